Context: an optimization exercise on an open-source flow, tuned for small area, a short achievable clock period and few clock cycles. The choices shown serve that exercise and are no tape-out recipe.
RTL that was checked went through simulation tests only; none was proved equivalent to the original.
The runs stand in the order in which they began. Some may have run side by side, so a run need not build on the results above it, and the first need not be the original design.
Some runs may be left out. An edit can pass the tests and still lose a function that they never use.
The RTL of run 3 was laid out without a check of its function.

## flow/design.v

```verilog
module ALU (
    input [31:0] A,
    input [31:0] B,
    input [2:0] func,
    input sub_sra,
    input branch_type_op,
    input [4:0] shamt,
    output reg [31:0] Q,
    output reg EQ,
    output reg A_greater_than_equal_B_signed,
    output reg A_greater_than_equal_B_unsigned,
    output reg A_less_than_B_signed,
    output reg A_less_than_B_unsigned
);
always @ (*) begin
    case (func)
        3'b000 : begin
            if (sub_sra)
                Q = $signed(A) - $signed(B);
            else
                Q = A + B;
        end
        3'b001 : Q = A << B[4:0];
        3'b010 : begin
            if ( $signed(A) < $signed(B))
                Q = 32'b1;
            else
                Q = 32'b0;
        end
        3'b011 : begin
            if ( A < B)
                Q = 32'b1;
            else
                Q = 32'b0;
        end
        3'b100 : Q = A ^ B;
        3'b101 : begin
            if (sub_sra)
                Q = $signed(A) >>> B[4:0];
            else
                Q = A >> B[4:0];
        end
        3'b110 : Q = A | B;
        3'b111 : Q = A & B;
        default: Q = 32'b0;
    endcase
    EQ = (A == B);
    A_less_than_B_signed = ($signed(A) < $signed(B));
    A_less_than_B_unsigned = (A < B);
    A_greater_than_equal_B_signed = ($signed(A) >= $signed(B));
    A_greater_than_equal_B_unsigned = (A >= B);
end
endmodule
module registers (
    input clk,
    input rst_n,
    input wr_en,
    input rd_en,
    input [4:0] write_address, address_A, address_B,
    input [31:0] write_data,
    output reg [31:0] data_A, data_B
    );
    reg [31:0] register [31:1];
    always @ ( posedge clk ) begin
        if (wr_en && write_address != 5'd0)
            register[write_address] <= write_data;
    end
    always @ ( posedge clk or negedge rst_n ) begin
        if (!rst_n) begin
            data_A <= 32'b0;
            data_B <= 32'b0;
        end
        else begin
            if (!wr_en && rd_en) begin
                data_A <= (address_A == 5'd0) ? 32'b0 : register[address_A];
                data_B <= (address_B == 5'd0) ? 32'b0 : register[address_B];
            end
        end
    end
endmodule
module program_counter (
    input clk,
    input rst_n,
    input en,
    input pc_int_ext_alu_sel,
    input pc_alu_incr_4_imm_sel,
    input [31:0] ext_alu_in,
    input [31:0] imm_val,
    output reg [31:0] pc,
    output [31:0] pc_alu_out
);
wire [31:0] pc_d_in, adder_A_in;
reg [31:0] ext_alu_in_reg;
assign adder_A_in = pc_alu_incr_4_imm_sel ? imm_val : 32'h4;
assign pc_alu_out = adder_A_in + pc;
assign pc_d_in = pc_int_ext_alu_sel ? ext_alu_in_reg : pc_alu_out;
always @ (posedge clk or negedge rst_n) begin
    if (!rst_n)
        pc <= 32'b0;
    else begin
        if (en)
            pc <= {pc_d_in[31:2], 2'b0};
        else
            pc <= pc;
    end
end
always @ (posedge clk) begin
    ext_alu_in_reg <= ext_alu_in;
end
endmodule
module sign_extender (
    input [31:0] instruction,
    input [2:0] sx_type,
    output reg [31:0] imm_sign_extended
    );
always @ (instruction or sx_type) begin
    case (sx_type)
        3'b000 : imm_sign_extended = 32'b0;
        3'b001 : imm_sign_extended = { {20{instruction[31]}}, instruction[31:25], instruction[11:7] };
        3'b010 : imm_sign_extended = { {20{instruction[31]}}, instruction[31:20] };
        3'b011 : imm_sign_extended = { {20'b0}, instruction[31:20] };
        3'b100 : imm_sign_extended = { instruction[31:12], {12'b0} };
        3'b101 : imm_sign_extended = { {19{instruction[31]}}, instruction[31], instruction[7] , instruction[30:25] , instruction[11:8] , 1'b0};
        3'b110 : imm_sign_extended = { {11{instruction[31]}}, instruction[31], instruction[19:12], instruction[20], instruction[30:21], 1'b0};
        3'b111 : imm_sign_extended = { {27{instruction[31]}}, instruction[24:20] };
        default: imm_sign_extended = 32'b0;
    endcase
end
endmodule
module instruction_register (
	input clk,
	input en,
	input [31:0] D,
	input rst_n,
	output reg [31:0] Q);
	always @ (posedge clk or negedge rst_n) begin
		if (!rst_n)
			Q <= 32'b0;
		else begin
			if (en)
				Q <= D;
			else
				Q <= Q;
		end
	end
endmodule  
module mux_4x1 (
    input [1:0] select,
    input [31:0] A0,
    input [31:0] A1,
    input [31:0] A2,
    input [31:0] A3,
    output reg [31:0] Z
);
always @ (*) begin
    case (select)
        2'b00 : Z = A0;
        2'b01 : Z = A1;
        2'b10 : Z = A2;
        2'b11 : Z = A3;
        default : Z = A0;
    endcase
end
endmodule
module load_store_unit (
    input [2:0] func,
    input [1:0] byte_offset,
    input [31:0] store_data,
    input [31:0] mem_rdata,
    output reg [31:0] mem_wdata,
    output reg [3:0] mem_wstrb,
    output reg [31:0] load_data
);
    reg [31:0] shifted;
    always @ (*) begin
        case (func[1:0])
            2'b00 : begin
                mem_wdata = {4{store_data[7:0]}};
                mem_wstrb = 4'b0001 << byte_offset;
            end
            2'b01 : begin
                mem_wdata = {2{store_data[15:0]}};
                mem_wstrb = byte_offset[1] ? 4'b1100 : 4'b0011;
            end
            default : begin
                mem_wdata = store_data;
                mem_wstrb = 4'b1111;
            end
        endcase
        shifted = mem_rdata >> {byte_offset, 3'b000};
        case (func)
            3'b000 : load_data = {{24{shifted[7]}}, shifted[7:0]};
            3'b001 : load_data = {{16{shifted[15]}}, shifted[15:0]};
            3'b100 : load_data = {24'b0, shifted[7:0]};
            3'b101 : load_data = {16'b0, shifted[15:0]};
            default: load_data = mem_rdata;
        endcase
    end
endmodule
module controller_new (
    input clk,
    input rst_n,
    input [31:0] data_from_instruction_reg,
    input EQ,
    input A_greater_than_equal_B_signed,
    input A_greater_than_equal_B_unsigned,
    input A_less_than_B_signed,
    input A_less_than_B_unsigned,
    input mem_ready,
    output reg sub_sra_out,
    output reg [2:0] ALU_func,
    output reg ALU_pc_adder_select,
    output reg [1:0] write_reg_sel,
    output reg ALU_A_select,
    output reg ALU_B_select,
    output reg mem_en,
    output reg mem_wr_en,
    output reg reg_wr_en,
    output reg reg_rd_en,
    output reg instruction_reg_en,
    output reg pc_en,
    output reg pc_alu_incr_4_imm_sel,
    output reg pc_int_ext_alu_sel,
    output reg [2:0] sx_type,
    output reg run_complete,
    output reg branch_type_op
);
    parameter FETCH  = 3'd0,
              DECODE = 3'd1,
              EXEC   = 3'd2,
              MEM    = 3'd3,
              JUMP   = 3'd4,
              HALT   = 3'd5;
    parameter zero_extend = 0,
              imm_s_extend = 1,
              imm_i_sign_extend = 2,
              imm_i_zero_extend = 3,
              imm_u_extend = 4,
              imm_b_extend = 5,
              imm_j_extend = 6,
              shamt_i_extend = 7;
    parameter OP_R      = 7'b0110011,
              OP_S      = 7'b0100011,
              OP_LOAD   = 7'b0000011,
              OP_IMM    = 7'b0010011,
              OP_B      = 7'b1100011,
              OP_LUI    = 7'b0110111,
              OP_AUIPC  = 7'b0010111,
              OP_JAL    = 7'b1101111,
              OP_JALR   = 7'b1100111,
              OP_SYSTEM = 7'b1110011;
    reg [2:0] state, next_state;
    wire [6:0] opcode;
    wire [2:0] func;
    wire sub_sra_in;
    wire is_ebreak;
    reg branch_taken;
    assign opcode = data_from_instruction_reg[6:0];
    assign func = data_from_instruction_reg[14:12];
    assign sub_sra_in = data_from_instruction_reg[30];
    assign is_ebreak = (data_from_instruction_reg == 32'h00100073);
    always @ (posedge clk or negedge rst_n) begin
        if (!rst_n)
            state <= FETCH;
        else
            state <= next_state;
    end
    always @ (*) begin
        case (func)
            3'b000 : branch_taken = EQ;
            3'b001 : branch_taken = ~EQ;
            3'b100 : branch_taken = A_less_than_B_signed;
            3'b101 : branch_taken = A_greater_than_equal_B_signed;
            3'b110 : branch_taken = A_less_than_B_unsigned;
            3'b111 : branch_taken = A_greater_than_equal_B_unsigned;
            default: branch_taken = 1'b0;
        endcase
    end
    always @ (*) begin
        sub_sra_out = 1'b0;
        ALU_func = 3'b000;
        ALU_A_select = 1'b0;
        ALU_B_select = 1'b0;
        sx_type = zero_extend;
        write_reg_sel = 2'b01;
        branch_type_op = 1'b0;
        case (opcode)
            OP_R : begin
                ALU_func = func;
                sub_sra_out = sub_sra_in;
            end
            OP_IMM : begin
                ALU_func = func;
                ALU_B_select = 1'b1;
                if (func == 3'd1 || func == 3'd5) begin
                    sx_type = shamt_i_extend;
                    sub_sra_out = sub_sra_in;
                end
                else
                    sx_type = imm_i_sign_extend;
            end
            OP_LOAD : begin
                sx_type = imm_i_sign_extend;
                ALU_B_select = 1'b1;
                write_reg_sel = 2'b10;
            end
            OP_S : begin
                sx_type = imm_s_extend;
                ALU_B_select = 1'b1;
            end
            OP_B : begin
                sx_type = imm_b_extend;
                branch_type_op = 1'b1;
            end
            OP_LUI : begin
                sx_type = imm_u_extend;
                write_reg_sel = 2'b11;
            end
            OP_AUIPC : begin
                sx_type = imm_u_extend;
                ALU_A_select = 1'b1;
                ALU_B_select = 1'b1;
            end
            OP_JAL : begin
                sx_type = imm_j_extend;
                ALU_A_select = 1'b1;
                ALU_B_select = 1'b1;
                write_reg_sel = 2'b00;
            end
            OP_JALR : begin
                sx_type = imm_i_sign_extend;
                ALU_B_select = 1'b1;
                write_reg_sel = 2'b00;
            end
            default : ;
        endcase
    end
    always @ (*) begin
        next_state = state;
        ALU_pc_adder_select = 1'b0;
        mem_en = 1'b0;
        mem_wr_en = 1'b0;
        reg_wr_en = 1'b0;
        reg_rd_en = 1'b0;
        instruction_reg_en = 1'b0;
        pc_en = 1'b0;
        pc_alu_incr_4_imm_sel = 1'b0;
        pc_int_ext_alu_sel = 1'b0;
        run_complete = 1'b0;
        case (state)
            FETCH : begin
                mem_en = 1'b1;
                if (mem_ready) begin
                    instruction_reg_en = 1'b1;
                    next_state = DECODE;
                end
            end
            DECODE : begin
                reg_rd_en = 1'b1;
                next_state = EXEC;
            end
            EXEC : begin
                case (opcode)
                    OP_R, OP_IMM, OP_LUI, OP_AUIPC : begin
                        reg_wr_en = 1'b1;
                        pc_en = 1'b1;
                        next_state = FETCH;
                    end
                    OP_B : begin
                        pc_alu_incr_4_imm_sel = branch_taken;
                        pc_en = 1'b1;
                        next_state = FETCH;
                    end
                    OP_JAL, OP_JALR : begin
                        reg_wr_en = 1'b1;
                        next_state = JUMP;
                    end
                    OP_LOAD, OP_S : begin
                        next_state = MEM;
                    end
                    OP_SYSTEM : begin
                        if (is_ebreak)
                            next_state = HALT;
                        else begin
                            pc_en = 1'b1;
                            next_state = FETCH;
                        end
                    end
                    default : begin
                        pc_en = 1'b1;
                        next_state = FETCH;
                    end
                endcase
            end
            MEM : begin
                ALU_pc_adder_select = 1'b1;
                mem_en = 1'b1;
                mem_wr_en = (opcode == OP_S);
                if (mem_ready) begin
                    reg_wr_en = (opcode == OP_LOAD);
                    pc_en = 1'b1;
                    next_state = FETCH;
                end
            end
            JUMP : begin
                pc_int_ext_alu_sel = 1'b1;
                pc_en = 1'b1;
                next_state = FETCH;
            end
            HALT : begin
                run_complete = 1'b1;
            end
            default : next_state = FETCH;
        endcase
    end
endmodule
module riscv_top (
    input clk,
    input rst_n,
    output mem_req,
    output mem_we,
    output [31:0] mem_addr,
    output [31:0] mem_wdata,
    output [3:0] mem_wstrb,
    input mem_ready,
    input [31:0] mem_rdata,
    output run_complete
    );
    wire [31:0] instr_reg_out, pc_out, pc_alu_out, mem_address, ALU_result, sx_imm_val;
    wire [31:0] A_in, B_in, rs1_val, rs2_val, mux_4x1_out, load_data;
    wire [2:0] ALU_func_data;
    wire pc_alu_incr_4_imm_sel, pc_int_ext_alu_sel, EQ, A_less_than_B_signed, A_less_than_B_unsigned;
    wire sub_sra_data, ALU_pc_adder_select, ALU_A_select, ALU_B_select, mem_en, mem_wr_en;
    wire reg_rd_en, reg_wr_en, instruction_reg_en, pc_en;
    wire A_greater_than_equal_B_signed, A_greater_than_equal_B_unsigned, branch_type_op;
    wire [1:0] write_reg_sel;
    wire [2:0] sx_type;
    program_counter pgm_cntr (.clk(clk), .rst_n(rst_n), .en(pc_en), .pc_alu_incr_4_imm_sel(pc_alu_incr_4_imm_sel),
    .pc_int_ext_alu_sel(pc_int_ext_alu_sel), .imm_val(sx_imm_val), .ext_alu_in(ALU_result), .pc(pc_out), .pc_alu_out(pc_alu_out));
    controller_new fsm_controller (.clk(clk), .rst_n(rst_n), .data_from_instruction_reg(instr_reg_out), .EQ(EQ), .A_less_than_B_signed(A_less_than_B_signed),
    .A_less_than_B_unsigned(A_less_than_B_unsigned), .mem_ready(mem_ready), .sub_sra_out(sub_sra_data) , .ALU_func(ALU_func_data),
    .ALU_pc_adder_select(ALU_pc_adder_select), .write_reg_sel(write_reg_sel), .ALU_A_select(ALU_A_select),
    .ALU_B_select(ALU_B_select), .mem_en(mem_en), .mem_wr_en(mem_wr_en),
    .reg_rd_en(reg_rd_en), .reg_wr_en(reg_wr_en), .instruction_reg_en(instruction_reg_en), .pc_en(pc_en), .sx_type(sx_type),
    .pc_alu_incr_4_imm_sel(pc_alu_incr_4_imm_sel), .pc_int_ext_alu_sel(pc_int_ext_alu_sel),
    .run_complete(run_complete),
    .A_greater_than_equal_B_signed(A_greater_than_equal_B_signed), .A_greater_than_equal_B_unsigned(A_greater_than_equal_B_unsigned),
    .branch_type_op(branch_type_op));
    assign mem_address = ALU_pc_adder_select ? ALU_result : pc_out;
    assign mem_req = mem_en;
    assign mem_we = mem_wr_en;
    assign mem_addr = mem_address;
    load_store_unit lsu (.func(instr_reg_out[14:12]), .byte_offset(mem_address[1:0]), .store_data(rs2_val), .mem_rdata(mem_rdata),
    .mem_wdata(mem_wdata), .mem_wstrb(mem_wstrb), .load_data(load_data));
    instruction_register ins_reg (.clk(clk), .rst_n(rst_n), .en(instruction_reg_en), .D(mem_rdata), .Q(instr_reg_out));
    sign_extender sx (.sx_type(sx_type), .instruction(instr_reg_out), .imm_sign_extended(sx_imm_val));
    assign A_in = ALU_A_select ? pc_out : rs1_val;
    assign B_in = ALU_B_select ? sx_imm_val : rs2_val;
    ALU main_ALU (.func(ALU_func_data), .sub_sra(sub_sra_data), .shamt(sx_imm_val[4:0]), .A(A_in), .B(B_in), .Q(ALU_result),
    .EQ(EQ), .A_less_than_B_signed(A_less_than_B_signed), .A_less_than_B_unsigned(A_less_than_B_unsigned),
    .A_greater_than_equal_B_signed(A_greater_than_equal_B_signed), .A_greater_than_equal_B_unsigned(A_greater_than_equal_B_unsigned),
    .branch_type_op(branch_type_op));
    registers Register (.clk(clk), .rst_n(rst_n), .wr_en(reg_wr_en), .rd_en(reg_rd_en), .write_address(instr_reg_out[11:7]),
    .address_A(instr_reg_out[19:15]), .address_B(instr_reg_out[24:20]), .write_data(mux_4x1_out),
    .data_A(rs1_val), .data_B(rs2_val));
    mux_4x1 mux_0 (.select(write_reg_sel), .A0(pc_alu_out), .A1(ALU_result), .A2(load_data), .A3(sx_imm_val), .Z(mux_4x1_out));
endmodule
```

## flow/run.sh

```bash
#!/bin/bash
# synth_recipe.tcl (not shown) runs the flow's synth.tcl, then flattens the netlist and writes it again
# the make line also repeats each setting of config.mk as NAME=value (left out here)
make -C /OpenROAD-flow-scripts/flow DESIGN_CONFIG=/design/flow/config.mk WORK_HOME=/design/flow/orfs CLKGATE_MAP_FILE= SYNTH_SCRIPT=/design/flow/synth_recipe.tcl finish
```

## flow/config.mk

```make
export PLATFORM = sky130hd
export DESIGN_NAME = riscv_top
export DESIGN_NICKNAME = riscv_top
export VERILOG_FILES = /design/flow/design.v
export SDC_FILE = /design/flow/constraint.sdc
export NUM_CORES = 4
export LEC_CHECK = 0
export CAP_MARGIN = 20
export CORE_MARGIN = 2
export CORE_UTILIZATION = 40
export SLEW_MARGIN = 20
```

## flow/constraint.sdc

```tcl
create_clock -name core_clock -period 12.0 [get_ports {clk}]
set_input_delay 2.4000 -clock core_clock [delete_from_list [all_inputs] [get_ports {clk}]]
set_output_delay 2.4000 -clock core_clock [all_outputs]
set_load 0.01 [all_outputs]
```

==> summary.txt, run 1 <==
crit-path max FO=21; Fmax=89.1 MHz; CTS Buffer Depth=3; syn nets=4874; later-pin clock latency in the skew report=0.76 ns; Post-synth ARST share=0.112; Post-Syn Area=64400 sq um; Critical Path AT=8.82 ns; Hold-fix buffers, CTS=0; TNS Setup=0 ns; port bufs=105; top cells by area, synth=edfxtp_1, mux4_2, mux2i_1; Ys Warns=8; Antenna Violating Nets Remaining=0; CP delay by family, top=compound AO/OA/AOI/OAI gates; Vias=45.8k; 1st-iter DRT viols=6246; vias per std cell=6.55; cts repair resizes=0; first-pass GRT wire length=340 mm; die height=405 um; Die Span X=405 um; #FFs+latches synth=1151; FF-to-FF Start=ins_reg.Q[5]; DRC viols=0; startpoint types=flip-flop; critical path class=reg2out; R2R cell count=36; final core utilization=0.452; HP Class=reg2reg; hold path startpoint=pgm_cntr.ext_alu_in_reg[31]; Max Cap Viol=0; WL per Instance=34.9 um; area grow syn2layout=12.4%; Root Driver=clkbuf_16; Post-CTS Setup Bufs=0; Worst Path Buf+Inv=5; crit end category=output port; Synth cell types=88; hpwl dp=158 mm; Place WS=1.30 ns; worst-case clock skew=0.0474 ns; Post-synth EDFFs=992; NumNets Final=4895; TritonCTS clock tree=done; total global routing track utilization=0.294; I/O pin total=106; First-pass DRT Iterations=8; fillers=14.2k; grt total ovfl=0; site row count=147; proportion of layout cells with a drive suffix above 1=0.226; R2R Setup Slk=1.40 ns; vias in the first global route=44.0k; Slew headroom=0.235; gpl congestion=1.03; ys flop type=edfxtp_1; reg2reg end=Register.register[19][31]; Num CTS Buffers=113; die area=164000 sq um; Core Footprint=160000 sq um; Sinks on Clock Net=1151; Worst Hold Depth=1; fin crit period=11.22 ns; Synth area leader=edfxtp_1; max reg flops=992; sequential cell area fraction in the yosys report=0.522; slowest CP cell=nor4_1; Pins Over Slew Limit=0; Routed WL=244 mm; Slew @ Worst Pin=1.15 ns; Tcrit/Tclk final=0.935; pin count of the biggest net entering global routing=105; H-tree Lvls=3; Biggest register=Register.register; most common cell in the netlist=edfxtp_1; count of final hold-check violations=0; area fraction of the dominant cell type after synthesis=0.463; starting density of the core=0.402; Crit path required time=9.60 ns; mean area per synthesized cell=13.7 sq um; RSZ-0062 raised after global routing=false; most frequent cells after synthesis=edfxtp_1, mux4_2, nand2_1; final worst slack=0.781 ns; Critical Path Max Stage Delay=0.85 ns; status=finished clean; Worst path depth=25; Mapped Cells=4710; initial antenna violation count=16; Worst-path clk slew=0.07 ns; final setup fails=0; Worst Hold End=pgm_cntr.pc[31]
[per-stage QoR]
stage	std cells	instance area (sq um)	hold slack, ns
4_1_cts	6989	72300	0.476
2_1_floorplan	4710	64400	0.439
6_report	6994	72300	0.479
5_1_grt	6991	72300	0.489
3_5_place_dp	6774	68500	0.453
3_3_place_gp	6774	68500	0.451
[routing by layer]
| layer | vias up | track usage | routed length [um] | part of all wire |
|---|---|---|---|---|
| met5 | - | 0 | 82 | 0.00034 |
| met4 | 14 | 0.121 | 11000 | 0.045 |
| met3 | 524 | 0.0559 | 24000 | 0.098 |
| met2 | 2793 | 0.458 | 112000 | 0.46 |
| met1 | 23800 | 0.404 | 96900 | 0.40 |
| li1 | 18700 | - | - | - |
[worst reg2reg max path: cells and delay by family, from the launching register on]
| family | cells | cell delay, ns |
|---|---|---|
| AO/OA/AOI/OAI | 17 | 4.81 |
| AND/OR/NAND/NOR | 11 | 3.02 |
| buffers and inverters | 3 | 0.85 |
| adder cells (fa/ha/maj) | 2 | 0.65 |
| multiplexers | 2 | 0.35 |
| flip-flops | 1 | 0.33 |
| XOR/XNOR | 1 | 0.29 |
[kinds of logic after synthesis]
kind of cell | count (synthesis) | share of synthesized area
buf+inv | 489 | 0.0299
mux | 948 | 0.254
compound gates | 962 | 0.0950
xor+xnor | 48 | 0.00653
flops | 1151 | 0.522
fa+ha+maj | 129 | 0.0254
simple gates | 983 | 0.0666
[cells in the final DEF (no fill, tap or decap), types with 115 or more instances in the layout]
master and instances:
a21oi_1 260, buf_4 166, clkbuf_16 115, dfrtp_1 117
edfxtp_1 992, ha_1 126, mux2i_1 327, mux4_2 540
nand2_1 404, nor2_1 284, o21ai_0 259
[how the worst max path moves through the flow]
stage            startpoint                        end
6_report       ins_reg.Q[5]               mem_addr[26]
3_3_place_gp   ins_reg.Q[5]  Register.register[18][31]
3_5_place_dp   ins_reg.Q[5]  Register.register[18][31]
2_1_floorplan  ins_reg.Q[2]  Register.register[10][31]
4_1_cts        ins_reg.Q[5]               mem_addr[26]
5_1_grt        ins_reg.Q[5]               mem_addr[30]
[final cells by class]
class                      count  area (sq um)  share of cell area
inverter                     119           449             0.00621
multi-input combinational   3070         29300               0.405
timing repair buffer         276          2380              0.0329
sequential                  1151         33700               0.465
clock buffer                 152          3120              0.0431
antenna                        3          7.51            0.000104
tap                         2160          2700              0.0374
clock inverter                63           706             0.00975
Testbench counts, summed over its fixed seeds: cycles 53,967.
Power of run 1 is not shown: the default activity estimate is doubtful for this run.
==> run 2: changes to the inputs <==
==> flow/design.v (replaced) <==
module ALU (
    input [31:0] A,
    input [31:0] B,
    input [31:0] imm,
    input use_imm,
    input [2:0] func,
    input alt,
    output reg [31:0] Q,
    output [31:0] sum,
    output reg taken
);
    wire [31:0] op2 = use_imm ? imm : B;
    wire sub = alt & (func == 3'b000);
    assign sum = A + (sub ? ~op2 : op2) + {31'd0, sub};
    wire eq = (A == op2);
    wire ltu = (A < op2);
    wire lt = (A[31] ^ op2[31]) ? A[31] : ltu;
    always @ (*) begin
        case (func)
            3'b000 : Q = sum;
            3'b001 : Q = A << op2[4:0];
            3'b010 : Q = {31'd0, lt};
            3'b011 : Q = {31'd0, ltu};
            3'b100 : Q = A ^ op2;
            3'b101 : begin
                if (alt)
                    Q = $signed(A) >>> op2[4:0];
                else
                    Q = A >> op2[4:0];
            end
            3'b110 : Q = A | op2;
            default: Q = A & op2;
        endcase
        case (func)
            3'b000 : taken = eq;
            3'b001 : taken = ~eq;
            3'b100 : taken = lt;
            3'b101 : taken = ~lt;
            3'b110 : taken = ltu;
            3'b111 : taken = ~ltu;
            default: taken = 1'b0;
        endcase
    end
endmodule
module registers (
    input clk,
    input we,
    input [4:0] wa,
    input [31:0] wd,
    input [4:0] ra1, ra2,
    output [31:0] rd1, rd2
    );
    reg [31:0] register [31:1];
    always @ (posedge clk) begin
        if (we && wa != 5'd0)
            register[wa] <= wd;
    end
    assign rd1 = (ra1 == 5'd0) ? 32'b0 : register[ra1];
    assign rd2 = (ra2 == 5'd0) ? 32'b0 : register[ra2];
endmodule
module sign_extender (
    input [31:0] instruction,
    output is_load, is_store, is_branch, is_jal, is_jalr, is_lui, is_auipc, is_opimm, is_op, is_ebreak,
    output reg [31:0] imm
    );
    wire [31:0] i = instruction;
    wire [4:0] op = i[6:2];
    assign is_load   = (op == 5'b00000);
    assign is_store  = (op == 5'b01000);
    assign is_branch = (op == 5'b11000);
    assign is_jal    = (op == 5'b11011);
    assign is_jalr   = (op == 5'b11001);
    assign is_lui    = (op == 5'b01101);
    assign is_auipc  = (op == 5'b00101);
    assign is_opimm  = (op == 5'b00100);
    assign is_op     = (op == 5'b01100);
    assign is_ebreak = (i == 32'h00100073);
    always @ (*) begin
        if (is_store)
            imm = {{20{i[31]}}, i[31:25], i[11:7]};
        else if (is_branch)
            imm = {{19{i[31]}}, i[31], i[7], i[30:25], i[11:8], 1'b0};
        else if (is_lui | is_auipc)
            imm = {i[31:12], 12'b0};
        else if (is_jal)
            imm = {{11{i[31]}}, i[31], i[19:12], i[20], i[30:21], 1'b0};
        else
            imm = {{20{i[31]}}, i[31:20]};
    end
endmodule
module load_store_unit (
    input [2:0] func,
    input [1:0] byte_offset,
    input [31:0] store_data,
    input [31:0] mem_rdata,
    output reg [31:0] mem_wdata,
    output reg [3:0] mem_wstrb,
    output reg [31:0] load_data
);
    reg [31:0] shifted;
    always @ (*) begin
        case (func[1:0])
            2'b00 : begin
                mem_wdata = {4{store_data[7:0]}};
                mem_wstrb = 4'b0001 << byte_offset;
            end
            2'b01 : begin
                mem_wdata = {2{store_data[15:0]}};
                mem_wstrb = byte_offset[1] ? 4'b1100 : 4'b0011;
            end
            default : begin
                mem_wdata = store_data;
                mem_wstrb = 4'b1111;
            end
        endcase
        shifted = mem_rdata >> {byte_offset, 3'b000};
        case (func)
            3'b000 : load_data = {{24{shifted[7]}}, shifted[7:0]};
            3'b001 : load_data = {{16{shifted[15]}}, shifted[15:0]};
            3'b100 : load_data = {24'b0, shifted[7:0]};
            3'b101 : load_data = {16'b0, shifted[15:0]};
            default: load_data = mem_rdata;
        endcase
    end
endmodule
module riscv_top (
    input clk,
    input rst_n,
    output mem_req,
    output mem_we,
    output [31:0] mem_addr,
    output [31:0] mem_wdata,
    output [3:0] mem_wstrb,
    input mem_ready,
    input [31:0] mem_rdata,
    output run_complete
    );
    reg        ex_valid;
    reg        halted;
    reg [31:0] ex_a, ex_b, ex_imm;
    reg [29:0] ex_pc;        
    reg [29:0] npc;          
    reg [4:0]  ex_rd;
    reg [2:0]  ex_f3;
    reg        ex_wr, ex_alt, ex_useimm;
    reg        ex_load, ex_store, ex_branch, ex_jal, ex_jalr, ex_lui, ex_auipc, ex_ebreak, ex_pcres;
    wire [31:0] alu_q, sum;
    wire        taken;
    ALU alu (.A(ex_a), .B(ex_b), .imm(ex_imm), .use_imm(ex_useimm), .func(ex_f3), .alt(ex_alt),
             .Q(alu_q), .sum(sum), .taken(taken));
    wire [31:0] pct = {ex_pc & {30{~ex_lui}}, 2'b00} + ex_imm;
    wire [31:0] link = {npc, 2'b00};
    wire ex_mem = ex_valid & (ex_load | ex_store);
    wire redirect_pc = ex_valid & (ex_jal | (ex_branch & taken));
    wire redirect_r = ex_valid & ex_jalr;
    wire ebreak_now = ex_valid & ex_ebreak;
    assign run_complete = halted | ebreak_now;
    wire fetching = ~halted & ~ex_mem & ~ebreak_now;
    wire [31:0] fa = ex_mem      ? sum :
                     redirect_r  ? {sum[31:2], 2'b00} :
                     redirect_pc ? {pct[31:2], 2'b00} :
                                   link;
    assign mem_req = ~run_complete;
    assign mem_we = ex_mem & ex_store;
    assign mem_addr = fa;
    wire [31:0] load_data;
    load_store_unit lsu (.func(ex_f3), .byte_offset(sum[1:0]), .store_data(ex_b), .mem_rdata(mem_rdata),
                         .mem_wdata(mem_wdata), .mem_wstrb(mem_wstrb), .load_data(load_data));
    wire [31:0] res_nl = (ex_jal | ex_jalr) ? link : ex_pcres ? pct : alu_q;
    wire [31:0] wdata = ex_load ? load_data : res_nl;
    wire        rf_we = ex_valid & ex_wr & (~ex_load | mem_ready);
    wire [31:0] ins = mem_rdata;
    wire [4:0]  rs1 = ins[19:15], rs2 = ins[24:20];
    wire [31:0] r1, r2;
    registers rf (.clk(clk), .we(rf_we), .wa(ex_rd), .wd(wdata), .ra1(rs1), .ra2(rs2), .rd1(r1), .rd2(r2));
    wire byp_ok = ex_valid & ex_wr;
    wire [31:0] a_in = (byp_ok & (rs1 == ex_rd)) ? res_nl : r1;
    wire [31:0] b_in = (byp_ok & (rs2 == ex_rd)) ? res_nl : r2;
    wire d_load, d_store, d_branch, d_jal, d_jalr, d_lui, d_auipc, d_opimm, d_op, d_ebreak;
    wire [31:0] d_imm;
    sign_extender dec (.instruction(ins), .is_load(d_load), .is_store(d_store), .is_branch(d_branch),
                       .is_jal(d_jal), .is_jalr(d_jalr), .is_lui(d_lui), .is_auipc(d_auipc),
                       .is_opimm(d_opimm), .is_op(d_op), .is_ebreak(d_ebreak), .imm(d_imm));
    wire d_wr = (d_load | d_jal | d_jalr | d_lui | d_auipc | d_opimm | d_op) & (ins[11:7] != 5'd0);
    always @ (posedge clk or negedge rst_n) begin
        if (!rst_n) begin
            ex_valid <= 1'b0;
            halted <= 1'b0;
            npc <= 30'd0;
        end
        else begin
            if (ebreak_now)
                halted <= 1'b1;
            if (fetching) begin
                ex_valid <= mem_ready;
                npc <= mem_ready ? fa[31:2] + 30'd1 : fa[31:2];
            end
            else if (ex_mem & mem_ready)
                ex_valid <= 1'b0;
        end
    end
    always @ (posedge clk) begin
        if (fetching & mem_ready) begin
            ex_a <= a_in;
            ex_b <= b_in;
            ex_imm <= d_imm;
            ex_pc <= fa[31:2];
            ex_rd <= ins[11:7];
            ex_f3 <= ins[14:12];
            ex_wr <= d_wr;
            ex_alt <= ins[30] & (d_op | (d_opimm & ins[14:12] == 3'b101));
            ex_useimm <= ~(d_op | d_branch);
            ex_load <= d_load;
            ex_store <= d_store;
            ex_branch <= d_branch;
            ex_jal <= d_jal;
            ex_jalr <= d_jalr;
            ex_lui <= d_lui;
            ex_auipc <= d_auipc;
            ex_pcres <= d_lui | d_auipc;
            ex_ebreak <= d_ebreak;
        end
    end
endmodule
==> summary.txt, run 2 <==
status=finished clean; startpoint types=flip-flop; Crit path required time=9.60 ns; Core Footprint=165000 sq um; initial antenna violation count=8; Post-Syn Area=66100 sq um; I/O pin total=106; Critical Path AT=6.69 ns; vias in the first global route=44.4k; most frequent cells in the layout=edfxtp_1, mux4_2, mux2i_1; Biggest register=rf.register; sequential cell area fraction in the yosys report=0.528; later-pin clock latency in the skew report=0.79 ns; Num CTS Buffers=134; first-pass GRT wire length=345 mm; Final Cell Area=74600 sq um; TritonCTS clock tree=done; reg2reg end=npc[28]; NumNets Final=4888; placed inst area=70200 sq um; Fmax=110 MHz; met3 Usage GRT=0.0557; vias per std cell=6.55; Slew headroom=0.208; RSZ-0062 raised after global routing=false; top cells by area, synth=edfxtp_1, mux4_2, mux2i_1; Synth area leader=edfxtp_1; die area=169000 sq um; count of final hold-check violations=0; Post-synth ARST share=0.0274; H-tree Lvls=4; mean area per synthesized cell=14.2 sq um; commonest non-fill, non-tap cell in the layout=edfxtp_1; post-synthesis adder-cell area fraction=0.0303; DRC viols=0; Post-synth EDFFs=1137; Placed Cells=6746; WL per Instance=35.1 um; syn nets=4850; port bufs=105; CTS Buffer Depth=3; critical path class=reg2out; final worst slack=2.91 ns; fillers=14.4k; #FFs+latches synth=1169; Worst Setup EP=mem_addr[20]; area grow syn2layout=12.8%; Die Span X=411 um; crit end category=output port; Pins Over Slew Limit=0; Synth Area in Compound Gates=0.0900; HP Class=reg2reg; crit-path max FO=32; fin crit period=9.09 ns; cts repair resizes=0; main combinational cell family by area after synthesis=multiplexers; 1st-iter DRT viols=6598; R2R cell count=16; Root Driver=clkbuf_16; GR Util met2=0.431; die height=411 um; final setup fails=0; Sinks on Clock Net=1169; R2R Setup Slk=4.62 ns; hpwl dp=159 mm; Hold-fix buffers, CTS=0; Ys Warns=5; Slew @ Worst Pin=1.18 ns; area fraction of the dominant cell type after synthesis=0.516; Antenna Violating Nets Remaining=0; ys flop type=edfxtp_1; total global routing track utilization=0.289; max reg flops=992; Worst-path clk slew=0.06 ns; First-pass DRT Iterations=6; Final Non-Filler Cells=6993; most frequent cells after synthesis=edfxtp_1, mux4_2, nor2_1; starting density of the core=0.402; Post-CTS Setup Bufs=0; Most Used Layer, Global Route=met2; Place WS=3.80 ns; grt total ovfl=0; worst-case clock skew=0.0437 ns; Synth cell types=87; site row count=149; grt met1 use=0.414; TNS Setup=0 ns; post-synthesis mux area share=0.246; most common cell in the netlist=edfxtp_1; FF-to-FF Start=ex_useimm; Routed WL=246 mm; Synth Area in XOR/XNOR=0.0150; Vias=45.8k; pin count of the biggest net entering global routing=145; Crit. Startpoint=ex_useimm; Max Cap Viol=0; proportion of layout cells with a drive suffix above 1=0.220; gpl congestion=1.03; Synth Area in Simple Gates=0.0633; Tcrit/Tclk final=0.758; Mapped Cells=4656
## run 2: area by class of cell
cell class	instances	area, sq um	share of cell area
clock inverters	72	697	0.00934
repair buffers	257	2270	0.0304
flip-flops and latches	1169	34900	0.469
well taps	2189	2740	0.0367
inverters	112	422	0.00565
multi-input cells	3020	29900	0.401
clock buffers	169	3570	0.0478
diodes	5	12.5	0.000168
## run 2: routing by layer
metal | vias up | wire (um)
met5 | - | 36
met4 | 6 | 11200
met3 | 425 | 23400
met2 | 2512 | 109000
met1 | 24000 | 101000
li1 | 18800 | -
## run 2: cells by family after synthesis
family	after synthesis
xor+xnor	113
flops	1169
fa+ha+maj	159
simple gates	904
mux	901
buf+inv	467
compound gates	943
## run 2: critical path, stage by stage, from the launching register on
cell	delay, ns
edfxtp_1	0.32
buf_4	0.59
mux2i_1	0.46
ha_1	0.38
nor4_2	0.59
nand4_1	0.35
or4_1	0.60
a311oi_2	0.42
a21oi_1	0.30
nand3_1	0.19
buf_4	0.32
nand2_1	0.10
a2bb2oi_1	0.53
clkdlybuf4s50_1	0.70
## run 2: worst min path at each step
| stage | start | endpoint | slack, ns | cells past startpoint |
|---|---|---|---|---|
| 6_report | halted | halted | 0.51 | 1 |
| 5_1_grt | halted | halted | 0.54 | 1 |
| 4_1_cts | halted | halted | 0.51 | 1 |
| 2_1_floorplan | npc[20] | npc[20] | 0.46 | 2 |
| 3_3_place_gp | halted | halted | 0.49 | 1 |
| 3_5_place_dp | npc[9] | npc[9] | 0.50 | 2 |
## run 2: per-stage QoR
stage,utilization,hold WS (ns)
5_1_grt,0.453,0.535
4_1_cts,0.453,0.510
3_5_place_dp,0.427,0.496
6_report,0.453,0.513
2_1_floorplan,-,0.459
3_3_place_gp,0.426,0.489
Testbench counts for the RTL of run 2, summed over its fixed seeds: cycles 20,570.
Power of run 2 is not shown: the default activity estimate is doubtful for this run.
==> run 3: changes to the inputs <==
==> flow/design.v (replaced) <==
module ALU (
    input [31:0] A,
    input [31:0] B,
    input [2:0] func,
    input alt,
    output reg [31:0] Q,
    output reg taken
);
    wire sub = alt & (func == 3'b000);
    wire [31:0] sum = A + (sub ? ~B : B) + {31'd0, sub};
    wire eq = (A == B);
    wire ltu = (A < B);
    wire lt = (A[31] ^ B[31]) ? A[31] : ltu;
    always @ (*) begin
        case (func)
            3'b000 : Q = sum;
            3'b001 : Q = A << B[4:0];
            3'b010 : Q = {31'd0, lt};
            3'b011 : Q = {31'd0, ltu};
            3'b100 : Q = A ^ B;
            3'b101 : begin
                if (alt)
                    Q = $signed(A) >>> B[4:0];
                else
                    Q = A >> B[4:0];
            end
            3'b110 : Q = A | B;
            default: Q = A & B;
        endcase
        case (func)
            3'b000 : taken = eq;
            3'b001 : taken = ~eq;
            3'b100 : taken = lt;
            3'b101 : taken = ~lt;
            3'b110 : taken = ltu;
            3'b111 : taken = ~ltu;
            default: taken = 1'b0;
        endcase
    end
endmodule
module registers (
    input clk,
    input we,
    input [4:0] wa,
    input [31:0] wd,
    input [4:0] ra1, ra2,
    output reg [31:0] rd1, rd2
    );
    reg [31:0] register [31:1];
    always @ (posedge clk) begin
        if (we && wa != 5'd0)
            register[wa] <= wd;
    end
    integer k;
    always @ (*) begin
        rd1 = 32'b0;
        rd2 = 32'b0;
        for (k = 1; k < 32; k = k + 1) begin
            rd1 = rd1 | (register[k] & {32{ra1 == k}});
            rd2 = rd2 | (register[k] & {32{ra2 == k}});
        end
    end
endmodule
module sign_extender (
    input [31:0] instruction,
    output is_load, is_store, is_branch, is_jal, is_jalr, is_lui, is_auipc, is_opimm, is_op, is_ebreak,
    output reg [31:0] imm
    );
    wire [31:0] i = instruction;
    wire [4:0] op = i[6:2];
    assign is_load   = (op == 5'b00000);
    assign is_store  = (op == 5'b01000);
    assign is_branch = (op == 5'b11000);
    assign is_jal    = (op == 5'b11011);
    assign is_jalr   = (op == 5'b11001);
    assign is_lui    = (op == 5'b01101);
    assign is_auipc  = (op == 5'b00101);
    assign is_opimm  = (op == 5'b00100);
    assign is_op     = (op == 5'b01100);
    assign is_ebreak = (i == 32'h00100073);
    always @ (*) begin
        if (is_store)
            imm = {{20{i[31]}}, i[31:25], i[11:7]};
        else if (is_branch)
            imm = {{19{i[31]}}, i[31], i[7], i[30:25], i[11:8], 1'b0};
        else if (is_lui | is_auipc)
            imm = {i[31:12], 12'b0};
        else if (is_jal)
            imm = {{11{i[31]}}, i[31], i[19:12], i[20], i[30:21], 1'b0};
        else
            imm = {{20{i[31]}}, i[31:20]};
    end
endmodule
module load_store_unit (
    input [2:0] func,
    input [1:0] byte_offset,
    input [31:0] store_data,
    input [31:0] mem_rdata,
    output reg [31:0] mem_wdata,
    output reg [3:0] mem_wstrb,
    output reg [31:0] load_data
);
    reg [31:0] shifted;
    always @ (*) begin
        case (func[1:0])
            2'b00 : begin
                mem_wdata = {4{store_data[7:0]}};
                mem_wstrb = 4'b0001 << byte_offset;
            end
            2'b01 : begin
                mem_wdata = {2{store_data[15:0]}};
                mem_wstrb = byte_offset[1] ? 4'b1100 : 4'b0011;
            end
            default : begin
                mem_wdata = store_data;
                mem_wstrb = 4'b1111;
            end
        endcase
        shifted = mem_rdata >> {byte_offset, 3'b000};
        case (func)
            3'b000 : load_data = {{24{shifted[7]}}, shifted[7:0]};
            3'b001 : load_data = {{16{shifted[15]}}, shifted[15:0]};
            3'b100 : load_data = {24'b0, shifted[7:0]};
            3'b101 : load_data = {16'b0, shifted[15:0]};
            default: load_data = mem_rdata;
        endcase
    end
endmodule
module riscv_top (
    input clk,
    input rst_n,
    output mem_req,
    output mem_we,
    output [31:0] mem_addr,
    output [31:0] mem_wdata,
    output [3:0] mem_wstrb,
    input mem_ready,
    input [31:0] mem_rdata,
    output run_complete
    );
    reg        halted;
    reg [31:0] ex_a;         
    reg [31:0] ex_b;         
    reg [31:0] ex_imm;       
    reg [29:0] npc;          
    reg [4:0]  ex_rd;
    reg [2:0]  ex_f3;
    reg        ex_alt;
    reg        ex_wr, ex_ld, ex_st, ex_br, ex_jal, ex_jalr, ex_imres, ex_eb;
    wire [31:0] alu_q;
    wire        taken;
    ALU alu (.A(ex_a), .B(ex_b), .func(ex_f3), .alt(ex_alt), .Q(alu_q), .taken(taken));
    wire [31:0] agu = ex_a + ex_imm;
    wire [31:0] link = {npc, 2'b00};
    wire ex_mem = ex_ld | ex_st;
    assign run_complete = halted | ex_eb;
    wire fetching = ~halted & ~ex_mem & ~ex_eb;
    wire [31:0] fa = (ex_mem | ex_jalr) ? agu :
                     (ex_jal | (ex_br & taken)) ? ex_imm :
                     link;
    assign mem_req = ~run_complete;
    assign mem_we = ex_st;
    assign mem_addr = {fa[31:2], ex_mem ? fa[1:0] : 2'b00};
    wire [31:0] load_data;
    load_store_unit lsu (.func(ex_f3), .byte_offset(agu[1:0]), .store_data(ex_b), .mem_rdata(mem_rdata),
                         .mem_wdata(mem_wdata), .mem_wstrb(mem_wstrb), .load_data(load_data));
    wire [31:0] res_nl = (ex_jal | ex_jalr) ? link : ex_imres ? ex_imm : alu_q;
    wire [31:0] wdata = ex_ld ? load_data : res_nl;
    wire        rf_we = ex_wr & (~ex_ld | mem_ready);
    wire [31:0] ins = mem_rdata;
    wire [4:0]  rs1 = ins[19:15], rs2 = ins[24:20];
    wire [31:0] r1, r2;
    registers rf (.clk(clk), .we(rf_we), .wa(ex_rd), .wd(wdata), .ra1(rs1), .ra2(rs2), .rd1(r1), .rd2(r2));
    wire d_load, d_store, d_branch, d_jal, d_jalr, d_lui, d_auipc, d_opimm, d_op, d_ebreak;
    wire [31:0] d_imm;
    sign_extender dec (.instruction(ins), .is_load(d_load), .is_store(d_store), .is_branch(d_branch),
                       .is_jal(d_jal), .is_jalr(d_jalr), .is_lui(d_lui), .is_auipc(d_auipc),
                       .is_opimm(d_opimm), .is_op(d_op), .is_ebreak(d_ebreak), .imm(d_imm));
    wire [31:0] a_in = (ex_wr & (rs1 == ex_rd)) ? res_nl : r1;
    wire [31:0] b_rs = (ex_wr & (rs2 == ex_rd)) ? res_nl : r2;
    wire [31:0] b_in = d_opimm ? d_imm : b_rs;
    wire [31:0] pcrel = {fa[31:2], 2'b00} + d_imm;
    wire [31:0] imm_in = (d_branch | d_jal | d_auipc) ? pcrel : d_imm;
    wire d_wr = (d_load | d_jal | d_jalr | d_lui | d_auipc | d_opimm | d_op) & (ins[11:7] != 5'd0);
    wire take = fetching & mem_ready;    
    wire hold = ex_mem & ~mem_ready;     
    always @ (posedge clk or negedge rst_n) begin
        if (!rst_n) begin
            halted <= 1'b0;
            npc <= 30'd0;
            ex_wr <= 1'b0;
            ex_ld <= 1'b0;
            ex_st <= 1'b0;
            ex_br <= 1'b0;
            ex_jal <= 1'b0;
            ex_jalr <= 1'b0;
            ex_eb <= 1'b0;
        end
        else begin
            if (ex_eb)
                halted <= 1'b1;
            if (fetching)
                npc <= mem_ready ? fa[31:2] + 30'd1 : fa[31:2];
            if (!hold) begin
                ex_wr <= take & d_wr;
                ex_ld <= take & d_load;
                ex_st <= take & d_store;
                ex_br <= take & d_branch;
                ex_jal <= take & d_jal;
                ex_jalr <= take & d_jalr;
                ex_eb <= take & d_ebreak;
            end
        end
    end
    always @ (posedge clk) begin
        if (take) begin
            ex_a <= a_in;
            ex_b <= b_in;
            ex_imm <= imm_in;
            ex_rd <= ins[11:7];
            ex_f3 <= ins[14:12];
            ex_alt <= ins[30] & (d_op | (d_opimm & ins[14:12] == 3'b101));
            ex_imres <= d_lui | d_auipc;
        end
    end
endmodule
--- a/flow/config.mk
+++ b/flow/config.mk
@@ -5,7 +5,9 @@
 export SDC_FILE = /design/flow/constraint.sdc
 export NUM_CORES = 4
 export LEC_CHECK = 0
+export ABC_CLOCK_PERIOD_IN_PS = 5000
 export CAP_MARGIN = 20
 export CORE_MARGIN = 2
 export CORE_UTILIZATION = 40
+export SETUP_SLACK_MARGIN = 5
 export SLEW_MARGIN = 20
==> summary.txt, run 3 <==
status=finished clean; WL per Instance=43.5 um; total global routing track utilization=0.400; die area=157000 sq um; R2R Setup Slk=5.02 ns; die height=396 um; Post-synth EDFFs=1098; Core Footprint=152000 sq um; proportion of layout cells with a drive suffix above 1=0.155; Ys Warns=5; grt total ovfl=0; TritonCTS clock tree=done; Slew headroom=0.115; area grow syn2layout=16.9%; reg2reg end=rf.register[2][25]; Final Cell Area=72000 sq um; First-pass DRT Iterations=12; Worst Hold End=halted; vias in the first global route=53.1k; Tcrit/Tclk final=0.582; Post-synth ARST share=0.0335; ys flop type=edfxtp_1; Pins Over Slew Limit=0; most frequent cells after synthesis=edfxtp_1, nor2_1, a221oi_1; Synth cell types=96; later-pin clock latency in the skew report=0.83 ns; fillers=13.7k; Routed WL=327 mm; crit end category=output port; Crit path required time=9.60 ns; placed inst area=66200 sq um; vias per std cell=7.67; TNS Setup=0 ns; worst-case clock skew=0.102 ns; Critical Path AT=4.59 ns; most common cell in the netlist=edfxtp_1; HP Class=reg2reg; Fmax=143 MHz; commonest non-fill, non-tap cell in the layout=edfxtp_1; Die Span X=396 um; starting density of the core=0.404; initial antenna violation count=16; critical path class=reg2out; Sinks on Clock Net=1136; area fraction of the dominant cell type after synthesis=0.535; most frequent cells in the layout=edfxtp_1, a221oi_1, a22o_1; #FFs+latches synth=1136; Antenna Violating Nets Remaining=0; 1st-iter DRT viols=13.3k; startpoint types=flip-flop; FF-to-FF Start=ex_f3[1]; NumNets Final=5591; mean area per synthesized cell=11.8 sq um; I/O pin total=106; H-tree Lvls=3; Vias=57.6k; R2R cell count=19; Num CTS Buffers=117; first-pass GRT wire length=437 mm; port bufs=105; Root Driver=clkbuf_16; count of final hold-check violations=0; Slew @ Worst Pin=1.32 ns; Worst-path clk slew=0.06 ns; Mapped Cells=5207; hpwl dp=195 mm; Synth area leader=edfxtp_1; hold path startpoint=halted; DRC viols=0; top cells by area, synth=edfxtp_1, a221oi_1, a22o_1; Post-Syn Area=61600 sq um; CTS Buffer Depth=3; Max Cap Viol=0; final setup fails=0; sequential cell area fraction in the yosys report=0.551; syn nets=5433; max reg flops=992; crit-path max FO=13; gpl congestion=1.03; site row count=143; RSZ-0062 raised after global routing=true; Biggest register=rf.register; Worst Hold Depth=1; pin count of the biggest net entering global routing=122; fin crit period=6.99 ns
-- run 3: repair_timing --
item,4_1_cts,5_1_grt
hold buffers,0,0
setup endpoints to repair,42,181
setup buffers,69,32
gates resized for setup,103,37
cloned,4,1
pin swaps,19,16
-- run 3: worst max path at each step --
stage / from / endpoint / slack [ns] / cells after the start
final: ex_a[22] / mem_addr[31] / 5.01 / 14
after global placement: mem_rdata[6] / ex_imm[31] / 3.51 / 18
after CTS: ex_b[28] / mem_addr[21] / 4.95 / 12
after floorplan: mem_rdata[3] / ex_imm[31] / 5.07 / 19
after detailed placement: mem_rdata[6] / ex_imm[31] / 3.49 / 18
after global routing: mem_rdata[5] / ex_imm[31] / 4.88 / 18
-- run 3: metrics by stage --
stage	utilization	cells	setup slack [ns]	hold WS [ns]
3_5_place_dp	0.434	7169	3.49	0.447
3_3_place_gp	0.434	7169	3.51	0.444
5_1_grt	0.472	7499	4.88	0.491
4_1_cts	0.468	7464	4.95	0.461
2_1_floorplan	-	5207	5.07	0.431
6_report	0.472	7515	5.01	0.458
-- run 3: area by class of cell --
type,count,area (sq um),share of cell area
diodes,17,42.5,0.000591
clock inverters,96,1230,0.0171
inverters,122,464,0.00645
multi-input cells,3567,27200,0.378
flip-flops and latches,1136,33900,0.471
clock buffers,126,2970,0.0413
well taps,2030,2540,0.0353
repair buffers,421,3580,0.0498
-- run 3: worst max-delay path: stages (launching register included) --
cell,delay (ns)
edfxtp_1,0.34
buf_6,0.19
inv_1,0.06
ha_1,0.33
nor4_4,0.37
nand4_4,0.21
or4_4,0.58
a31o_4,0.28
o21a_4,0.18
nand3_4,0.15
buf_12,0.14
mux2i_1,0.17
o21ai_0,0.09
a211o_1,0.35
dlygate4sd2_1,0.32
-- run 3: cells by family after synthesis --
group | share of synthesized area
fa+ha+maj | 0.0392
xor+xnor | 0.0172
compound gates | 0.226
mux | 0.0387
buf+inv | 0.0320
simple gates | 0.0963
flops | 0.551
-- run 3: metal layers --
layer	share of wire	routed length, um	global-route usage	vias up
met4	0.10	33200	0.297	14
met5	0.00069	225	0.00585	-
met1	0.32	106000	0.474	27500
met2	0.40	131000	0.565	6541
met3	0.17	56400	0.184	2014
li1	-	-	-	21600
Power of run 3 is not shown: the default activity estimate is doubtful for this run.
==> run 4: changes to the inputs <==
--- a/flow/design.v
+++ b/flow/design.v
@@ -3,38 +3,36 @@
     input [31:0] B,
     input [2:0] func,
     input alt,
-    output reg [31:0] Q,
-    output reg taken
-);
-    wire sub = alt & (func == 3'b000);
-    wire [31:0] sum = A + (sub ? ~B : B) + {31'd0, sub};
-    wire eq = (A == B);
-    wire ltu = (A < B);
-    wire lt = (A[31] ^ B[31]) ? A[31] : ltu;
+    output reg [31:0] Q
+);
+    wire sub = (alt & (func == 3'b000)) | (func[2:1] == 2'b01);
+    wire [31:0] sum;
+    wire co;
+    fast_add #(32) add (.a(A), .b(sub ? ~B : B), .cin(sub), .s(sum), .cout(co));
+    wire ltu = ~co;
+    wire lt = (A[31] ^ B[31]) ? A[31] : sum[31];
+    reg [31:0] a_rev, sh_rev;
+    wire left = ~func[2];
+    wire [31:0] sh_in = left ? a_rev : A;
+    wire [32:0] sh_ext = {alt & A[31] & func[2], sh_in};
+    wire [32:0] sh_out = $signed(sh_ext) >>> B[4:0];
+    integer k;
+    always @ (*) begin
+        for (k = 0; k < 32; k = k + 1) begin
+            a_rev[k] = A[31-k];
+            sh_rev[k] = sh_out[31-k];
+        end
+    end
     always @ (*) begin
         case (func)
             3'b000 : Q = sum;
-            3'b001 : Q = A << B[4:0];
+            3'b001 : Q = sh_rev;
             3'b010 : Q = {31'd0, lt};
             3'b011 : Q = {31'd0, ltu};
             3'b100 : Q = A ^ B;
-            3'b101 : begin
-                if (alt)
-                    Q = $signed(A) >>> B[4:0];
-                else
-                    Q = A >> B[4:0];
-            end
+            3'b101 : Q = sh_out[31:0];
             3'b110 : Q = A | B;
             default: Q = A & B;
-        endcase
-        case (func)
-            3'b000 : taken = eq;
-            3'b001 : taken = ~eq;
-            3'b100 : taken = lt;
-            3'b101 : taken = ~lt;
-            3'b110 : taken = ltu;
-            3'b111 : taken = ~ltu;
-            default: taken = 1'b0;
         endcase
     end
 endmodule
@@ -60,6 +58,52 @@
             rd2 = rd2 | (register[k] & {32{ra2 == k}});
         end
     end
+endmodule
+module fast_add #(parameter W = 32, parameter L = 5) (
+    input [W-1:0] a,
+    input [W-1:0] b,
+    input cin,
+    output [W-1:0] s,
+    output cout
+);
+    wire [W-1:0] g [0:L];
+    wire [W-1:0] p [0:L];
+    wire [W-1:0] x = a ^ b;
+    assign g[0] = {a[W-1:1] & b[W-1:1], (a[0] & b[0]) | (x[0] & cin)};
+    assign p[0] = x;
+    genvar l, i;
+    generate
+        for (l = 0; l < L; l = l + 1) begin : lvl
+            for (i = 0; i < W; i = i + 1) begin : bitpos
+                if (i >= (1 << l)) begin : comb
+                    assign g[l+1][i] = g[l][i] | (p[l][i] & g[l][i - (1 << l)]);
+                    assign p[l+1][i] = p[l][i] & p[l][i - (1 << l)];
+                end
+                else begin : pass
+                    assign g[l+1][i] = g[l][i];
+                    assign p[l+1][i] = p[l][i];
+                end
+            end
+        end
+    endgenerate
+    assign s = x ^ {g[L][W-2:0], cin};
+    assign cout = g[L][W-1];
+endmodule
+module fast_inc #(parameter W = 30) (
+    input [W-1:0] a,
+    output [W-1:0] s
+);
+    genvar i;
+    generate
+        for (i = 0; i < W; i = i + 1) begin : bitpos
+            if (i == 0) begin : lsb
+                assign s[0] = ~a[0];
+            end
+            else begin : upper
+                assign s[i] = a[i] ^ (&a[i-1:0]);
+            end
+        end
+    endgenerate
 endmodule
 module sign_extender (
     input [31:0] instruction,
@@ -141,30 +185,26 @@
     reg        halted;
     reg [31:0] ex_a;         
     reg [31:0] ex_b;         
-    reg [31:0] ex_imm;       
+    reg [31:0] ex_t;         
     reg [29:0] npc;          
     reg [4:0]  ex_rd;
     reg [2:0]  ex_f3;
-    reg        ex_alt;
-    reg        ex_wr, ex_ld, ex_st, ex_br, ex_jal, ex_jalr, ex_imres, ex_eb;
+    reg        ex_alt, ex_imres, ex_link;
+    reg        ex_wr, ex_ld, ex_st, ex_jump, ex_eb;
     wire [31:0] alu_q;
-    wire        taken;
-    ALU alu (.A(ex_a), .B(ex_b), .func(ex_f3), .alt(ex_alt), .Q(alu_q), .taken(taken));
-    wire [31:0] agu = ex_a + ex_imm;
+    ALU alu (.A(ex_a), .B(ex_b), .func(ex_f3), .alt(ex_alt), .Q(alu_q));
     wire [31:0] link = {npc, 2'b00};
     wire ex_mem = ex_ld | ex_st;
     assign run_complete = halted | ex_eb;
     wire fetching = ~halted & ~ex_mem & ~ex_eb;
-    wire [31:0] fa = (ex_mem | ex_jalr) ? agu :
-                     (ex_jal | (ex_br & taken)) ? ex_imm :
-                     link;
+    wire [31:0] fa = (ex_mem | ex_jump) ? ex_t : link;
     assign mem_req = ~run_complete;
     assign mem_we = ex_st;
     assign mem_addr = {fa[31:2], ex_mem ? fa[1:0] : 2'b00};
     wire [31:0] load_data;
-    load_store_unit lsu (.func(ex_f3), .byte_offset(agu[1:0]), .store_data(ex_b), .mem_rdata(mem_rdata),
+    load_store_unit lsu (.func(ex_f3), .byte_offset(ex_t[1:0]), .store_data(ex_b), .mem_rdata(mem_rdata),
                          .mem_wdata(mem_wdata), .mem_wstrb(mem_wstrb), .load_data(load_data));
-    wire [31:0] res_nl = (ex_jal | ex_jalr) ? link : ex_imres ? ex_imm : alu_q;
+    wire [31:0] res_nl = ex_link ? link : ex_imres ? ex_t : alu_q;
     wire [31:0] wdata = ex_ld ? load_data : res_nl;
     wire        rf_we = ex_wr & (~ex_ld | mem_ready);
     wire [31:0] ins = mem_rdata;
@@ -179,9 +219,33 @@
     wire [31:0] a_in = (ex_wr & (rs1 == ex_rd)) ? res_nl : r1;
     wire [31:0] b_rs = (ex_wr & (rs2 == ex_rd)) ? res_nl : r2;
     wire [31:0] b_in = d_opimm ? d_imm : b_rs;
-    wire [31:0] pcrel = {fa[31:2], 2'b00} + d_imm;
-    wire [31:0] imm_in = (d_branch | d_jal | d_auipc) ? pcrel : d_imm;
+    wire d_pcrel = d_branch | d_jal | d_auipc;
+    wire [31:0] t_base = d_pcrel ? {fa[31:2], 2'b00} : (a_in & {32{~d_lui}});
+    wire [31:0] t_in;
+    wire t_co;
+    fast_add #(32) t_add (.a(t_base), .b(d_imm), .cin(1'b0), .s(t_in), .cout(t_co));
+    wire br_eq = (a_in == b_rs);
+    wire [31:0] br_diff;
+    wire br_nb;
+    fast_add #(32) br_cmp (.a(a_in), .b(~b_rs), .cin(1'b1), .s(br_diff), .cout(br_nb));
+    wire br_ltu = ~br_nb;
+    wire br_lt = (a_in[31] ^ b_rs[31]) ? a_in[31] : br_ltu;
+    reg  br_taken;
+    always @ (*) begin
+        case (ins[14:12])
+            3'b000 : br_taken = br_eq;
+            3'b001 : br_taken = ~br_eq;
+            3'b100 : br_taken = br_lt;
+            3'b101 : br_taken = ~br_lt;
+            3'b110 : br_taken = br_ltu;
+            3'b111 : br_taken = ~br_ltu;
+            default: br_taken = 1'b0;
+        endcase
+    end
     wire d_wr = (d_load | d_jal | d_jalr | d_lui | d_auipc | d_opimm | d_op) & (ins[11:7] != 5'd0);
+    wire d_jump = d_jal | d_jalr | (d_branch & br_taken);
+    wire [29:0] fa_inc;
+    fast_inc #(30) npc_inc (.a(fa[31:2]), .s(fa_inc));
     wire take = fetching & mem_ready;    
     wire hold = ex_mem & ~mem_ready;     
     always @ (posedge clk or negedge rst_n) begin
@@ -191,23 +255,19 @@
             ex_wr <= 1'b0;
             ex_ld <= 1'b0;
             ex_st <= 1'b0;
-            ex_br <= 1'b0;
-            ex_jal <= 1'b0;
-            ex_jalr <= 1'b0;
+            ex_jump <= 1'b0;
             ex_eb <= 1'b0;
         end
         else begin
             if (ex_eb)
                 halted <= 1'b1;
             if (fetching)
-                npc <= mem_ready ? fa[31:2] + 30'd1 : fa[31:2];
+                npc <= mem_ready ? fa_inc : fa[31:2];
             if (!hold) begin
                 ex_wr <= take & d_wr;
                 ex_ld <= take & d_load;
                 ex_st <= take & d_store;
-                ex_br <= take & d_branch;
-                ex_jal <= take & d_jal;
-                ex_jalr <= take & d_jalr;
+                ex_jump <= take & d_jump;
                 ex_eb <= take & d_ebreak;
             end
         end
@@ -216,11 +276,12 @@
         if (take) begin
             ex_a <= a_in;
             ex_b <= b_in;
-            ex_imm <= imm_in;
+            ex_t <= t_in;
             ex_rd <= ins[11:7];
             ex_f3 <= ins[14:12];
             ex_alt <= ins[30] & (d_op | (d_opimm & ins[14:12] == 3'b101));
             ex_imres <= d_lui | d_auipc;
-        end
-    end
-endmodule
+            ex_link <= d_jal | d_jalr;
+        end
+    end
+endmodule
--- a/flow/config.mk
+++ b/flow/config.mk
@@ -5,7 +5,6 @@
 export SDC_FILE = /design/flow/constraint.sdc
 export NUM_CORES = 4
 export LEC_CHECK = 0
-export ABC_CLOCK_PERIOD_IN_PS = 5000
 export CAP_MARGIN = 20
 export CORE_MARGIN = 2
 export CORE_UTILIZATION = 40
==> summary.txt, run 4 <==
die area=153000 sq um; Fmax=141 MHz; worst path cell trace=dlymetal6s2s_1, buf_12, nand3b_1, buf_12, buf_4, nor2_4, buf_4, a22oi_1, nand2_1, nor4_1, nand3_2, o31a_1, a22o_1, ha_1, o21a_1, o21ai_0, o311ai_2, a21oi_2, inv_1, a31oi_1, a221oi_1; startpoint types=input pin; later-pin clock latency in the skew report=0.79 ns; I/O pin total=106; Critical Path Max Stage Delay=0.73 ns; Worst Hold End=halted; Max Cap Viol=0; fin crit period=7.08 ns; Pins Over Slew Limit=0; site row count=142; Num CTS Buffers=117; Crit path required time=12.53 ns; area grow syn2layout=19.1%; pin count of the biggest net entering global routing=74; Slew headroom=0.0931; ys flop type=edfxtp_1; crit end category=flip-flop; gpl congestion=1.06; starting density of the core=0.401; hold path startpoint=halted; RSZ-0062 raised after global routing=false; most common cell in the netlist=edfxtp_1; Synth area leader=edfxtp_1; initial antenna violation count=16; status=finished clean; R2R Setup Slk=5.05 ns; die height=391 um; TNS Setup=0 ns; crit-path max FO=19; Root Driver=clkbuf_16; Crit. Startpoint=mem_rdata[18]; Post-synth ARST share=0.0317; slowest CP cell=nor4_1; final setup fails=0; reg2reg end=ex_t[30]; Ys Warns=6; syn nets=5314; commonest non-fill, non-tap cell in the layout=edfxtp_1; Hold Slack=0.472 ns; WL per Instance=44.2 um; Mapped Cells=5116; #FFs+latches synth=1135; top cells by area, synth=edfxtp_1, a22oi_1, ha_1; most frequent cells after synthesis=edfxtp_1, a22oi_1, nand2_1; most frequent cells in the layout=edfxtp_1, a22oi_1, nand2_1; Vias=56.4k; H-tree Lvls=3; R2R cell count=22; max reg flops=992; 1st-iter DRT viols=13.2k; Worst Hold Depth=1; Antenna Violating Nets Remaining=0; Post-Syn Area=59900 sq um; Tcrit/Tclk final=0.590; Post-synth EDFFs=1099; Sinks on Clock Net=1135; Synth cell types=99; vias in the first global route=51.5k; First-pass DRT Iterations=15; vias per std cell=7.63; Worst-path clk slew=0.06 ns; proportion of layout cells with a drive suffix above 1=0.171; total global routing track utilization=0.411; grt total ovfl=0; Slew @ Worst Pin=1.35 ns; CTS Buffer Depth=3; Critical Path AT=7.61 ns; Die Span X=391 um; critical path class=in2reg; area fraction of the dominant cell type after synthesis=0.551; hpwl dp=198 mm; CP delay by family, top=compound AO/OA/AOI/OAI gates; sequential cell area fraction in the yosys report=0.566; port bufs=105; NumNets Final=5528; Biggest register=rf.register; mean area per synthesized cell=11.7 sq um; Worst Path Buf+Inv=6; HP Class=reg2reg; TritonCTS clock tree=done; DRC viols=0; Routed WL=327 mm; count of final hold-check violations=0; first-pass GRT wire length=432 mm; worst-case clock skew=0.0482 ns; Core Footprint=149000 sq um; FF-to-FF Start=ex_a[7]
[run 4: cell count changes after synthesis, sizes merged, moves of 20 or more]
cell,previous run,this run
a21oi,267,177
a221oi,354,147
a22o,343,160
a22oi,243,622
a31oi,44,24
buf,71,94
ha,188,161
inv,118,138
nand2,310,439
nor2,365,311
o21ai,227,248
[run 4: final cells by class]
cell class | count | area, sq um
antenna | 14 | 35.0
fill | 13200 | 77900
clock buffer | 137 | 3040
sequential | 1135 | 33900
inverter | 143 | 547
multi-input combinational | 3449 | 25600
timing repair buffer | 484 | 4860
tap | 1944 | 2430
clock inverter | 84 | 940
[run 4: logic make-up (layout without fill, tap and decap cells)]
| kind of cell | Yosys count | after routing | share of synthesized area |
|---|---|---|---|
| AO/OA/AOI/OAI | 1717 | 1717 | 0.209 |
| AND/OR/NAND/NOR | 1297 | 1299 | 0.103 |
| flip-flops | 1135 | 1135 | 0.566 |
| buffers and inverters | 534 | 848 | 0.0351 |
| adder cells (fa/ha/maj) | 163 | 163 | 0.0343 |
| multiplexers | 159 | 159 | 0.0364 |
| XOR/XNOR | 111 | 111 | 0.0162 |
| other | 0 | 14 | 0 |
[run 4: layer usage]
layer,global-route usage,wire length (um)
met3,0.183,54000
met1,0.480,105000
met2,0.582,131000
met5,0,354
met4,0.333,35900
[run 4: repair_timing]
item / in CTS / in global routing
pin swaps: 56 / 45
cloned: 6 / 8
buffers inserted: 119 / 42
gates resized for setup: 175 / 133
hold buffers: 0 / 0
endpoints found under the setup margin: 28 / 14
[run 4: worst max path at each step]
| stage | to | slack, ns | cells after the start |
|---|---|---|---|
| 2_1_floorplan | ex_t[31] | 4.99 | 23 |
| 5_1_grt | ex_t[30] | 4.93 | 25 |
| 3_5_place_dp | ex_t[30] | 2.66 | 27 |
| 6_report | ex_t[29] | 4.92 | 21 |
| 4_1_cts | ex_t[31] | 4.98 | 26 |
| 3_3_place_gp | ex_t[30] | 2.76 | 27 |
[run 4: through the flow]
step                       util  cells  setup slack (ns)  cell area (sq um)
after floorplan               -   5116              4.99              59900
after global placement    0.431   6979              2.76              64300
after detailed placement  0.431   6979              2.66              64300
after CTS                 0.470   7325              4.98              70200
after global routing      0.478   7378              4.93              71300
final                     0.478   7390              4.92              71400
Testbench counts for the RTL of run 4, summed over its fixed seeds: cycles 20,570.
Power of run 4 is not shown: the default activity estimate is doubtful for this run.
==> run 5: changes to the inputs <==
--- a/flow/design.v
+++ b/flow/design.v
@@ -3,14 +3,14 @@
     input [31:0] B,
     input [2:0] func,
     input alt,
+    input sub,               
     output reg [31:0] Q
 );
-    wire sub = (alt & (func == 3'b000)) | (func[2:1] == 2'b01);
     wire [31:0] sum;
     wire co;
-    fast_add #(32) add (.a(A), .b(sub ? ~B : B), .cin(sub), .s(sum), .cout(co));
+    fast_add #(32) add (.a(A), .b(B), .cin(sub), .s(sum), .cout(co));
     wire ltu = ~co;
-    wire lt = (A[31] ^ B[31]) ? A[31] : sum[31];
+    wire lt = (A[31] ^ ~B[31]) ? A[31] : sum[31];
     reg [31:0] a_rev, sh_rev;
     wire left = ~func[2];
     wire [31:0] sh_in = left ? a_rev : A;
@@ -183,29 +183,25 @@
     output run_complete
     );
     reg        halted;
+    reg [31:0] addr;         
     reg [31:0] ex_a;         
     reg [31:0] ex_b;         
-    reg [31:0] ex_t;         
-    reg [29:0] npc;          
     reg [4:0]  ex_rd;
     reg [2:0]  ex_f3;
-    reg        ex_alt, ex_imres, ex_link;
-    reg        ex_wr, ex_ld, ex_st, ex_jump, ex_eb;
+    reg        ex_alt, ex_sub;
+    reg        ex_wr, ex_ld, ex_st, ex_eb;
     wire [31:0] alu_q;
-    ALU alu (.A(ex_a), .B(ex_b), .func(ex_f3), .alt(ex_alt), .Q(alu_q));
-    wire [31:0] link = {npc, 2'b00};
+    ALU alu (.A(ex_a), .B(ex_b), .func(ex_f3), .alt(ex_alt), .sub(ex_sub), .Q(alu_q));
     wire ex_mem = ex_ld | ex_st;
     assign run_complete = halted | ex_eb;
     wire fetching = ~halted & ~ex_mem & ~ex_eb;
-    wire [31:0] fa = (ex_mem | ex_jump) ? ex_t : link;
     assign mem_req = ~run_complete;
     assign mem_we = ex_st;
-    assign mem_addr = {fa[31:2], ex_mem ? fa[1:0] : 2'b00};
+    assign mem_addr = addr;
     wire [31:0] load_data;
-    load_store_unit lsu (.func(ex_f3), .byte_offset(ex_t[1:0]), .store_data(ex_b), .mem_rdata(mem_rdata),
+    load_store_unit lsu (.func(ex_f3), .byte_offset(addr[1:0]), .store_data(ex_b), .mem_rdata(mem_rdata),
                          .mem_wdata(mem_wdata), .mem_wstrb(mem_wstrb), .load_data(load_data));
-    wire [31:0] res_nl = ex_link ? link : ex_imres ? ex_t : alu_q;
-    wire [31:0] wdata = ex_ld ? load_data : res_nl;
+    wire [31:0] wdata = ex_ld ? load_data : alu_q;
     wire        rf_we = ex_wr & (~ex_ld | mem_ready);
     wire [31:0] ins = mem_rdata;
     wire [4:0]  rs1 = ins[19:15], rs2 = ins[24:20];
@@ -216,20 +212,22 @@
     sign_extender dec (.instruction(ins), .is_load(d_load), .is_store(d_store), .is_branch(d_branch),
                        .is_jal(d_jal), .is_jalr(d_jalr), .is_lui(d_lui), .is_auipc(d_auipc),
                        .is_opimm(d_opimm), .is_op(d_op), .is_ebreak(d_ebreak), .imm(d_imm));
-    wire [31:0] a_in = (ex_wr & (rs1 == ex_rd)) ? res_nl : r1;
-    wire [31:0] b_rs = (ex_wr & (rs2 == ex_rd)) ? res_nl : r2;
-    wire [31:0] b_in = d_opimm ? d_imm : b_rs;
+    wire [31:0] a_rs = (ex_wr & (rs1 == ex_rd)) ? alu_q : r1;
+    wire [31:0] b_rs = (ex_wr & (rs2 == ex_rd)) ? alu_q : r2;
+    wire [29:0] pc_inc;
+    fast_inc #(30) pc_add4 (.a(addr[31:2]), .s(pc_inc));
+    wire [31:0] pc4 = {pc_inc, 2'b00};
     wire d_pcrel = d_branch | d_jal | d_auipc;
-    wire [31:0] t_base = d_pcrel ? {fa[31:2], 2'b00} : (a_in & {32{~d_lui}});
-    wire [31:0] t_in;
+    wire [31:0] t_base = d_pcrel ? addr : a_rs;
+    wire [31:0] t_sum;
     wire t_co;
-    fast_add #(32) t_add (.a(t_base), .b(d_imm), .cin(1'b0), .s(t_in), .cout(t_co));
-    wire br_eq = (a_in == b_rs);
+    fast_add #(32) t_add (.a(t_base), .b(d_imm), .cin(1'b0), .s(t_sum), .cout(t_co));
+    wire br_eq = (a_rs == b_rs);
     wire [31:0] br_diff;
     wire br_nb;
-    fast_add #(32) br_cmp (.a(a_in), .b(~b_rs), .cin(1'b1), .s(br_diff), .cout(br_nb));
+    fast_add #(32) br_cmp (.a(a_rs), .b(~b_rs), .cin(1'b1), .s(br_diff), .cout(br_nb));
     wire br_ltu = ~br_nb;
-    wire br_lt = (a_in[31] ^ b_rs[31]) ? a_in[31] : br_ltu;
+    wire br_lt = (a_rs[31] ^ b_rs[31]) ? a_rs[31] : br_ltu;
     reg  br_taken;
     always @ (*) begin
         case (ins[14:12])
@@ -242,32 +240,39 @@
             default: br_taken = 1'b0;
         endcase
     end
+    wire d_mem = d_load | d_store;
+    wire d_jump = d_jal | d_jalr;
+    wire d_next_sum = d_mem | d_jump | (d_branch & br_taken);
+    wire [31:0] next_addr = d_next_sum ? {t_sum[31:1], t_sum[0] & ~d_jalr} : pc4;
+    wire [31:0] a_in = (d_mem | d_jump) ? pc4 : d_lui ? 32'd0 : d_auipc ? addr : a_rs;
+    wire        d_alu = d_op | d_opimm;
+    wire        d_sub = (d_op & ins[14:12] == 3'b000 & ins[30]) | (d_alu & ins[14:13] == 2'b01);
+    wire [31:0] b_val = (d_opimm | d_lui | d_auipc) ? d_imm : d_jump ? 32'd0 : b_rs;
+    wire [31:0] b_in = b_val ^ {32{d_sub}};
     wire d_wr = (d_load | d_jal | d_jalr | d_lui | d_auipc | d_opimm | d_op) & (ins[11:7] != 5'd0);
-    wire d_jump = d_jal | d_jalr | (d_branch & br_taken);
-    wire [29:0] fa_inc;
-    fast_inc #(30) npc_inc (.a(fa[31:2]), .s(fa_inc));
     wire take = fetching & mem_ready;    
+    wire done = ex_mem & mem_ready;      
     wire hold = ex_mem & ~mem_ready;     
     always @ (posedge clk or negedge rst_n) begin
         if (!rst_n) begin
             halted <= 1'b0;
-            npc <= 30'd0;
+            addr <= 32'd0;
             ex_wr <= 1'b0;
             ex_ld <= 1'b0;
             ex_st <= 1'b0;
-            ex_jump <= 1'b0;
             ex_eb <= 1'b0;
         end
         else begin
             if (ex_eb)
                 halted <= 1'b1;
-            if (fetching)
-                npc <= mem_ready ? fa_inc : fa[31:2];
+            if (take)
+                addr <= next_addr;
+            else if (done)
+                addr <= ex_a;
             if (!hold) begin
                 ex_wr <= take & d_wr;
                 ex_ld <= take & d_load;
                 ex_st <= take & d_store;
-                ex_jump <= take & d_jump;
                 ex_eb <= take & d_ebreak;
             end
         end
@@ -276,12 +281,10 @@
         if (take) begin
             ex_a <= a_in;
             ex_b <= b_in;
-            ex_t <= t_in;
             ex_rd <= ins[11:7];
-            ex_f3 <= ins[14:12];
+            ex_f3 <= (d_alu | d_mem) ? ins[14:12] : 3'b000;
             ex_alt <= ins[30] & (d_op | (d_opimm & ins[14:12] == 3'b101));
-            ex_imres <= d_lui | d_auipc;
-            ex_link <= d_jal | d_jalr;
-        end
-    end
-endmodule
+            ex_sub <= d_sub;
+        end
+    end
+endmodule
==> summary.txt, run 5 <==
status=finished clean; die area=150000 sq um; Pins Over Slew Limit=0; site row count=140; NumNets Final=5630; fin crit period=7.03 ns; most common cell in the netlist=edfxtp_1; area grow syn2layout=22.1%; Routed WL=318 mm; Mapped Cells=5128; count of final hold-check violations=0; Max Cap Viol=0; initial antenna violation count=9; Slew @ Worst Pin=1.29 ns; vias per std cell=7.65; Fmax=142 MHz; 1st-iter DRT viols=14.3k; Worst-path clk slew=0.06 ns; die height=388 um; TNS Setup=0 ns; Root Driver=clkbuf_16; crit end category=flip-flop; max reg flops=992; commonest non-fill, non-tap cell in the layout=edfxtp_1; most frequent cells after synthesis=edfxtp_1, a22oi_1, nand2_1; starting density of the core=0.403; startpoint types=input pin; final setup fails=0; Sinks on Clock Net=1103; Slew headroom=0.129; Critical Path AT=7.65 ns; crit-path max FO=23; proportion of layout cells with a drive suffix above 1=0.206; Vias=57.2k; Synth area leader=edfxtp_1; worst-case clock skew=0.0845 ns; sequential cell area fraction in the yosys report=0.560; Ys Warns=6; #FFs+latches synth=1103; port bufs=105; first-pass GRT wire length=427 mm; total global routing track utilization=0.407; area fraction of the dominant cell type after synthesis=0.544; Synth cell types=103; Post-synth EDFFs=1066; pin count of the biggest net entering global routing=64; most frequent cells in the layout=edfxtp_1, a22oi_1, nand2_1; later-pin clock latency in the skew report=0.80 ns; Post-synth ARST share=0.0335; Biggest register=rf.register; syn nets=5299; Antenna Violating Nets Remaining=0; TritonCTS clock tree=done; Num CTS Buffers=114; critical path class=in2reg; DRC viols=0; Crit path required time=12.62 ns; CTS Buffer Depth=3; vias in the first global route=52.3k; hpwl dp=184 mm; mean area per synthesized cell=11.5 sq um; R2R Setup Slk=5.10 ns; top cells by area, synth=edfxtp_1, a22oi_1, nand2_1; H-tree Lvls=3; ys flop type=edfxtp_1; Tcrit/Tclk final=0.586; RSZ-0062 raised after global routing=true; WL per Instance=42.5 um; Core Footprint=146000 sq um; HP Class=reg2reg; grt total ovfl=0; First-pass DRT Iterations=14; I/O pin total=106; gpl congestion=1.07; Post-Syn Area=58800 sq um; Die Span X=388 um
-- run 5: cell count changes after synthesis, sizes merged, moves of 23 or more --
cell,delta
a22o,-121
xor2,+33
edfxtp,-33
nand2,+50
nand3,+44
xnor2,-49
nand4,-23
nor2,-41
a221oi,-99
a22oi,+205
ha,-29
-- run 5: logic make-up (layout without fill, tap and decap cells) --
kind of cell | count (synthesis) | after routing | share of synthesized area
AOI/OAI and AO/OA | 1742 | 1745 | 0.209
xor gates and xnor gates | 95 | 95 | 0.0141
adders and majority gates | 136 | 136 | 0.0294
buffers and inverters | 534 | 945 | 0.0361
DFF | 1103 | 1103 | 0.560
muxes | 184 | 184 | 0.0441
other | 0 | 12 | 0
and+or+nand+nor | 1334 | 1341 | 0.107
-- run 5: per-stage QoR --
step	util	instances	setup slack (ns)	instance area, sq um	hold slack (ns)
2_1_floorplan	-	5128	5.00	58800	0.431
3_3_place_gp	0.433	6965	2.35	63100	0.445
3_5_place_dp	0.433	6970	2.34	63200	0.451
4_1_cts	0.483	7409	5.00	70500	0.467
5_1_grt	0.492	7466	4.93	71800	0.497
6_report	0.492	7478	4.97	71800	0.462
-- run 5: final timing paths --
check,start,end,cells past startpoint
setup / recovery,mem_rdata[22],addr[27],22
hold / removal,halted,halted,1
setup reg to reg,ex_b[0],addr[28],22
hold reg to reg,halted,halted,1
max in group asynchronous,rst_n,ex_ld,2
min in group asynchronous,rst_n,addr[4],2
-- run 5: routing by layer --
metal	share of wire	up-vias	GRT usage
met2	0.39	6710	0.557
met4	0.11	22	0.320
li1	-	21100	-
met3	0.18	2251	0.193
met5	0.0020	-	0.00925
met1	0.32	27000	0.486
-- run 5: layout make-up --
type / count / area [sq um]
clock inverters: 80 / 840
inverters: 143 / 559
flip-flops and latches: 1103 / 32900
multi-input cells: 3501 / 26300
diodes: 12 / 30.0
clock buffers: 126 / 2950
fillers: 12700 / 74100
repair buffers: 596 / 5840
well taps: 1917 / 2400
-- run 5: repair_timing --
action	in CTS	in global routing
pin swaps	95	81
endpoints found under the setup margin	32	32
buffers inserted	212	54
gates resized for setup	299	188
gates cloned	21	2
hold buffers	0	0
-- run 5: worst max-delay path, cell delays in order --
cell	delay, ns
clkdlybuf4s15_2	0.42
or3b_2	0.63
nor2_4	0.16
clkbuf_8	0.42
a22oi_1	0.15
and4_1	0.24
nand4_1	0.07
nor4_1	0.06
nand2_2	0.22
o21ai_0	0.20
ha_1	0.29
a211oi_1	0.23
o21ai_1	0.15
a221o_1	0.34
a31oi_2	0.19
o2111ai_2	0.18
o211ai_4	0.50
buf_6	0.18
a21oi_4	0.09
buf_6	0.17
a31oi_2	0.19
o311ai_2	0.12
Testbench counts for the RTL of run 5, summed over its fixed seeds: cycles 20,570.
Power of run 5 is not shown: the default activity estimate is doubtful for this run.
==> run 6: changes to the inputs <==
--- a/flow/config.mk
+++ b/flow/config.mk
@@ -8,5 +8,8 @@
 export CAP_MARGIN = 20
 export CORE_MARGIN = 2
 export CORE_UTILIZATION = 40
+export CTS_BUF_LIST = sky130_fd_sc_hd__clkbuf_16
+export CTS_CLUSTER_DIAMETER = 100
+export CTS_CLUSTER_SIZE = 20
 export SETUP_SLACK_MARGIN = 5
 export SLEW_MARGIN = 20
==> summary.txt, run 6 <==
vias in the first global route=51.9k; die height=388 um; Tcrit/Tclk final=0.596; area grow syn2layout=19.1%; Critical Path AT=7.76 ns; Pins Over Slew Limit=0; Sinks on Clock Net=1103; startpoint types=input pin; die area=150000 sq um; 1st-iter DRT viols=13.9k; critical path class=in2reg; status=finished clean; site row count=140; Post-synth ARST share=0.0335; crit-path max FO=23; worst path cell trace=clkdlybuf4s15_2, or3b_2, nor2_4, buf_6, a22oi_1, and4_1, nand4_1, nor4_2, nand2_2, o21ai_1, ha_1, a211oi_1, o21ai_1, a221o_1, a31oi_2, o2111ai_2, o211ai_4, buf_4, a21o_2, mux2i_1, o21ai_1; slowest CP cell=or3b_2; final setup fails=0; WL per Instance=43.3 um; gpl congestion=1.07; I/O pin total=106; Biggest register=rf.register; Synth area leader=edfxtp_1; max reg flops=992; Post-Syn Area=58800 sq um; RSZ-0062 raised after global routing=true; first-pass GRT wire length=425 mm; hpwl dp=184 mm; area fraction of the dominant cell type after synthesis=0.544; proportion of layout cells with a drive suffix above 1=0.195; Synth cell types=103; later-pin clock latency in the skew report=0.75 ns; Antenna Violating Nets Remaining=0; grt total ovfl=0; fin crit period=7.15 ns; initial antenna violation count=15; Slew headroom=0.184; sequential cell area fraction in the yosys report=0.560; mean area per synthesized cell=11.5 sq um; Mapped Cells=5128; H-tree Lvls=3; Worst-path clk slew=0.08 ns; most frequent cells in the layout=edfxtp_1, a22oi_1, nand2_1; top cells by area, synth=edfxtp_1, a22oi_1, nand2_1; Critical Path Max Stage Delay=0.63 ns; First-pass DRT Iterations=13; most frequent cells after synthesis=edfxtp_1, a22oi_1, nand2_1; Root Driver=clkbuf_16; DRC viols=0; Slew @ Worst Pin=1.22 ns; HP Class=reg2reg; most common cell in the netlist=edfxtp_1; syn nets=5299; Routed WL=318 mm; Crit path required time=12.61 ns; starting density of the core=0.403; crit end category=flip-flop; TritonCTS clock tree=done; port bufs=105; CTS Buffer Depth=3; ys flop type=edfxtp_1; TNS Setup=0 ns; vias per std cell=7.71; Fmax=140 MHz; Die Span X=388 um; Ys Warns=6; Post-synth EDFFs=1066; pin count of the biggest net entering global routing=64; Core Footprint=146000 sq um; Vias=56.7k; Num CTS Buffers=67; total global routing track utilization=0.405; CP dominant cell by count=o21ai_1; #FFs+latches synth=1103; NumNets Final=5584; commonest non-fill, non-tap cell in the layout=edfxtp_1; Max Cap Viol=0; count of final hold-check violations=0; worst-case clock skew=0.0667 ns
run 6: worst max-delay path: cells and delay by family:
kind                     cells  cell delay (ns)
AO/OA/AOI/OAI               10             2.29
AND/OR/NAND/NOR              6             1.40
buffers and inverters        3             1.11
adder cells (fa/ha/maj)      1             0.26
multiplexers                 1             0.23
run 6: worst paths after layout:
check                            to           from  slack, ns  depth (start not counted)
hold reg to reg              halted          ex_eb       0.46                          1
setup reg to reg           addr[20]        ex_b[1]       5.08                         30
setup / recovery           addr[20]  mem_rdata[22]       4.85                         21
hold / removal               halted          ex_eb       0.46                          1
min in group asynchronous   addr[3]          rst_n       1.76                          2
max in group asynchronous     ex_eb          rst_n       9.79                          2
run 6: area by class of cell:
type	count	area, sq um
multi-input cells	3501	26300
well taps	1917	2400
diodes	8	20.0
inverters	143	556
repair buffers	597	5930
clock inverters	17	196
fillers	12900	75900
clock buffers	68	1700
flip-flops and latches	1103	32900
run 6: routing by layer:
metal | GRT usage | share of wire | up-vias
met2 | 0.560 | 0.39 | 6725
met3 | 0.189 | 0.18 | 2184
met5 | 0.0278 | 0.0025 | -
met1 | 0.485 | 0.32 | 26800
met4 | 0.311 | 0.11 | 34
li1 | - | - | 21000
run 6: through the flow:
stage	hold WS, ns	cell area (sq um)	instances	setup slack [ns]	utilization
floorplan	0.431	58800	5128	5.00	-
finish	0.463	70000	7354	4.85	0.480
detailed placement	0.451	63200	6970	2.34	0.433
CTS	0.470	68800	7296	5.00	0.472
global route	0.493	70000	7347	4.86	0.480
global placement	0.445	63100	6965	2.35	0.433
run 6: kinds of logic (layout without fill, tap and decap cells):
group           count (synthesis)  after routing  share of synthesized area
flops                        1103           1103                      0.560
other cells                     0              8                          0
fa+ha+maj                     136            136                     0.0294
xor+xnor                       95             95                     0.0141
simple gates                 1334           1340                      0.107
buf+inv                       534            825                     0.0361
mux                           184            184                     0.0441
compound gates               1742           1746                      0.209
run 6: repair_timing:
item / CTS / global route
hold buffers: 0 / 0
endpoints found under the setup margin: 32 / 32
pin swaps: 96 / 80
cloned: 21 / 2
gates resized for setup: 312 / 171
setup buffers: 220 / 47
Power of run 6 is not shown: the default activity estimate is doubtful for this run.
==> run 7: changes to the inputs <==
==> flow/design.v: back to that of run 4 <==
==> summary.txt, run 7 <==
top cells by area, synth=edfxtp_1, a22oi_1, ha_1; grt met1 use=0.479; final setup fails=0; met3 Usage GRT=0.179; later-pin clock latency in the skew report=0.74 ns; port bufs=105; site row count=142; commonest non-fill, non-tap cell in the layout=edfxtp_1; Pins Over Slew Limit=0; hpwl dp=198 mm; worst-case clock skew=0.0526 ns; HP Class=reg2reg; Biggest register=rf.register; pin count of the biggest net entering global routing=74; total global routing track utilization=0.408; sequential cell area fraction in the yosys report=0.566; TNS Setup=0 ns; crit end category=flip-flop; Sinks on Clock Net=1135; Crit path required time=12.59 ns; NumNets Final=5486; vias in the first global route=50.9k; WL per Instance=44.9 um; 1st-iter DRT viols=13.1k; count of final hold-check violations=0; H-tree Lvls=3; I/O pin total=106; first-pass GRT wire length=429 mm; Synth cell types=99; critical path class=in2reg; GR Util met2=0.580; Post-synth EDFFs=1099; Antenna Violating Nets Remaining=0; Max Cap Viol=0; proportion of layout cells with a drive suffix above 1=0.157; Slew @ Worst Pin=1.21 ns; Reg area=33900 sq um; syn nets=5314; most frequent cells after synthesis=edfxtp_1, a22oi_1, nand2_1; Routed WL=326 mm; Slew headroom=0.178; gpl congestion=1.06; grt total ovfl=0; startpoint types=input pin; most common cell in the netlist=edfxtp_1; Fmax=141 MHz; vias per std cell=7.73; most frequent cells in the layout=edfxtp_1, a22oi_1, nand2_1; First-pass DRT Iterations=15; TritonCTS clock tree=done; initial antenna violation count=22; Root Driver=clkbuf_16; Vias=56.2k; #FFs+latches synth=1135; Num CTS Buffers=68; status=finished clean; Mapped Cells=5116; fillers=13.3k; starting density of the core=0.401; RSZ-0062 raised after global routing=true; crit-path max FO=31; Post-synth ARST share=0.0317; Critical Path AT=7.69 ns; area grow syn2layout=15.9%; Hold-fix buffers, CTS=0; Post-Syn Area=59900 sq um; Tcrit/Tclk final=0.591; mean area per synthesized cell=11.7 sq um; die height=391 um; Most Used Layer, Global Route=met2; Core Footprint=149000 sq um; CTS Buffer Depth=3; die area=153000 sq um; Die Span X=391 um; Worst-path clk slew=0.10 ns; area fraction of the dominant cell type after synthesis=0.551; ys flop type=edfxtp_1; max reg flops=992; Ys Warns=6; Synth area leader=edfxtp_1; fin crit period=7.10 ns; DRC viols=0; Multi-input gate area=25700 sq um
run 7: worst paths after layout:
kind	start	to	slack (ns)	depth (start not counted)
worst max-delay path	mem_rdata[24]	ex_jump	4.90	20
worst min-delay path	halted	halted	0.48	1
worst max register to register	ex_alt	ex_jump	4.95	27
worst min register to register	halted	halted	0.48	1
max in group asynchronous	rst_n	ex_st	9.74	2
min in group asynchronous	rst_n	ex_wr	1.74	2
run 7: kinds of logic after synthesis:
logic type,after synthesis,share of synthesized area
xor gates and xnor gates,111,0.0162
buffers and inverters,534,0.0351
muxes,159,0.0364
and+or+nand+nor,1297,0.103
adders and majority gates,163,0.0343
AOI/OAI and AO/OA,1717,0.209
DFF,1135,0.566
run 7: worst max-delay path, cell delays in order:
cell	delay, ns
clkdlybuf4s50_1	0.50
buf_12	0.23
or3b_4	0.27
nor2_4	0.05
buf_12	0.16
buf_4	0.23
buf_4	0.29
a221oi_1	0.33
nand4_1	0.13
nor3_1	0.80
nand2_1	0.19
o21ai_0	0.29
ha_1	0.26
nand4_1	0.10
nor2_1	0.28
nand4_1	0.22
nor4b_2	0.40
xor2_1	0.16
a31oi_1	0.21
o211ai_1	0.11
run 7: final cells by class:
class | count | area share
antenna | 16 | 0.000576
clock buffer | 69 | 0.0249
clock inverter | 27 | 0.00279
inverter | 143 | 0.00787
multi-input combinational | 3449 | 0.370
sequential | 1135 | 0.488
tap | 1944 | 0.0350
timing repair buffer | 491 | 0.0710
run 7: per-stage QoR:
stage | setup slack (ns) | instance area [sq um] | hold WS (ns) | std cells | util
floorplan | 4.99 | 59900 | 0.431 | 5116 | -
detailed placement | 2.66 | 64300 | 0.445 | 6979 | 0.431
CTS | 4.99 | 68200 | 0.475 | 7195 | 0.457
finish | 4.90 | 69500 | 0.476 | 7274 | 0.465
global route | 4.90 | 69400 | 0.520 | 7259 | 0.465
global placement | 2.76 | 64300 | 0.444 | 6979 | 0.431
run 7: layer usage:
metal | up-vias | part of all wire
met1 | 26800 | 0.32
met4 | 28 | 0.11
li1 | 20800 | -
met3 | 2097 | 0.17
met5 | - | 0.0016
met2 | 6510 | 0.40
run 7: what timing repair did:
| item | in CTS | in global routing |
|---|---|---|
| setup buffers | 114 | 53 |
| endpoints found under the setup margin | 28 | 17 |
| pin swaps | 58 | 55 |
| gates cloned | 6 | 9 |
| resized for setup | 197 | 146 |
Testbench counts for the RTL of run 7, summed over its fixed seeds: cycles 20,570.
Power of run 7 is not shown: the default activity estimate is doubtful for this run.

port drivers added, routing unchanged:
In the flow no input, the clock included, has a driving cell. The finished layouts below were timed again as built, in two steps.
Step 1, drivers: a clkbuf_16 drives clk and a buf_2 each remaining input, both assumed.
Step 2 adds t to the input delays and takes it off the output delays; t is the mean of the earliest and latest rising clock arrival at the registers after step 1. Input paths then give back, and output paths get back, about the clock's delay inside the block.
Slacks: no drivers / after step 1 / after step 2; pairs: no drivers / after step 1.
run | t (ns) | slack for setup (ns) | hold slack, ns | worst setup path after step 2 | worst data-port slew with drivers (ns)
run 1 | 0.816 | 0.781 / 0.697 / 1.401 | 0.479 / 0.479 / 0.479 | register to register | 0.10
run 2 | 0.856 | 2.908 / 2.821 / 3.677 | 0.513 / 0.513 / 0.513 | register to output | 0.06
run 3 | 0.855 | 5.011 / 4.934 / 4.210 | 0.458 / 0.458 / 0.458 | input to register | 0.09
run 4 | 0.847 | 4.921 / 4.976 / 4.129 | 0.472 / 0.472 / 0.472 | input to register | 0.15
run 5 | 0.838 | 4.967 / 5.013 / 4.175 | 0.462 / 0.462 / 0.462 | input to register | 0.07
run 6 | 0.809 | 4.851 / 4.907 / 4.098 | 0.463 / 0.463 / 0.463 | input to register | 0.07
run 7 | 0.792 | 4.903 / 4.952 / 4.168 | 0.476 / 0.476 / 0.476 | input to register | 0.15
After both steps setup and hold are still met in every run listed. The setup slack of run 3, which loses most, moves by -0.077 ns with the drivers and by -0.801 ns with both steps.
